Background: an optimization exercise with open tools, aiming at a short achievable clock period and few clock cycles. Do not read the settings as production practice. Function was checked by simulation only, so behaviour that the tests miss may differ from the original. The runs stand in the order in which they began. Some may have run side by side, so a run need not build on the results above it, and the first need not be the original design. Some runs may be left out. An edit can pass the tests and still lose a function that they never use. Power figures rest on the tool's default switching activity, not on a simulated workload.

### design/flow/design.v
module mips_core (
    input             clock,
    input             reset,
    output     [31:2] mem_addr,
    output            mem_we,
    output      [3:0] mem_be,      
    output     [31:0] mem_wdata,
    input      [31:0] mem_rdata
);
    localparam M_NONE = 4'd0, M_LB = 4'd1, M_LH = 4'd2, M_LWL = 4'd3, M_LW = 4'd4,
               M_LBU = 4'd5, M_LHU = 4'd6, M_LWR = 4'd7, M_SB = 4'd8, M_SH = 4'd9,
               M_SWL = 4'd10, M_SW = 4'd11, M_SWR = 4'd12, M_SC = 4'd13;
    reg [31:0] pc;
    reg [31:0] ifid_instr;
    reg [31:0] ifid_pc4;
    reg        idex_wr;
    reg  [4:0] idex_dst;
    reg  [3:0] idex_aluop;
    reg [31:0] idex_a;
    reg [31:0] idex_b;
    reg [31:0] idex_rtval;
    reg  [4:0] idex_shamt;
    reg        idex_ovchk;
    reg  [3:0] idex_mem;
    reg        exmem_wr;
    reg  [4:0] exmem_dst;
    reg [31:0] exmem_val;
    reg [31:0] exmem_rtval;
    reg  [3:0] exmem_mem;
    reg        memwb_wr;
    reg  [4:0] memwb_dst;
    reg [31:0] memwb_val;
    wire exmem_is_load  = (exmem_mem != M_NONE) && (exmem_mem <= M_LWR);
    wire exmem_is_store = (exmem_mem >= M_SB);
    wire exmem_memop    = exmem_is_load | exmem_is_store;
    wire [31:0] ins    = ifid_instr;
    wire  [5:0] op     = ins[31:26];
    wire  [5:0] fn     = ins[5:0];
    wire  [4:0] rs     = ins[25:21];
    wire  [4:0] rt     = ins[20:16];
    wire  [4:0] rd     = ins[15:11];
    wire [31:0] simm   = {{16{ins[15]}}, ins[15:0]};
    wire [31:0] zimm   = {16'd0, ins[15:0]};
    wire [31:0] rf_a, rf_b;
    wire        wb_we = memwb_wr && (memwb_dst != 5'd0);
    mips_regfile REGS (
        .clock(clock), .reset(reset),
        .addra(rs), .dataa(rf_a),
        .addrb(rt), .datab(rf_b),
        .we(wb_we), .addrw(memwb_dst), .dataw(memwb_val)
    );
    wire [31:0] ex_result;
    wire        ex_wr;
    wire [31:0] va = (rs == 5'd0)                         ? 32'd0 :
                     (ex_wr    && idex_dst  == rs)        ? ex_result :
                     (exmem_wr && exmem_dst == rs)        ? exmem_val :
                     (memwb_wr && memwb_dst == rs)        ? memwb_val : rf_a;
    wire [31:0] vb = (rt == 5'd0)                         ? 32'd0 :
                     (ex_wr    && idex_dst  == rt)        ? ex_result :
                     (exmem_wr && exmem_dst == rt)        ? exmem_val :
                     (memwb_wr && memwb_dst == rt)        ? memwb_val : rf_b;
    localparam A_ADD = 4'd0, A_SUB = 4'd1, A_AND = 4'd2, A_OR = 4'd3, A_XOR = 4'd4,
               A_NOR = 4'd5, A_SLT = 4'd6, A_SLTU = 4'd7, A_SLL = 4'd8, A_SRL = 4'd9,
               A_SRA = 4'd10, A_PASSB = 4'd11;
    reg        d_wr;
    reg  [4:0] d_dst;
    reg  [3:0] d_aluop;
    reg        d_useimm;
    reg [31:0] d_imm;
    reg        d_link;
    reg        d_varshift;
    reg        d_ovchk;
    reg  [3:0] d_mem;
    reg        d_branch;    
    reg [31:0] d_target;
    wire [31:0] br_target = ifid_pc4 + {simm[29:0], 2'b00};
    wire [31:0] j_target  = {ifid_pc4[31:28], ins[25:0], 2'b00};
    wire        a_eq_b    = (va == vb);
    wire        a_neg     = va[31];
    wire        a_zero    = (va == 32'd0);
    always @* begin
        d_wr = 1'b0; d_dst = rd; d_aluop = A_ADD; d_useimm = 1'b0; d_imm = simm;
        d_link = 1'b0; d_varshift = 1'b0; d_ovchk = 1'b0; d_mem = M_NONE;
        d_branch = 1'b0; d_target = br_target;
        case (op)
        6'b000000: begin
            case (fn)
            6'b000000: begin d_wr = 1'b1; d_aluop = A_SLL; end
            6'b000010: begin d_wr = 1'b1; d_aluop = A_SRL; end
            6'b000011: begin d_wr = 1'b1; d_aluop = A_SRA; end
            6'b000100: begin d_wr = 1'b1; d_aluop = A_SLL; d_varshift = 1'b1; end
            6'b000110: begin d_wr = 1'b1; d_aluop = A_SRL; d_varshift = 1'b1; end
            6'b000111: begin d_wr = 1'b1; d_aluop = A_SRA; d_varshift = 1'b1; end
            6'b001000: begin d_branch = 1'b1; d_target = va; end                         
            6'b001001: begin d_branch = 1'b1; d_target = va; d_wr = 1'b1; d_link = 1'b1; end  
            6'b100000: begin d_wr = 1'b1; d_aluop = A_ADD; d_ovchk = 1'b1; end
            6'b100001: begin d_wr = 1'b1; d_aluop = A_ADD; end
            6'b100010: begin d_wr = 1'b1; d_aluop = A_SUB; d_ovchk = 1'b1; end
            6'b100011: begin d_wr = 1'b1; d_aluop = A_SUB; end
            6'b100100: begin d_wr = 1'b1; d_aluop = A_AND; end
            6'b100101: begin d_wr = 1'b1; d_aluop = A_OR;  end
            6'b100110: begin d_wr = 1'b1; d_aluop = A_XOR; end
            6'b100111: begin d_wr = 1'b1; d_aluop = A_NOR; end
            6'b101010: begin d_wr = 1'b1; d_aluop = A_SLT; end
            6'b101011: begin d_wr = 1'b1; d_aluop = A_SLTU; end
            default: ;
            endcase
        end
        6'b000001: begin  
            d_dst = 5'd31;
            case (rt)
            5'b00000: d_branch = a_neg;                                    
            5'b00001: d_branch = ~a_neg;                                   
            5'b10000: begin d_branch = a_neg;  d_wr = 1'b1; d_link = 1'b1; end  
            5'b10001: begin d_branch = ~a_neg; d_wr = 1'b1; d_link = 1'b1; end  
            default: ;
            endcase
        end
        6'b000010: begin d_branch = 1'b1; d_target = j_target; end             
        6'b000011: begin d_branch = 1'b1; d_target = j_target; d_wr = 1'b1;    
                         d_link = 1'b1; d_dst = 5'd31; end
        6'b000100: d_branch = a_eq_b;                                          
        6'b000101: d_branch = ~a_eq_b;                                         
        6'b000110: d_branch = a_neg | a_zero;                                  
        6'b000111: d_branch = ~a_neg & ~a_zero;                                
        6'b001000: begin d_wr = 1'b1; d_dst = rt; d_useimm = 1'b1; d_ovchk = 1'b1; end  
        6'b001001: begin d_wr = 1'b1; d_dst = rt; d_useimm = 1'b1; end                
        6'b001010: begin d_wr = 1'b1; d_dst = rt; d_useimm = 1'b1; d_aluop = A_SLT; end
        6'b001011: begin d_wr = 1'b1; d_dst = rt; d_useimm = 1'b1; d_aluop = A_SLTU; end
        6'b001100: begin d_wr = 1'b1; d_dst = rt; d_useimm = 1'b1; d_imm = zimm; d_aluop = A_AND; end
        6'b001101: begin d_wr = 1'b1; d_dst = rt; d_useimm = 1'b1; d_imm = zimm; d_aluop = A_OR;  end
        6'b001110: begin d_wr = 1'b1; d_dst = rt; d_useimm = 1'b1; d_imm = zimm; d_aluop = A_XOR; end
        6'b001111: begin d_wr = 1'b1; d_dst = rt; d_useimm = 1'b1; d_imm = {ins[15:0], 16'd0};
                         d_aluop = A_PASSB; end                                          
        6'b100000: begin d_wr = 1'b1; d_dst = rt; d_useimm = 1'b1; d_mem = M_LB;  end
        6'b100001: begin d_wr = 1'b1; d_dst = rt; d_useimm = 1'b1; d_mem = M_LH;  end
        6'b100010: begin d_wr = 1'b1; d_dst = rt; d_useimm = 1'b1; d_mem = M_LWL; end
        6'b100011: begin d_wr = 1'b1; d_dst = rt; d_useimm = 1'b1; d_mem = M_LW;  end
        6'b100100: begin d_wr = 1'b1; d_dst = rt; d_useimm = 1'b1; d_mem = M_LBU; end
        6'b100101: begin d_wr = 1'b1; d_dst = rt; d_useimm = 1'b1; d_mem = M_LHU; end
        6'b100110: begin d_wr = 1'b1; d_dst = rt; d_useimm = 1'b1; d_mem = M_LWR; end
        6'b101000: begin d_useimm = 1'b1; d_mem = M_SB;  end
        6'b101001: begin d_useimm = 1'b1; d_mem = M_SH;  end
        6'b101010: begin d_useimm = 1'b1; d_mem = M_SWL; end
        6'b101011: begin d_useimm = 1'b1; d_mem = M_SW;  end
        6'b101110: begin d_useimm = 1'b1; d_mem = M_SWR; end
        6'b110000: begin d_wr = 1'b1; d_dst = rt; d_useimm = 1'b1; d_mem = M_LW;  end  
        6'b111000: begin d_wr = 1'b1; d_dst = rt; d_useimm = 1'b1; d_mem = M_SC;  end  
        default: ;
        endcase
    end
    wire idex_is_load = ((idex_mem != M_NONE) && (idex_mem <= M_LWR)) || (idex_mem == M_SC);
    wire load_use = idex_is_load && idex_wr && (idex_dst != 5'd0) &&
                    ((idex_dst == rs) || (idex_dst == rt));
    wire stall = exmem_memop | load_use;
    wire [31:0] pc4 = pc + 32'd4;
    always @(posedge clock) begin
        if (reset) begin
            pc         <= 32'd0;
            ifid_instr <= 32'd0;
            ifid_pc4   <= 32'd0;
        end else if (!stall) begin
            pc         <= d_branch ? d_target : pc4;
            ifid_instr <= mem_rdata;
            ifid_pc4   <= pc4;
        end
    end
    always @(posedge clock) begin
        if (reset || stall) begin
            idex_wr    <= 1'b0;
            idex_dst   <= 5'd0;
            idex_aluop <= A_ADD;
            idex_a     <= 32'd0;
            idex_b     <= 32'd0;
            idex_rtval <= 32'd0;
            idex_shamt <= 5'd0;
            idex_ovchk <= 1'b0;
            idex_mem   <= M_NONE;
        end else begin
            idex_wr    <= d_wr;
            idex_dst   <= d_dst;
            idex_aluop <= d_link ? A_PASSB : d_aluop;
            idex_a     <= va;
            idex_b     <= d_link ? (ifid_pc4 + 32'd4) : (d_useimm ? d_imm : vb);
            idex_rtval <= vb;
            idex_shamt <= d_varshift ? va[4:0] : ins[10:6];
            idex_ovchk <= d_ovchk;
            idex_mem   <= d_mem;
        end
    end
    wire        ovf;
    mips_alu ALU (
        .op(idex_aluop), .a(idex_a), .b(idex_b), .rtval(idex_rtval),
        .shamt(idex_shamt), .result(ex_result), .overflow(ovf)
    );
    assign ex_wr = idex_wr && !(idex_ovchk && ovf);
    always @(posedge clock) begin
        if (reset) begin
            exmem_wr    <= 1'b0;
            exmem_dst   <= 5'd0;
            exmem_val   <= 32'd0;
            exmem_rtval <= 32'd0;
            exmem_mem   <= M_NONE;
        end else begin
            exmem_wr    <= ex_wr;
            exmem_dst   <= idex_dst;
            exmem_val   <= ex_result;
            exmem_rtval <= idex_rtval;
            exmem_mem   <= idex_mem;
        end
    end
    wire  [1:0] ba = exmem_val[1:0];
    wire [31:0] ld_val;
    wire  [3:0] st_be;
    wire [31:0] st_data;
    mips_lsu LSU (
        .kind(exmem_mem), .ba(ba), .rdata(mem_rdata), .rtval(exmem_rtval),
        .ld_val(ld_val), .st_be(st_be), .st_data(st_data)
    );
    assign mem_addr  = exmem_memop ? exmem_val[31:2] : pc[31:2];
    assign mem_we    = exmem_is_store;
    assign mem_be    = exmem_is_store ? st_be : 4'b0000;
    assign mem_wdata = st_data;
    always @(posedge clock) begin
        if (reset) begin
            memwb_wr  <= 1'b0;
            memwb_dst <= 5'd0;
            memwb_val <= 32'd0;
        end else begin
            memwb_wr  <= exmem_wr;
            memwb_dst <= exmem_dst;
            memwb_val <= (exmem_is_load) ? ld_val :
                         (exmem_mem == M_SC) ? 32'd1 : exmem_val;
        end
    end
endmodule
module mips_regfile (
    input             clock,
    input             reset,
    input       [4:0] addra,
    output     [31:0] dataa,
    input       [4:0] addrb,
    output     [31:0] datab,
    input             we,
    input       [4:0] addrw,
    input      [31:0] dataw
);
    reg [31:0] regs [1:31];
    integer i;
    always @(posedge clock) begin
        if (reset) begin
            for (i = 1; i < 32; i = i + 1)
                regs[i] <= 32'd0;
        end else if (we && addrw != 5'd0) begin
            regs[addrw] <= dataw;
        end
    end
    assign dataa = (addra == 5'd0) ? 32'd0 : regs[addra];
    assign datab = (addrb == 5'd0) ? 32'd0 : regs[addrb];
endmodule
module mips_alu (
    input       [3:0] op,
    input      [31:0] a,
    input      [31:0] b,
    input      [31:0] rtval,
    input       [4:0] shamt,
    output reg [31:0] result,
    output            overflow
);
    wire [31:0] sum  = a + b;
    wire [31:0] diff = a - b;
    wire        is_sub = (op == 4'd1);
    assign overflow = is_sub ? ((a[31] != b[31]) && (diff[31] != a[31]))
                             : ((a[31] == b[31]) && (sum[31]  != a[31]));
    wire        slt  = (a[31] != b[31]) ? a[31] : diff[31];
    wire        sltu = (a < b);
    always @* begin
        case (op)
        4'd0:  result = sum;
        4'd1:  result = diff;
        4'd2:  result = a & b;
        4'd3:  result = a | b;
        4'd4:  result = a ^ b;
        4'd5:  result = ~(a | b);
        4'd6:  result = {31'd0, slt};
        4'd7:  result = {31'd0, sltu};
        4'd8:  result = rtval << shamt;
        4'd9:  result = rtval >> shamt;
        4'd10: result = $signed(rtval) >>> shamt;
        default: result = b;
        endcase
    end
endmodule
module mips_lsu (
    input       [3:0] kind,
    input       [1:0] ba,
    input      [31:0] rdata,
    input      [31:0] rtval,
    output reg [31:0] ld_val,
    output reg  [3:0] st_be,
    output reg [31:0] st_data
);
    reg  [7:0] byte_sel;
    reg [15:0] half_sel;
    always @* begin
        case (ba)
        2'd0: byte_sel = rdata[31:24];
        2'd1: byte_sel = rdata[23:16];
        2'd2: byte_sel = rdata[15:8];
        default: byte_sel = rdata[7:0];
        endcase
        half_sel = ba[1] ? rdata[15:0] : rdata[31:16];
        case (kind)
        4'd1: ld_val = {{24{byte_sel[7]}}, byte_sel};
        4'd2: ld_val = {{16{half_sel[15]}}, half_sel};
        4'd3: case (ba)                                     
              2'd0: ld_val = rdata;
              2'd1: ld_val = {rdata[23:0], rtval[7:0]};
              2'd2: ld_val = {rdata[15:0], rtval[15:0]};
              default: ld_val = {rdata[7:0], rtval[23:0]};
              endcase
        4'd5: ld_val = {24'd0, byte_sel};
        4'd6: ld_val = {16'd0, half_sel};
        4'd7: case (ba)                                     
              2'd0: ld_val = {rtval[31:8], rdata[31:24]};
              2'd1: ld_val = {rtval[31:16], rdata[31:16]};
              2'd2: ld_val = {rtval[31:24], rdata[31:8]};
              default: ld_val = rdata;
              endcase
        default: ld_val = rdata;                            
        endcase
        case (kind)
        4'd8: begin                                         
            st_be   = 4'b1000 >> ba;
            st_data = {4{rtval[7:0]}};
        end
        4'd9: begin                                         
            st_be   = ba[1] ? 4'b0011 : 4'b1100;
            st_data = {2{rtval[15:0]}};
        end
        4'd10: begin                                        
            st_be   = 4'b1111 >> ba;
            st_data = rtval >> {ba, 3'b000};
        end
        4'd12: begin                                        
            st_be   = 4'b1111 << (2'd3 - ba);
            st_data = rtval << {(2'd3 - ba), 3'b000};
        end
        default: begin                                      
            st_be   = 4'b1111;
            st_data = rtval;
        end
        endcase
    end
endmodule
### design/flow/config.mk
export PLATFORM = sky130hd
export DESIGN_NAME = mips_core
export DESIGN_NICKNAME = mips_core
export VERILOG_FILES = /design/flow/design.v
export SDC_FILE = /design/flow/constraint.sdc
export NUM_CORES = 4
export LEC_CHECK = 0
export CAP_MARGIN = 20
export CORE_MARGIN = 2
export CORE_UTILIZATION = 40
export SLEW_MARGIN = 20
### design/flow/run.sh
#!/bin/bash
# synth_recipe.tcl (not shown) runs the flow's synth.tcl, then flattens the netlist and writes it again
# the make line also repeats each setting of config.mk as NAME=value (left out here)
make -C /OpenROAD-flow-scripts/flow DESIGN_CONFIG=/design/flow/config.mk WORK_HOME=/design/flow/orfs CLKGATE_MAP_FILE= SYNTH_SCRIPT=/design/flow/synth_recipe.tcl finish
### design/flow/constraint.sdc
create_clock -name core_clock -period 10.0 [get_ports {clock}]
set_input_delay 2.0000 -clock core_clock [delete_from_list [all_inputs] [get_ports {clock}]]
set_output_delay 2.0000 -clock core_clock [all_outputs]
set_load 0.01 [all_outputs]
==> results of run 1 <==
-- layout make-up --
| class | instances | area [µm²] |
|---|---|---|
| diodes | 12 | 30.0 |
| clock inverters | 81 | 937 |
| repair buffers | 343 | 2980 |
| well taps | 2838 | 3550 |
| fillers | 19600 | 118000 |
| clock buffers | 204 | 4250 |
| inverters | 136 | 512 |
| multi-input cells | 5348 | 46100 |
| flip-flops and latches | 1358 | 37500 |
-- per-layer routing --
metal	global-route usage	part of all wire	vias to the layer above	wire, µm
li1	-	-	28200	-
met1	0.409	0.37	34200	133000
met2	0.509	0.46	4186	166000
met3	0.0674	0.097	918	35000
met4	0.209	0.076	10	27600
met5	0	0.00015	-	55
-- final timing paths --
check,from,end,slack (ns),cells after the start
worst min register to register,pc[0],ifid_pc4[0],0.46,2
worst min-delay path,pc[0],ifid_pc4[0],0.46,2
worst max register to register,idex_b[4],pc[26],0.97,31
worst max-delay path,idex_b[4],pc[26],0.97,31
-- power breakdown --
part / switching [mW] / internal (mW)
clock network: 2.54 / 3.31
registers: 0.596 / 6.38
logic: 2.82 / 1.61
-- kinds of logic after synthesis --
family | synth area share
AND/OR/NAND/NOR | 0.163
AO/OA/AOI/OAI | 0.111
flip-flops | 0.434
multiplexers | 0.215
buffers and inverters | 0.0412
XOR/XNOR | 0.0154
adder cells (fa/ha/maj) | 0.0205
other | 0.0000435
-- sequential cells by signal (all words and copies together) (netlist names), 5 cells and up, named ones only --
name         flops
REGS.regs     1024
exmem_rtval     32
exmem_val       32
idex_a          32
idex_b          32
idex_rtval      32
ifid_instr      32
ifid_pc4        32
memwb_val       32
pc              32
exmem_dst        5
idex_dst         5
idex_shamt       5
memwb_dst        5
-- cell usage after synthesis, drive strengths merged, types with 63 or more instances --
cell    instances
inv           132
a21oi         268
clkbuf        568
mux2           79
o211ai         63
nor3          120
a22oi          79
edfxtp       1024
nor2          512
buf           177
nor2b          95
a211oi        129
dfxtp         334
xnor2          77
mux4          706
o21ai         317
nand3         181
mux2i         173
nand2         476
xor2           75
ha            135
and2         1023
-- per-stage QoR --
stage	instances	setup WS (ns)	cell area (µm²)	utilization	hold WS, ns
6_report	10300	0.968	95900	0.447	0.457
5_1_grt	10300	0.575	95900	0.447	0.475
4_1_cts	10300	1.12	95800	0.447	0.457
3_5_place_dp	10000	1.19	90700	0.423	0.457
3_3_place_gp	10000	1.26	90600	0.422	0.445
2_1_floorplan	7587	3.69	86400	-	0.425
-- worst register-to-register path, delay by kind of cell (launching register included) --
family,cells,cell delay [ns]
AO/OA/AOI/OAI,10,3.09
multiplexers,1,0.24
AND/OR/NAND/NOR,12,2.97
adder cells (fa/ha/maj),2,0.90
buffers and inverters,4,0.93
XOR/XNOR,2,0.37
flip-flops,1,0.37
==> run notes, run 1 <==
- The floorplan step set the die width to 468 µm.
- In the layout the commonest cells are sky130_fd_sc_hd__edfxtp_1, sky130_fd_sc_hd__and2_1, sky130_fd_sc_hd__mux4_2, sky130_fd_sc_hd__nor2_1, sky130_fd_sc_hd__nand2_1.
- The power per cell area is 180 nW/µm².
- The static leakage power is 33.4 nW.
- The H-tree was split into 4 levels.
- The site row count is 170.
- The number of nets in the layout is 7516.
- The cell count after synthesis came out at 7556.
- The floorplan die area is 219000 µm².
- The number of buffers inserted by hold repair at cts is 0.
- Clock tree synthesis inserted a total of 156 buffers.
- Across all layers, the routed design uses 67.5k vias.
- For the worst setup path, the data required time is 10.64 ns.
- Averaged over all synthesized cells, the footprint is 11.4 µm².
- The slew at the pin closest to its max-slew limit is 1.26 ns.
- The share of the Yosys chip area taken by registers is 0.434.
- The die is 468 µm tall.
- Setup violations remaining at the end of the flow were counted as 0.
- The area fraction of the dominant cell type after synthesis is 0.356.
- The congestion estimate from routability-driven global placement came to 1.01.
- The cell family contributing the most delay on the critical path is compound AO/OA/AOI/OAI gates.
- The number of enable flip-flop cells after synthesis is 1024.
- The minimum clock period is 9.03 ns.
- The total count of hold-check failures in the final report is 0.
- The final global-route overflow total is 0.
- Setup repair after global routing left no endpoint under its margin.
- The worst setup path is captured at a flop.
- Sorting the synthesized cells by area gives the leading types as sky130_fd_sc_hd__edfxtp_1, sky130_fd_sc_hd__mux4_2, sky130_fd_sc_hd__dfxtp_1.
- The count of final max-slew check failures is 0.
- The worst-case headroom to the max-slew limit is 0.152.
- Of the available clock period, the critical path in the final layout requires 0.903.
- The clock tree from TritonCTS is built.
- The mean routed wirelength per cell is 35.1 µm.
- The class of the most critical setup path is reg2reg.
- Port buffering added 100 buffers.
- The flow ran to the end and the layout has no timing, DRC or antenna violations.
- Synthesis inferred 1358 register bits.
- The first global-routing pass estimated 508000 µm of wire.
- The min-delay analysis places its worst path in the category reg2reg.
- The number of different library cells used by synthesis comes to 101.
- Of all nets on the critical path, the largest fanout is 21.
- The clock insertion delay at the later pin of the skew report is 0.84 ns.
- The detailed-route DRC error count is 0.
- The initial utilization of the core area, before any placement, comes to 0.402.
- For this run, the total global-route usage over all layers was measured as 0.325.
- 101 I/O pins were placed.
- The worst-case clock buffer depth is 3.
- The routed wire length is 362000 µm.
- The worst-case IR drop observed on VDD is 0.198 mV.
- The count of nets left with antenna violations after detail routing is 0.
- On the worst path, the slowest cell contributes a delay of 0.61 ns.
- On the critical path, the stage with the largest delay is an instance of sky130_fd_sc_hd__o211ai_1.
- The DRC marker count from the first detailed-route iteration is 9862.
- Of all cell types, the one taking the most synthesized area is sky130_fd_sc_hd__edfxtp_1.
- The CTS root buffer is sky130_fd_sc_hd__clkbuf_16.
- Yosys printed 4 warnings.
- The commonest register cell after synthesis is sky130_fd_sc_hd__edfxtp_1.
- The pin count of the biggest net entering global routing is 85.
- The clock-pin slew on the worst setup and hold paths is 0.06 ns.
- After routing, the total negative slack on setup checks comes to 0 ns.
- Static timing analysis puts the maximum clock frequency at 111 MHz.
- The number of global-route vias before repair is 65.7k.
- STA puts the critical path data arrival time at 9.67 ns.
- The floorplan core area is 214000 µm².
- The number of setup buffers added after CTS is 0.
- The critical path buffer and inverter count is 4.
- The first-pass iteration count of the detailed router is 8.
- The number of clock sinks is 1358.
- The tool flagged a number of max-cap violations equal to 0.
- Summed over all nets, the half-perimeter wirelength after detailed placement is 245000 µm.
- The most frequent standard cell in the layout excluding fill and tap cells is sky130_fd_sc_hd__edfxtp_1.
- The mapped netlist covers 86300 µm².
- After detailed routing, the number of vias per cell comes to 6.54.
- The initial antenna violation count was 14.
- The total power is 17.3 mW.
- In the synthesized netlist the async set-or-reset flop fraction comes to 0.
- The category of the worst setup path launch point is a flop.
- Relative to the synthesized area, the layout overhead comes to 11.2%.
- In the final layout, the share of cells above drive strength 1 is 0.195.
- Between clock sinks in the finished design, the worst skew comes to 0.0589 ns.
- The count of cells resized by post-cts repair is 0.
Testbench counts, summed over its fixed seeds: cycles 29,227.
==> run 2, diff against run 1 <==
==> design/flow/design.v (replaced) <==
module mips_core (
    input             clock,
    input             reset,
    output     [31:2] mem_addr,
    output            mem_we,
    output      [3:0] mem_be,      
    output     [31:0] mem_wdata,
    input      [31:0] mem_rdata
);
    localparam L_B = 3'd0, L_H = 3'd1, L_WL = 3'd2, L_W = 3'd3, L_BU = 3'd4,
               L_HU = 3'd5, L_WR = 3'd6;
    localparam S_B = 3'd0, S_H = 3'd1, S_WL = 3'd2, S_W = 3'd3, S_WR = 3'd4;
    localparam B_EQ = 3'd0, B_NE = 3'd1, B_LEZ = 3'd2, B_GTZ = 3'd3,
               B_LTZ = 3'd4, B_GEZ = 3'd5;
    reg [31:2] maddr;
    reg        o_we;
    reg  [3:0] o_be;
    reg [31:0] o_wdata;
    reg [31:2] fpc;
    reg        d_valid;
    reg [31:0] d_ir;
    reg [31:2] d_pc;
    reg        e_wr;         
    reg  [4:0] e_dst;
    reg [31:0] e_a;
    reg [31:0] e_b;
    reg [31:0] e_rt;
    reg  [4:0] e_shamt;
    reg        e_s_add, e_s_sub, e_s_and, e_s_or, e_s_xor, e_s_nor,
               e_s_slt, e_s_sltu, e_s_sll, e_s_srl, e_s_sra, e_s_b, e_s_one;
    reg        e_ovadd, e_ovsub;
    reg        e_load;       
    reg        e_memop;      
    reg        e_store;
    reg  [2:0] e_lkind;
    reg  [2:0] e_skind;
    reg        e_br;         
    reg  [2:0] e_bkind;
    reg        e_pred;       
    reg        e_jr;         
    reg [31:2] e_alt;        
    reg        m_memop;
    reg        m_load;
    reg        m_wr;
    reg  [4:0] m_dst;
    reg [31:0] m_val;
    reg [31:0] m_rt;
    reg  [1:0] m_ba;
    reg  [2:0] m_lkind;
    assign mem_addr  = maddr;
    assign mem_we    = o_we;
    assign mem_be    = o_be;
    assign mem_wdata = o_wdata;
    wire [31:0] ins = d_ir;
    wire  [5:0] op  = ins[31:26];
    wire  [5:0] fn  = ins[5:0];
    wire  [4:0] rs  = ins[25:21];
    wire  [4:0] rt  = ins[20:16];
    wire  [4:0] rd  = ins[15:11];
    wire [31:0] simm = {{16{ins[15]}}, ins[15:0]};
    wire [31:0] zimm = {16'd0, ins[15:0]};
    reg        d_wr;
    reg  [4:0] d_dst;
    reg        d_use_rs, d_use_rt;
    reg        d_useimm;
    reg [31:0] d_imm;
    reg        d_link;
    reg        d_varshift;
    reg        s_add, s_sub, s_and, s_or, s_xor, s_nor, s_slt, s_sltu,
               s_sll, s_srl, s_sra, s_b, s_one;
    reg        d_ovadd, d_ovsub;
    reg        d_load, d_store;
    reg  [2:0] d_lkind, d_skind;
    reg        d_br;
    reg  [2:0] d_bkind;
    reg        d_j;          
    reg        d_jr;
    always @* begin
        d_wr = 1'b0; d_dst = rd; d_use_rs = 1'b0; d_use_rt = 1'b0;
        d_useimm = 1'b0; d_imm = simm; d_link = 1'b0; d_varshift = 1'b0;
        s_add = 1'b0; s_sub = 1'b0; s_and = 1'b0; s_or = 1'b0; s_xor = 1'b0;
        s_nor = 1'b0; s_slt = 1'b0; s_sltu = 1'b0; s_sll = 1'b0; s_srl = 1'b0;
        s_sra = 1'b0; s_b = 1'b0; s_one = 1'b0;
        d_ovadd = 1'b0; d_ovsub = 1'b0;
        d_load = 1'b0; d_store = 1'b0; d_lkind = L_W; d_skind = S_W;
        d_br = 1'b0; d_bkind = B_EQ; d_j = 1'b0; d_jr = 1'b0;
        case (op)
        6'b000000: begin
            d_use_rs = 1'b1; d_use_rt = 1'b1;
            case (fn)
            6'b000000: begin d_wr = 1'b1; s_sll = 1'b1; d_use_rs = 1'b0; end
            6'b000010: begin d_wr = 1'b1; s_srl = 1'b1; d_use_rs = 1'b0; end
            6'b000011: begin d_wr = 1'b1; s_sra = 1'b1; d_use_rs = 1'b0; end
            6'b000100: begin d_wr = 1'b1; s_sll = 1'b1; d_varshift = 1'b1; end
            6'b000110: begin d_wr = 1'b1; s_srl = 1'b1; d_varshift = 1'b1; end
            6'b000111: begin d_wr = 1'b1; s_sra = 1'b1; d_varshift = 1'b1; end
            6'b001000: begin d_jr = 1'b1; d_use_rt = 1'b0; end                      
            6'b001001: begin d_jr = 1'b1; d_use_rt = 1'b0; d_wr = 1'b1; d_link = 1'b1; s_b = 1'b1; end  
            6'b100000: begin d_wr = 1'b1; s_add = 1'b1; d_ovadd = 1'b1; end
            6'b100001: begin d_wr = 1'b1; s_add = 1'b1; end
            6'b100010: begin d_wr = 1'b1; s_sub = 1'b1; d_ovsub = 1'b1; end
            6'b100011: begin d_wr = 1'b1; s_sub = 1'b1; end
            6'b100100: begin d_wr = 1'b1; s_and = 1'b1; end
            6'b100101: begin d_wr = 1'b1; s_or  = 1'b1; end
            6'b100110: begin d_wr = 1'b1; s_xor = 1'b1; end
            6'b100111: begin d_wr = 1'b1; s_nor = 1'b1; end
            6'b101010: begin d_wr = 1'b1; s_slt = 1'b1; end
            6'b101011: begin d_wr = 1'b1; s_sltu = 1'b1; end
            default: begin d_use_rs = 1'b0; d_use_rt = 1'b0; end
            endcase
        end
        6'b000001: begin  
            d_dst = 5'd31; d_use_rs = 1'b1;
            case (rt)
            5'b00000: begin d_br = 1'b1; d_bkind = B_LTZ; end
            5'b00001: begin d_br = 1'b1; d_bkind = B_GEZ; end
            5'b10000: begin d_br = 1'b1; d_bkind = B_LTZ; d_wr = 1'b1; d_link = 1'b1; s_b = 1'b1; end
            5'b10001: begin d_br = 1'b1; d_bkind = B_GEZ; d_wr = 1'b1; d_link = 1'b1; s_b = 1'b1; end
            default: d_use_rs = 1'b0;
            endcase
        end
        6'b000010: d_j = 1'b1;                                                    
        6'b000011: begin d_j = 1'b1; d_wr = 1'b1; d_link = 1'b1; s_b = 1'b1; d_dst = 5'd31; end  
        6'b000100: begin d_br = 1'b1; d_bkind = B_EQ;  d_use_rs = 1'b1; d_use_rt = 1'b1; end
        6'b000101: begin d_br = 1'b1; d_bkind = B_NE;  d_use_rs = 1'b1; d_use_rt = 1'b1; end
        6'b000110: begin d_br = 1'b1; d_bkind = B_LEZ; d_use_rs = 1'b1; end
        6'b000111: begin d_br = 1'b1; d_bkind = B_GTZ; d_use_rs = 1'b1; end
        6'b001000: begin d_wr = 1'b1; d_dst = rt; d_use_rs = 1'b1; d_useimm = 1'b1; s_add = 1'b1; d_ovadd = 1'b1; end
        6'b001001: begin d_wr = 1'b1; d_dst = rt; d_use_rs = 1'b1; d_useimm = 1'b1; s_add = 1'b1; end
        6'b001010: begin d_wr = 1'b1; d_dst = rt; d_use_rs = 1'b1; d_useimm = 1'b1; s_slt = 1'b1; end
        6'b001011: begin d_wr = 1'b1; d_dst = rt; d_use_rs = 1'b1; d_useimm = 1'b1; s_sltu = 1'b1; end
        6'b001100: begin d_wr = 1'b1; d_dst = rt; d_use_rs = 1'b1; d_useimm = 1'b1; d_imm = zimm; s_and = 1'b1; end
        6'b001101: begin d_wr = 1'b1; d_dst = rt; d_use_rs = 1'b1; d_useimm = 1'b1; d_imm = zimm; s_or  = 1'b1; end
        6'b001110: begin d_wr = 1'b1; d_dst = rt; d_use_rs = 1'b1; d_useimm = 1'b1; d_imm = zimm; s_xor = 1'b1; end
        6'b001111: begin d_wr = 1'b1; d_dst = rt; d_useimm = 1'b1; d_imm = {ins[15:0], 16'd0}; s_b = 1'b1; end  
        6'b100000: begin d_wr = 1'b1; d_dst = rt; d_use_rs = 1'b1; d_useimm = 1'b1; d_load = 1'b1; d_lkind = L_B;  end
        6'b100001: begin d_wr = 1'b1; d_dst = rt; d_use_rs = 1'b1; d_useimm = 1'b1; d_load = 1'b1; d_lkind = L_H;  end
        6'b100010: begin d_wr = 1'b1; d_dst = rt; d_use_rs = 1'b1; d_use_rt = 1'b1; d_useimm = 1'b1; d_load = 1'b1; d_lkind = L_WL; end
        6'b100011: begin d_wr = 1'b1; d_dst = rt; d_use_rs = 1'b1; d_useimm = 1'b1; d_load = 1'b1; d_lkind = L_W;  end
        6'b100100: begin d_wr = 1'b1; d_dst = rt; d_use_rs = 1'b1; d_useimm = 1'b1; d_load = 1'b1; d_lkind = L_BU; end
        6'b100101: begin d_wr = 1'b1; d_dst = rt; d_use_rs = 1'b1; d_useimm = 1'b1; d_load = 1'b1; d_lkind = L_HU; end
        6'b100110: begin d_wr = 1'b1; d_dst = rt; d_use_rs = 1'b1; d_use_rt = 1'b1; d_useimm = 1'b1; d_load = 1'b1; d_lkind = L_WR; end
        6'b101000: begin d_use_rs = 1'b1; d_use_rt = 1'b1; d_useimm = 1'b1; d_store = 1'b1; d_skind = S_B;  end
        6'b101001: begin d_use_rs = 1'b1; d_use_rt = 1'b1; d_useimm = 1'b1; d_store = 1'b1; d_skind = S_H;  end
        6'b101010: begin d_use_rs = 1'b1; d_use_rt = 1'b1; d_useimm = 1'b1; d_store = 1'b1; d_skind = S_WL; end
        6'b101011: begin d_use_rs = 1'b1; d_use_rt = 1'b1; d_useimm = 1'b1; d_store = 1'b1; d_skind = S_W;  end
        6'b101110: begin d_use_rs = 1'b1; d_use_rt = 1'b1; d_useimm = 1'b1; d_store = 1'b1; d_skind = S_WR; end
        6'b110000: begin d_wr = 1'b1; d_dst = rt; d_use_rs = 1'b1; d_useimm = 1'b1; d_load = 1'b1; d_lkind = L_W; end  
        6'b111000: begin d_wr = 1'b1; d_dst = rt; d_use_rs = 1'b1; d_use_rt = 1'b1; d_useimm = 1'b1;              
                         d_store = 1'b1; d_skind = S_W; s_one = 1'b1; end
        default: ;
        endcase
    end
    reg [31:0] regs [1:31];
    wire [31:0] rf_a = (rs == 5'd0) ? 32'd0 : regs[rs];
    wire [31:0] rf_b = (rt == 5'd0) ? 32'd0 : regs[rt];
    wire [31:0] sum    = e_a + e_b;
    wire [32:0] diff   = {1'b0, e_a} - {1'b0, e_b};
    wire        ovf    = (e_ovadd & (e_a[31] == e_b[31]) & (sum[31] != e_a[31])) |
                         (e_ovsub & (e_a[31] != e_b[31]) & (diff[31] != e_a[31]));
    wire        slt    = (e_a[31] != e_b[31]) ? e_a[31] : diff[31];
    wire        sltu   = diff[32];
    wire [31:0] shl    = e_b << e_shamt;
    wire [31:0] shr    = e_b >> e_shamt;
    wire [31:0] sha    = $signed(e_b) >>> e_shamt;
    wire [31:0] ex_result =
        ({32{e_s_add}}  & sum)          |
        ({32{e_s_sub}}  & diff[31:0])   |
        ({32{e_s_and}}  & (e_a & e_b))  |
        ({32{e_s_or}}   & (e_a | e_b))  |
        ({32{e_s_xor}}  & (e_a ^ e_b))  |
        ({32{e_s_nor}}  & ~(e_a | e_b)) |
        ({32{e_s_sll}}  & shl)          |
        ({32{e_s_srl}}  & shr)          |
        ({32{e_s_sra}}  & sha)          |
        ({32{e_s_b}}    & e_b)          |
        {31'd0, (e_s_slt & slt) | (e_s_sltu & sltu)};
    wire ex_wr = e_wr & ~ovf;
    wire a_eq  = (e_a == e_rt);
    wire a_neg = e_a[31];
    wire a_zero = (e_a == 32'd0);
    reg  taken;
    always @* begin
        case (e_bkind)
        B_EQ:    taken = a_eq;
        B_NE:    taken = ~a_eq;
        B_LEZ:   taken = a_neg | a_zero;
        B_GTZ:   taken = ~a_neg & ~a_zero;
        B_LTZ:   taken = a_neg;
        default: taken = ~a_neg;
        endcase
    end
    wire        redirect   = e_jr | (e_br & (taken != e_pred));
    wire [31:2] redir_addr = e_jr ? e_a[31:2] : e_alt;
    wire  [1:0] ba = e_a[1:0] + e_b[1:0];
    reg   [3:0] st_be;
    reg  [31:0] st_data;
    always @* begin
        case (e_skind)
        S_B: begin
            st_be   = 4'b1000 >> ba;
            st_data = {4{e_rt[7:0]}};
        end
        S_H: begin
            st_be   = ba[1] ? 4'b0011 : 4'b1100;
            st_data = {2{e_rt[15:0]}};
        end
        S_WL: begin
            st_be   = 4'b1111 >> ba;
            st_data = e_rt >> {ba, 3'b000};
        end
        S_WR: begin
            st_be   = 4'b1111 << (2'd3 - ba);
            st_data = e_rt << {(2'd3 - ba), 3'b000};
        end
        default: begin
            st_be   = 4'b1111;
            st_data = e_rt;
        end
        endcase
    end
    wire fe_a = e_wr & (e_dst == rs);
    wire fe_b = e_wr & (e_dst == rt);
    wire fm_a = m_wr & (m_dst == rs);
    wire fm_b = m_wr & (m_dst == rt);
    wire [31:0] va_old = fm_a ? m_val : rf_a;
    wire [31:0] vb_old = fm_b ? m_val : rf_b;
    wire [31:0] va = (fe_a & ~ovf) ? ex_result : va_old;
    wire [31:0] vb = (fe_b & ~ovf) ? ex_result : vb_old;
    wire load_use = d_valid & e_load & e_wr &
                    ((d_use_rs & (e_dst == rs)) | (d_use_rt & (e_dst == rt)));
    wire fetch_ok = ~m_memop;
    wire adv      = fetch_ok & ~load_use;
    wire [31:2] d_pc1     = d_pc + 30'd1;
    wire [31:2] d_pc2     = d_pc + 30'd2;
    wire [31:2] br_target = d_pc1 + simm[29:0];
    wire [31:2] j_target  = {d_pc1[31:28], ins[25:0]};
    wire        d_back    = ins[15];
    wire        d_ptaken  = d_valid & (d_j | (d_br & d_back));
    wire [31:2] d_ptarget = d_j ? j_target : br_target;
    wire [31:2] fpc_n = redirect ? redir_addr :
                        (adv & d_ptaken) ? d_ptarget :
                        adv ? fpc + 30'd1 : fpc;
    reg  [7:0] byte_sel;
    reg [31:0] ld_val;
    wire [15:0] half_sel = m_ba[1] ? mem_rdata[15:0] : mem_rdata[31:16];
    always @* begin
        case (m_ba)
        2'd0: byte_sel = mem_rdata[31:24];
        2'd1: byte_sel = mem_rdata[23:16];
        2'd2: byte_sel = mem_rdata[15:8];
        default: byte_sel = mem_rdata[7:0];
        endcase
        case (m_lkind)
        L_B:  ld_val = {{24{byte_sel[7]}}, byte_sel};
        L_H:  ld_val = {{16{half_sel[15]}}, half_sel};
        L_WL: case (m_ba)
              2'd0: ld_val = mem_rdata;
              2'd1: ld_val = {mem_rdata[23:0], m_rt[7:0]};
              2'd2: ld_val = {mem_rdata[15:0], m_rt[15:0]};
              default: ld_val = {mem_rdata[7:0], m_rt[23:0]};
              endcase
        L_BU: ld_val = {24'd0, byte_sel};
        L_HU: ld_val = {16'd0, half_sel};
        L_WR: case (m_ba)
              2'd0: ld_val = {m_rt[31:8], mem_rdata[31:24]};
              2'd1: ld_val = {m_rt[31:16], mem_rdata[31:16]};
              2'd2: ld_val = {m_rt[31:24], mem_rdata[31:8]};
              default: ld_val = mem_rdata;
              endcase
        default: ld_val = mem_rdata;
        endcase
    end
    wire [31:0] wb_val = m_load ? ld_val : m_val;
    integer i;
    always @(posedge clock) begin
        if (reset) begin
            for (i = 1; i < 32; i = i + 1)
                regs[i] <= 32'd0;
        end else if (m_wr) begin
            regs[m_dst] <= wb_val;
        end
    end
    always @(posedge clock) begin
        if (reset) begin
            fpc     <= 30'd0;
            maddr   <= 30'd0;
            o_we    <= 1'b0;
            o_be    <= 4'd0;
        end else begin
            fpc     <= fpc_n;
            maddr   <= e_memop ? sum[31:2] : fpc_n;
            o_we    <= e_store;
            o_be    <= e_store ? st_be : 4'd0;
        end
        o_wdata <= st_data;
    end
    always @(posedge clock) begin
        if (reset) begin
            d_valid <= 1'b0;
        end else if (redirect) begin
            if (adv) d_valid <= 1'b0;
        end else if (adv) begin
            d_valid <= 1'b1;
        end
        if (adv) begin
            d_ir <= mem_rdata;
            d_pc <= fpc;
        end
    end
    wire go = adv & d_valid;
    always @(posedge clock) begin
        if (reset || !go) begin
            e_wr    <= 1'b0;
            e_load  <= 1'b0;
            e_memop <= 1'b0;
            e_store <= 1'b0;
            e_br    <= 1'b0;
            e_jr    <= 1'b0;
        end else begin
            e_wr    <= d_wr & (d_dst != 5'd0);
            e_load  <= d_load | (d_store & s_one);
            e_memop <= d_load | d_store;
            e_store <= d_store;
            e_br    <= d_br;
            e_jr    <= d_jr;
        end
        if (go) begin
            e_dst    <= d_dst;
            e_a      <= va;
            e_b      <= d_link ? {d_pc2, 2'b00} : (d_useimm ? d_imm : vb);
            e_rt     <= vb;
            e_shamt  <= d_varshift ? va[4:0] : ins[10:6];
            e_s_add  <= s_add | d_load | d_store;
            e_s_sub  <= s_sub;
            e_s_and  <= s_and;
            e_s_or   <= s_or;
            e_s_xor  <= s_xor;
            e_s_nor  <= s_nor;
            e_s_slt  <= s_slt;
            e_s_sltu <= s_sltu;
            e_s_sll  <= s_sll;
            e_s_srl  <= s_srl;
            e_s_sra  <= s_sra;
            e_s_b    <= s_b;
            e_s_one  <= s_one;
            e_ovadd  <= d_ovadd;
            e_ovsub  <= d_ovsub;
            e_lkind  <= d_lkind;
            e_skind  <= d_skind;
            e_bkind  <= d_bkind;
            e_pred   <= d_back;
            e_alt    <= d_back ? d_pc2 : br_target;
        end
    end
    always @(posedge clock) begin
        if (reset) begin
            m_memop <= 1'b0;
            m_load  <= 1'b0;
            m_wr    <= 1'b0;
        end else begin
            m_memop <= e_memop;
            m_load  <= e_memop & ~e_store;
            m_wr    <= ex_wr;
        end
        m_dst   <= e_dst;
        m_val   <= e_s_one ? 32'd1 : ex_result;
        m_rt    <= e_rt;
        m_ba    <= ba;
        m_lkind <= e_lkind;
    end
endmodule
--- a/design/flow/config.mk
+++ b/design/flow/config.mk
@@ -6,6 +6,8 @@
 export NUM_CORES = 4
 export LEC_CHECK = 0
+export ABC_CLOCK_PERIOD_IN_PS = 2500
 export CAP_MARGIN = 20
 export CORE_MARGIN = 2
 export CORE_UTILIZATION = 40
+export SETUP_SLACK_MARGIN = 5
 export SLEW_MARGIN = 20
==> run notes, run 2 <==
- Across the run, the number of max-cap violations was 0.
- The worst hold path terminates at m_lkind[0].
- The synthesized-area fraction occupied by and/or/nand/nor cells is 0.110.
- The vias per cell is 6.61.
- The flip-flop count of the largest register, all copies and words added is 1024.
- The class of the tightest hold or removal check is reg2reg.
- The worst-case clock buffer depth is 3.
- The share of synthesized area occupied by flip-flops and latches is 0.492.
- The category of the worst setup path launch point is a flop.
- The number of I/O port buffers is 100.
- After synthesis, the mean cell area works out to 12.1 µm².
- The main combinational cell family by area after synthesis is multiplexers.
- Along the worst path, the maximum fanout reaches 8.
- The worst register-to-register path begins at e_a[7].
- The total negative setup slack is 0 ns.
- For this block, the routed nets add up to 351000 µm of wire.
- The hold path startpoint is e_lkind[0].
- The worst-case headroom to the max-slew limit is 0.0610.
- The core region is 210000 µm².
- The number of clock sinks is 1457.
- The most numerous cell in the Yosys netlist is sky130_fd_sc_hd__nor2_1.
- The flow ran to the end and the layout has no timing, DRC or antenna violations.
- The pin count of the biggest net entering global routing is 116.
- In the final design database the tool counted 7094 nets.
- The largest single stage delay on the critical path is 0.54 ns.
- The number of hold buffers added after CTS was 0.
- The initial core utilization is 0.403.
- The static leakage power is 34.8 nW.
- The post-synthesis mux area share is 0.228.
- Detailed placement ended at an HPWL of 233000 µm.
- The relative area change from synthesis to final layout is 13.7%.
- The highest-delay cell along the critical path is sky130_fd_sc_hd__or4_4.
- The gate count of the mapped netlist is 6993.
- The clock tree from TritonCTS is built.
- Data arrives at the worst endpoint at 6.08 ns.
- The terminus of the critical flop-to-flop path is e_shamt[3].
- For this run, the top clock speed supported by timing is 181 MHz.
- For this run, the number of standard cells in the final layout without fillers is 9871.
- The number of CTS-inserted buffers is 161.
- Sorting the synthesized cells by how often they occur yields sky130_fd_sc_hd__nor2_1, sky130_fd_sc_hd__edfxtp_1, sky130_fd_sc_hd__mux4_2.
- The floorplan has 168 rows.
- Data on the critical path is required at its endpoint by 10.57 ns.
- The cell repeated most along the worst path is sky130_fd_sc_hd__buf_4.
- The aggregate global-route resource usage is 0.319.
- Dividing the detail-routed wire length by the instance count gives 35.5 µm.
- The final instance area is 96300 µm².
- The critical path in this run is classified as reg2reg.
- In the layout the commonest cells are sky130_fd_sc_hd__nor2_1, sky130_fd_sc_hd__edfxtp_1, sky130_fd_sc_hd__mux4_2, sky130_fd_sc_hd__nand2_1, sky130_fd_sc_hd__buf_4.
- The fraction of registers with async set or reset after synthesis is 0.
- In the routed design, unresolved DRC markers number 0.
- The largest register by flop count is regs.
- The worst setup margin is 4.49 ns.
- The synthesized flop and latch total is 1457.
- Measured along the y axis, the die boundary spans 464 µm.
- The critical path goes through inv_2 -> ha_4 -> or4_4 -> buf_6 -> nor4_4 -> buf_4 -> o21ai_4 -> a211oi_2 -> buf_4 -> o211ai_1 -> and2_4 -> o21bai_1 -> a21oi_2 -> o31ai_4 -> fa_1 -> xnor2_2 -> o21ai_4 -> buf_6 -> a211oi_4 -> buf_4 -> buf_12 -> a221oi_4 -> a21oi_2 -> mux2_4.
- After clock tree synthesis, the clock-pin slew on the worst setup and hold paths is 0.07 ns.
- The xor/xnor cell area share of the yosys netlist is 0.0197.
- The fraction of the cycle the final worst path needs is 0.551.
- The clock insertion delay at the later pin of the skew report is 0.83 ns.
- The overall die width is 464 µm.
- The count of final max-slew check failures is 0.
- The maximum resistive drop on vdd is 0.193 mV.
- The total number of vias is 65.2k.
- STA classifies the critical path endpoint as a flop.
- Once layout is complete, the utilization of the core stands at 0.458.
- In the post-synthesis netlist, the biggest area contributors are sky130_fd_sc_hd__edfxtp_1, sky130_fd_sc_hd__mux4_2, sky130_fd_sc_hd__nor2_1.
- The power per cell area is 183 nW/µm².
- The most frequent standard cell in the layout excluding fill and tap cells is sky130_fd_sc_hd__nor2_1.
- The arithmetic-cell share of the synthesized area counting full adders, half adders and majority gates is 0.0199.
- In the synthesized netlist the dominant register cell turns out to be sky130_fd_sc_hd__edfxtp_1.
- The final worst clock skew is 0.0637 ns.
- In this run the number of H-tree levels came out at 4.
- Timing analysis after detailed placement gives a worst setup slack of 2.63 ns.
- The number of global-route vias before repair came to 63.0k.
- For this run, the number of Yosys warnings is 1.
- The initial antenna violation count is 14.
- The final global-route overflow total is 0.
- The DRC marker count from the first detailed-route iteration is 10.4k.
- Counting I/O delays and the setup requirement, the final critical path takes 5.51 ns.
- Setup violations remaining at the end of the flow were counted as 0.
- Setup repair after global routing could not meet its margin everywhere.
- Counting the fill cells in the layout gives 18.9k.
- The design draws 17.6 mW.
- In this run the register-to-register setup slack is 4.49 ns.
- The count of nets left with antenna violations once routing finished came out at 0.
- The floorplan die area is 215000 µm².
- The first global-routing pass estimated 489000 µm of wire.
- The share of layout cells above drive strength 1 is 0.241.
- The first detailed-routing pass ran for 8 iterations.
- The cell sitting at the root of the clock tree is a sky130_fd_sc_hd__clkbuf_16.
- The number of cells traversed by the worst register-to-register path is 24.
- The area fraction of the dominant cell type after synthesis is 0.442.
- Counting instances, the worst hold path has a depth of 0.
- The placer's final routability congestion estimate is 1.04.
- The slew at the pin closest to its max-slew limit is 1.41 ns.
- The synthesized netlist occupies a cell area of 84600 µm².
- Hold timing on the final database bottoms out at a slack of 0.340 ns.
- The cell count after placement is 9466.
- Summing all placed instances gives a cell area of 88700 µm².
- Summed over all instances, the cell type with the most area after synthesis is sky130_fd_sc_hd__edfxtp_1.
- The number of different library cells in the post-synthesis netlist is 94.
- The post-synthesis compound-gate area fraction came to 0.0924.
- The number of enable flip-flop cells after synthesis is 1247.
- The total count of hold-check failures in the final report came to 0.
- Pin placement for this block handled 101 I/O pins.
-- run 2: cell types whose count changed after synthesis, sizes merged, moves of 49 or more --
cell	delta
nand3	-95
edfxtp	+223
nor2	+842
a21oi	+55
xnor2	+57
nor3	-49
and2	-1011
clkbuf	-53
dfxtp	-124
nor2b	-63
a211oi	-74
o21ai	-101
-- run 2: worst max-delay path: cells and delay by family (launching register included) --
kind | cells | cell delay, ns
xor+xnor | 1 | 0.19
flops | 1 | 0.46
simple gates | 3 | 0.91
fa+ha+maj | 2 | 0.73
compound gates | 10 | 1.59
buf+inv | 7 | 1.08
mux | 1 | 0.31
-- run 2: final cells by class --
class	count	area (µm²)	area share
Sequential cell	1457	41700	0.433
Multi-Input combinational cell	4714	41400	0.430
Clock buffer	217	4380	0.0455
Timing Repair Buffer	414	3810	0.0396
Tap cell	2805	3510	0.0365
Clock inverter	79	764	0.00794
Inverter	179	676	0.00702
Antenna cell	5	12.5	0.000130
Timing Repair inverter	1	5.00	0.0000520
-- run 2: how the worst max path moves through the flow --
stage / from / endpoint / slack, ns / cells after the start
final: e_a[7] / e_shamt[3] / 4.49 / 24
after global routing: e_a[7] / e_shamt[3] / 4.34 / 24
after CTS: e_a[7] / e_b[14] / 4.61 / 21
after detailed placement: e_a[5] / e_b[14] / 2.63 / 18
after global placement: e_a[5] / e_b[14] / 2.67 / 18
after floorplan: e_b[5] / e_rt[21] / 4.97 / 20
-- run 2: what timing repair did --
| action | in CTS | in global routing |
|---|---|---|
| resized for setup | 132 | 120 |
| setup endpoints to repair | 238 | 336 |
| gates cloned | 10 | 1 |
| buffers inserted | 55 | 36 |
| pin swaps | 26 | 31 |
-- run 2: logic make-up after synthesis --
logic type / count (synthesis)
adders and majority gates: 132
DFF: 1457
AOI/OAI and AO/OA: 1152
muxes: 1003
buffers and inverters: 823
and+or+nand+nor: 2236
xor gates and xnor gates: 190
-- run 2: layer usage --
| metal | vias up | global-route usage | routed length, µm |
|---|---|---|---|
| met5 | - | 0 | 80 |
| met2 | 4569 | 0.498 | 160000 |
| met4 | 12 | 0.205 | 27800 |
| li1 | 26500 | - | - |
| met1 | 33100 | 0.396 | 124000 |
| met3 | 993 | 0.0790 | 39100 |
-- run 2: power by group --
group / leakage, nW / switching [mW] / internal, mW
clock network: 2.50 / 2.63 / 3.31
registers: 14.6 / 0.425 / 6.94
logic: 17.7 / 2.74 / 1.55
Testbench counts for the RTL of run 2, summed over its fixed seeds: cycles 30,061.
==> run 3, diff against run 2 <==
--- a/design/flow/design.v
+++ b/design/flow/design.v
@@ -30,5 +30,5 @@
                e_s_slt, e_s_sltu, e_s_sll, e_s_srl, e_s_sra, e_s_b, e_s_one;
     reg        e_ovadd, e_ovsub;
-    reg        e_load;       
+    reg        e_late;       
     reg        e_memop;      
     reg        e_store;
@@ -155,10 +155,13 @@
     wire [31:0] rf_a = (rs == 5'd0) ? 32'd0 : regs[rs];
     wire [31:0] rf_b = (rt == 5'd0) ? 32'd0 : regs[rt];
-    wire [31:0] sum    = e_a + e_b;
-    wire [32:0] diff   = {1'b0, e_a} - {1'b0, e_b};
+    wire [31:0] sum;
+    wire [31:0] diff;
+    wire        sum_co, diff_co;
+    mips_add32 ADD (.a(e_a), .b(e_b),  .cin(1'b0), .s(sum),  .cout(sum_co));
+    mips_add32 SUB (.a(e_a), .b(~e_b), .cin(1'b1), .s(diff), .cout(diff_co));
     wire        ovf    = (e_ovadd & (e_a[31] == e_b[31]) & (sum[31] != e_a[31])) |
                          (e_ovsub & (e_a[31] != e_b[31]) & (diff[31] != e_a[31]));
     wire        slt    = (e_a[31] != e_b[31]) ? e_a[31] : diff[31];
-    wire        sltu   = diff[32];
+    wire        sltu   = ~diff_co;
     wire [31:0] shl    = e_b << e_shamt;
     wire [31:0] shr    = e_b >> e_shamt;
@@ -166,5 +169,5 @@
     wire [31:0] ex_result =
         ({32{e_s_add}}  & sum)          |
-        ({32{e_s_sub}}  & diff[31:0])   |
+        ({32{e_s_sub}}  & diff)   |
         ({32{e_s_and}}  & (e_a & e_b))  |
         ({32{e_s_or}}   & (e_a | e_b))  |
@@ -226,7 +229,7 @@
     wire [31:0] va_old = fm_a ? m_val : rf_a;
     wire [31:0] vb_old = fm_b ? m_val : rf_b;
-    wire [31:0] va = (fe_a & ~ovf) ? ex_result : va_old;
-    wire [31:0] vb = (fe_b & ~ovf) ? ex_result : vb_old;
-    wire load_use = d_valid & e_load & e_wr &
+    wire [31:0] va = fe_a ? ex_result : va_old;
+    wire [31:0] vb = fe_b ? ex_result : vb_old;
+    wire load_use = d_valid & e_late & e_wr &
                     ((d_use_rs & (e_dst == rs)) | (d_use_rt & (e_dst == rt)));
     wire fetch_ok = ~m_memop;
@@ -237,5 +240,21 @@
     wire [31:2] j_target  = {d_pc1[31:28], ins[25:0]};
     wire        d_back    = ins[15];
-    wire        d_ptaken  = d_valid & (d_j | (d_br & d_back));
+    wire        d_edep    = e_wr & ((d_use_rs & (e_dst == rs)) | (d_use_rt & (e_dst == rt)));
+    wire        d_eq      = (va_old == vb_old);
+    wire        d_neg     = va_old[31];
+    wire        d_zero    = (va_old == 32'd0);
+    reg         d_taken;
+    always @* begin
+        case (d_bkind)
+        B_EQ:    d_taken = d_eq;
+        B_NE:    d_taken = ~d_eq;
+        B_LEZ:   d_taken = d_neg | d_zero;
+        B_GTZ:   d_taken = ~d_neg & ~d_zero;
+        B_LTZ:   d_taken = d_neg;
+        default: d_taken = ~d_neg;
+        endcase
+    end
+    wire        d_bpred   = d_back;
+    wire        d_ptaken  = d_valid & (d_j | (d_br & d_bpred));
     wire [31:2] d_ptarget = d_j ? j_target : br_target;
     wire [31:2] fpc_n = redirect ? redir_addr :
@@ -313,5 +332,5 @@
         if (reset || !go) begin
             e_wr    <= 1'b0;
-            e_load  <= 1'b0;
+            e_late  <= 1'b0;
             e_memop <= 1'b0;
             e_store <= 1'b0;
@@ -320,5 +339,5 @@
         end else begin
             e_wr    <= d_wr & (d_dst != 5'd0);
-            e_load  <= d_load | (d_store & s_one);
+            e_late  <= d_load | (d_store & s_one) | d_ovadd | d_ovsub;
             e_memop <= d_load | d_store;
             e_store <= d_store;
@@ -326,8 +345,9 @@
             e_jr    <= d_jr;
         end
-        if (go) begin
+        begin
             e_dst    <= d_dst;
             e_a      <= va;
-            e_b      <= d_link ? {d_pc2, 2'b00} : (d_useimm ? d_imm : vb);
+            e_b      <= (fe_b & ~d_link & ~d_useimm) ? ex_result :
+                        d_link ? {d_pc2, 2'b00} : (d_useimm ? d_imm : vb_old);
             e_rt     <= vb;
             e_shamt  <= d_varshift ? va[4:0] : ins[10:6];
@@ -351,5 +371,5 @@
             e_bkind  <= d_bkind;
             e_pred   <= d_back;
-            e_alt    <= d_back ? d_pc2 : br_target;
+            e_alt    <= d_back ? d_pc2 : br_target;    
         end
     end
@@ -371,2 +391,55 @@
     end
 endmodule
+module mips_add32 (
+    input  [31:0] a,
+    input  [31:0] b,
+    input         cin,
+    output [31:0] s,
+    output        cout
+);
+    wire [31:0] p0 = a ^ b;
+    wire [31:0] g0 = (a & b) | {31'd0, p0[0] & cin};
+    wire [31:0] g1, p1, g2, p2, g3, p3, g4, p4, g5, p5;
+    genvar i;
+    generate
+        for (i = 0; i < 32; i = i + 1) begin : pfx
+            if (i >= 1) begin : l1
+                assign g1[i] = g0[i] | (p0[i] & g0[i-1]);
+                assign p1[i] = p0[i] & p0[i-1];
+            end else begin : l1n
+                assign g1[i] = g0[i];
+                assign p1[i] = p0[i];
+            end
+            if (i >= 2) begin : l2
+                assign g2[i] = g1[i] | (p1[i] & g1[i-2]);
+                assign p2[i] = p1[i] & p1[i-2];
+            end else begin : l2n
+                assign g2[i] = g1[i];
+                assign p2[i] = p1[i];
+            end
+            if (i >= 4) begin : l3
+                assign g3[i] = g2[i] | (p2[i] & g2[i-4]);
+                assign p3[i] = p2[i] & p2[i-4];
+            end else begin : l3n
+                assign g3[i] = g2[i];
+                assign p3[i] = p2[i];
+            end
+            if (i >= 8) begin : l4
+                assign g4[i] = g3[i] | (p3[i] & g3[i-8]);
+                assign p4[i] = p3[i] & p3[i-8];
+            end else begin : l4n
+                assign g4[i] = g3[i];
+                assign p4[i] = p3[i];
+            end
+            if (i >= 16) begin : l5
+                assign g5[i] = g4[i] | (p4[i] & g4[i-16]);
+                assign p5[i] = p4[i] & p4[i-16];
+            end else begin : l5n
+                assign g5[i] = g4[i];
+                assign p5[i] = p4[i];
+            end
+        end
+    endgenerate
+    assign s    = p0 ^ {g5[30:0], cin};
+    assign cout = g5[31];
+endmodule
==> design/flow/flow/run.sh (new file) <==
#!/bin/bash
# The standard ORFS layout (standard.sh: standard synthesis, floorplan,
# placement, CTS, routing), with timing repair asked to aim for a 3.2 ns
# period: ORFS only repairs paths whose slack is below SETUP_SLACK_MARGIN, so
# at the design's 10 ns clock its default effort stops well short of what
# the design can reach. The clock, constraints and everything else are the
# standard flow's. make's full output goes to standard.log here; ORFS keeps
# each step's own log under orfs/logs.
set -euo pipefail
bash standard.sh SETUP_SLACK_MARGIN=6.8 finish > standard.log 2>&1
==> design/flow/standard.sh (new file) <==
#!/bin/bash
# synth_recipe.tcl (not shown) runs the flow's synth.tcl, then flattens the netlist and writes it again
# the make line also repeats each setting of config.mk as NAME=value (left out here)
make -C /OpenROAD-flow-scripts/flow DESIGN_CONFIG=/design/flow/config.mk WORK_HOME=/design/flow/orfs CLKGATE_MAP_FILE= SYNTH_SCRIPT=/design/flow/synth_recipe.tcl "${@:-finish}"
--- a/design/flow/config.mk
+++ b/design/flow/config.mk
@@ -6,8 +6,6 @@
 export NUM_CORES = 4
 export LEC_CHECK = 0
-export ABC_CLOCK_PERIOD_IN_PS = 2500
 export CAP_MARGIN = 20
 export CORE_MARGIN = 2
 export CORE_UTILIZATION = 40
-export SETUP_SLACK_MARGIN = 5
 export SLEW_MARGIN = 20
removed: design/flow/run.sh
==> run notes, run 3 <==
- The run finished, with violations left.
- The violated checks flagged are capacitance limit, slew limit.
- The sequential share of power is 0.352.
- Counting I/O delays and the setup requirement, the final critical path takes 4.46 ns.
- The area fraction of the dominant cell type after synthesis is 0.394.
- The number of enable flip-flop cells after synthesis is 1086.
- The total negative setup slack is 0 ns.
- The maximum resistive drop on vdd is 0.205 mV.
- The placer's final routability congestion estimate is 1.02.
- The aggregate global-route resource usage is 0.372.
- Summed over all layers, the global routing overflow is 0.
- The initial utilization of the core area, before any placement, comes to 0.401.
- By area the synthesized netlist is led by sky130_fd_sc_hd__edfxtp_1, sky130_fd_sc_hd__mux4_2, sky130_fd_sc_hd__dfxtp_1.
- Dividing the detail-routed via count by the number of cells gives 7.11.
- The number of I/O port buffers is 100.
- In the layout the commonest cells are sky130_fd_sc_hd__edfxtp_1, sky130_fd_sc_hd__nor2_1, sky130_fd_sc_hd__mux4_2, sky130_fd_sc_hd__nor2_4, sky130_fd_sc_hd__buf_4.
- The relative area change from synthesis to final layout is 37.1%.
- The slew at the pin closest to its max-slew limit is 1.51 ns.
- Of all flip-flops after synthesis, the portion carrying an async set or reset was 0.
- Setup violations remaining at the end of the flow were counted as 0.
- The hold-critical path depth is 0.
- The power per cell area is 189 nW/µm².
- The capturing element type of the critical path is a flop.
- Setup repair after global routing could not meet its margin everywhere.
- The share of synthesized area occupied by flip-flops and latches is 0.483.
- In the final design database the tool counted 7780 nets.
- The commonest register cell after synthesis is sky130_fd_sc_hd__edfxtp_1.
- For this run, the number of Yosys warnings is 1.
- The count of final max-slew check failures was 12.
- The routed wire length is 429000 µm.
- The detailed-route DRC error count is 0.
- The maximum operating frequency is 224 MHz.
- The clock tree from TritonCTS is built.
- The die covers 211000 µm².
- The critical path is of the reg2reg type.
- Across the routed clock network, the largest skew measured is 0.0824 ns.
- The fraction of power spent switching nets is 0.372.
- The clock passes through at most 3 buffers.
- The initial antenna violation count is 36.
- Entering global routing, the biggest net connects 74 pins.
- The region available for standard cell placement spans 206000 µm².
- The global-route wire length before repair is 548000 µm.
- For this run, the detailed router's first-pass iteration total came to 12.
- The category of the worst setup path launch point is a flop.
- The analysis attributes to net switching a power of 7.98 mW.
- The number of cells traversed by the worst register-to-register path is 20.
- The DRC marker count from the first detailed-route iteration is 12.8k.
- The cell sitting at the root of the clock tree is a sky130_fd_sc_hd__clkbuf_16.
- After clock tree synthesis, the clock-pin slew on the worst setup and hold paths is 0.06 ns.
- STA puts the critical path data required time at 10.69 ns.
- The number of different library cells in the post-synthesis netlist is 91.
- After detailed routing, the average wire length per cell comes to 41.0 µm.
- The biggest area contributor in the post-synthesis netlist is sky130_fd_sc_hd__edfxtp_1.
- The HPWL after detailed placement is 220000 µm.
- Of the total power, combinational logic draws 0.365.
- The flip-flop count of the largest register, all copies and words added is 1024.
- The largest register by flop count is regs.
- The fraction of the cycle the final worst path needs is 0.446.
- 101 I/O pins were placed.
- After synthesis the netlist holds a flip-flop and latch count of 1457.
- Across all layers, the routed design uses 74.4k vias.
- The synthesized area divided by synthesized cell count is 11.8 µm².
- The die span in y is 459 µm.
- The slowest stage of the critical path belongs to the cell sky130_fd_sc_hd__fa_2.
- Leaving out fill and tap cells, the most frequent cell in the layout is sky130_fd_sc_hd__edfxtp_1.
- The overall die width is 459 µm.
- Of the total power, the clock network draws 0.283.
- Of the cells placed in the final design, the portion with a size suffix greater than 1 is 0.455.
- The biggest fanout along the worst timing path is 4.
- After floorplanning, the core was divided into 167 placement rows.
- The post-synth design cell area is 82900 µm².
- The highest cell delay on the worst timing path is 0.55 ns.
- Measured against its own limit, the worst slew margin works out to -0.0100.
- CTS built an H-tree with a depth of 4.
- The count of nets left with antenna violations after detail routing is 0.
- The clock insertion delay at the later pin of the skew report is 0.88 ns.
- The most numerous cell in the Yosys netlist is sky130_fd_sc_hd__nor2_1.
- In this run, CTS created clock tree buffers numbering 162.
- Internal power comes to 13.4 mW.
- The static leakage power is 40.1 nW.
- The critical path goes through inv_4 -> ha_4 -> o21ba_4 -> or4_4 -> a311oi_4 -> o22ai_4 -> nor4_4 -> o31ai_4 -> a221oi_2 -> a21oi_1 -> nor2_1 -> nor2_1 -> fa_2 -> o21ai_2 -> a21oi_2 -> nand3_1 -> a31oi_1 -> nand2_1 -> a21oi_4 -> a221oi_2.
- The cell count after placement is 9324.
- The gate count of the mapped netlist is 7002.
- The commonest cells after synthesis are sky130_fd_sc_hd__nor2_1, sky130_fd_sc_hd__edfxtp_1, sky130_fd_sc_hd__mux4_2.
- The total power is 21.4 mW.
- For this design, the sink count on the clock tree is 1457.
- The data arrival time of the critical path is 5.14 ns.
- The total count of hold-check failures in the final report is 0.
- The tightest min-delay check is of the reg2reg type.
- The number of buffers inserted by hold repair at cts is 0.
- The max-capacitance violation count is 2.
- The number of global-route vias before repair came to 68.6k.
- The finished layout holds 10.5k standard cells, fillers aside.
run 3: critical path: cells and delay by family (launching register included):
kind                     cells  cell delay (ns)
adder cells (fa/ha/maj)      2             0.77
flip-flops                   1             0.41
buffers and inverters        1             0.05
AND/OR/NAND/NOR              6             1.13
AO/OA/AOI/OAI               11             1.92
run 3: path summary, 6_finish.rpt:
kind,start,to,slack (ns)
worst max-delay path,e_a[1],e_b[31],5.54
worst min-delay path,e_lkind[1],m_lkind[1],0.33
worst max register to register,e_a[1],e_b[31],5.54
worst min register to register,e_lkind[1],m_lkind[1],0.33
run 3: power by group through the flow:
stage                     clock [mW]  combinational (mW)  sequential, mW
after global routing            6.26                7.88            7.53
after CTS                       6.00                6.45            7.46
after detailed placement           0                4.59            7.53
after floorplan                    0                3.14            7.23
after global placement             0                4.56            7.51
final                           6.06                7.81            7.54
run 3: metrics by stage:
| step | hold slack [ns] | util | setup WS, ns | instance area, µm² |
|---|---|---|---|---|
| finish | 0.326 | 0.550 | 5.54 | 114000 |
| global route | 0.330 | 0.550 | 5.40 | 114000 |
| CTS | 0.328 | 0.509 | 5.60 | 105000 |
| detailed placement | 0.314 | 0.422 | 4.48 | 87200 |
| global placement | 0.312 | 0.422 | 4.47 | 87100 |
| floorplan | 0.310 | - | 6.01 | 84500 |
run 3: layout make-up:
cell class,instances,area (µm²)
Fill cell,16200,92900
Timing Repair inverter,1,11.3
Tap cell,2704,3380
Multi-Input combinational cell,4801,49700
Clock buffer,207,4330
Sequential cell,1457,40300
Timing Repair Buffer,1012,14200
Antenna cell,16,40.0
Clock inverter,85,876
Inverter,170,704
run 3: timing repair:
| item | 4_1_cts | 5_1_grt |
|---|---|---|
| gates cloned | 126 | 45 |
| resized for setup | 1626 | 1387 |
| setup endpoints to repair | 2426 | 2192 |
| pin swaps | 177 | 216 |
| setup buffers | 448 | 201 |
run 3: per-layer routing:
layer | GRT usage | part of all wire | vias to the layer above
met5 | 0.00804 | 0.0025 | -
li1 | - | - | 28000
met3 | 0.153 | 0.16 | 2287
met4 | 0.294 | 0.11 | 52
met2 | 0.546 | 0.42 | 7141
met1 | 0.430 | 0.31 | 36900
run 3: logic make-up after synthesis:
family / count (synthesis) / synth area share
adders and majority gates: 141 / 0.0217
xor gates and xnor gates: 180 / 0.0190
buffers and inverters: 803 / 0.0377
AOI/OAI and AO/OA: 1206 / 0.0960
and+or+nand+nor: 2207 / 0.113
muxes: 1008 / 0.230
DFF: 1457 / 0.483
Testbench counts for the RTL of run 3, summed over its fixed seeds: cycles 30,161.
==> run 4, diff against run 3 <==
--- a/design/flow/design.v
+++ b/design/flow/design.v
@@ -20,5 +20,6 @@
     reg        d_valid;
     reg [31:0] d_ir;
-    reg [31:2] d_pc;
+    reg [31:2] d_pc1;       
+    reg [31:2] d_pc2;       
     reg        e_wr;         
     reg  [4:0] e_dst;
@@ -167,7 +168,5 @@
     wire [31:0] shr    = e_b >> e_shamt;
     wire [31:0] sha    = $signed(e_b) >>> e_shamt;
-    wire [31:0] ex_result =
-        ({32{e_s_add}}  & sum)          |
-        ({32{e_s_sub}}  & diff)   |
+    wire [31:0] ex_other =
         ({32{e_s_and}}  & (e_a & e_b))  |
         ({32{e_s_or}}   & (e_a | e_b))  |
@@ -177,6 +176,7 @@
         ({32{e_s_srl}}  & shr)          |
         ({32{e_s_sra}}  & sha)          |
-        ({32{e_s_b}}    & e_b)          |
-        {31'd0, (e_s_slt & slt) | (e_s_sltu & sltu)};
+        ({32{e_s_b}}    & e_b);
+    wire        ex_cmp    = (e_s_slt & slt) | (e_s_sltu & sltu);
+    wire [31:0] ex_result = ({32{e_s_add}} & sum) | ({32{e_s_sub}} & diff) | ex_other | {31'd0, ex_cmp};
     wire ex_wr = e_wr & ~ovf;
     wire a_eq  = (e_a == e_rt);
@@ -231,10 +231,20 @@
     wire [31:0] va = fe_a ? ex_result : va_old;
     wire [31:0] vb = fe_b ? ex_result : vb_old;
+    wire        fb_sel  = fe_b & ~d_link & ~d_useimm;
+    wire        fs_sel  = fe_a & d_varshift;
+    wire [31:0] b_old   = d_link ? {d_pc2, 2'b00} : (d_useimm ? d_imm : vb_old);
+    wire  [4:0] sh_old  = d_varshift ? va_old[4:0] : ins[10:6];
+    wire [31:0] nx_a  = ({32{fe_a & e_s_add}} & sum) | ({32{fe_a & e_s_sub}} & diff) |
+                        ({32{fe_a}} & ex_other) | {31'd0, fe_a & ex_cmp} | ({32{~fe_a}} & va_old);
+    wire [31:0] nx_b  = ({32{fb_sel & e_s_add}} & sum) | ({32{fb_sel & e_s_sub}} & diff) |
+                        ({32{fb_sel}} & ex_other) | {31'd0, fb_sel & ex_cmp} | ({32{~fb_sel}} & b_old);
+    wire [31:0] nx_rt = ({32{fe_b & e_s_add}} & sum) | ({32{fe_b & e_s_sub}} & diff) |
+                        ({32{fe_b}} & ex_other) | {31'd0, fe_b & ex_cmp} | ({32{~fe_b}} & vb_old);
+    wire  [4:0] nx_sh = ({5{fs_sel & e_s_add}} & sum[4:0]) | ({5{fs_sel & e_s_sub}} & diff[4:0]) |
+                        ({5{fs_sel}} & ex_other[4:0]) | {4'd0, fs_sel & ex_cmp} | ({5{~fs_sel}} & sh_old);
     wire load_use = d_valid & e_late & e_wr &
                     ((d_use_rs & (e_dst == rs)) | (d_use_rt & (e_dst == rt)));
     wire fetch_ok = ~m_memop;
     wire adv      = fetch_ok & ~load_use;
-    wire [31:2] d_pc1     = d_pc + 30'd1;
-    wire [31:2] d_pc2     = d_pc + 30'd2;
     wire [31:2] br_target = d_pc1 + simm[29:0];
     wire [31:2] j_target  = {d_pc1[31:28], ins[25:0]};
@@ -258,7 +268,8 @@
     wire        d_ptaken  = d_valid & (d_j | (d_br & d_bpred));
     wire [31:2] d_ptarget = d_j ? j_target : br_target;
+    wire [31:2] fpc1  = fpc + 30'd1;
     wire [31:2] fpc_n = redirect ? redir_addr :
                         (adv & d_ptaken) ? d_ptarget :
-                        adv ? fpc + 30'd1 : fpc;
+                        adv ? fpc1 : fpc;
     reg  [7:0] byte_sel;
     reg [31:0] ld_val;
@@ -325,5 +336,6 @@
         if (adv) begin
             d_ir <= mem_rdata;
-            d_pc <= fpc;
+            d_pc1 <= fpc1;
+            d_pc2 <= fpc + 30'd2;
         end
     end
@@ -347,9 +359,8 @@
         begin
             e_dst    <= d_dst;
-            e_a      <= va;
-            e_b      <= (fe_b & ~d_link & ~d_useimm) ? ex_result :
-                        d_link ? {d_pc2, 2'b00} : (d_useimm ? d_imm : vb_old);
-            e_rt     <= vb;
-            e_shamt  <= d_varshift ? va[4:0] : ins[10:6];
+            e_a      <= nx_a;
+            e_b      <= nx_b;
+            e_rt     <= nx_rt;
+            e_shamt  <= nx_sh;
             e_s_add  <= s_add | d_load | d_store;
             e_s_sub  <= s_sub;
@@ -398,48 +409,16 @@
     output        cout
 );
-    wire [31:0] p0 = a ^ b;
-    wire [31:0] g0 = (a & b) | {31'd0, p0[0] & cin};
-    wire [31:0] g1, p1, g2, p2, g3, p3, g4, p4, g5, p5;
-    genvar i;
-    generate
-        for (i = 0; i < 32; i = i + 1) begin : pfx
-            if (i >= 1) begin : l1
-                assign g1[i] = g0[i] | (p0[i] & g0[i-1]);
-                assign p1[i] = p0[i] & p0[i-1];
-            end else begin : l1n
-                assign g1[i] = g0[i];
-                assign p1[i] = p0[i];
-            end
-            if (i >= 2) begin : l2
-                assign g2[i] = g1[i] | (p1[i] & g1[i-2]);
-                assign p2[i] = p1[i] & p1[i-2];
-            end else begin : l2n
-                assign g2[i] = g1[i];
-                assign p2[i] = p1[i];
-            end
-            if (i >= 4) begin : l3
-                assign g3[i] = g2[i] | (p2[i] & g2[i-4]);
-                assign p3[i] = p2[i] & p2[i-4];
-            end else begin : l3n
-                assign g3[i] = g2[i];
-                assign p3[i] = p2[i];
-            end
-            if (i >= 8) begin : l4
-                assign g4[i] = g3[i] | (p3[i] & g3[i-8]);
-                assign p4[i] = p3[i] & p3[i-8];
-            end else begin : l4n
-                assign g4[i] = g3[i];
-                assign p4[i] = p3[i];
-            end
-            if (i >= 16) begin : l5
-                assign g5[i] = g4[i] | (p4[i] & g4[i-16]);
-                assign p5[i] = p4[i] & p4[i-16];
-            end else begin : l5n
-                assign g5[i] = g4[i];
-                assign p5[i] = p4[i];
-            end
-        end
-    endgenerate
-    assign s    = p0 ^ {g5[30:0], cin};
-    assign cout = g5[31];
+    wire [8:0] b0  = {1'b0, a[7:0]}   + {1'b0, b[7:0]}   + {8'd0, cin};
+    wire [8:0] b10 = {1'b0, a[15:8]}  + {1'b0, b[15:8]};
+    wire [8:0] b11 = {1'b0, a[15:8]}  + {1'b0, b[15:8]}  + 9'd1;
+    wire [8:0] b20 = {1'b0, a[23:16]} + {1'b0, b[23:16]};
+    wire [8:0] b21 = {1'b0, a[23:16]} + {1'b0, b[23:16]} + 9'd1;
+    wire [8:0] b30 = {1'b0, a[31:24]} + {1'b0, b[31:24]};
+    wire [8:0] b31 = {1'b0, a[31:24]} + {1'b0, b[31:24]} + 9'd1;
+    wire c8  = b0[8];
+    wire c16 = b10[8] | (b11[8] & c8);
+    wire c24 = b20[8] | (b21[8] & c16);
+    assign cout = b30[8] | (b31[8] & c24);
+    assign s = {c24 ? b31[7:0] : b30[7:0], c16 ? b21[7:0] : b20[7:0],
+                c8 ? b11[7:0] : b10[7:0], b0[7:0]};
 endmodule
==> run notes, run 4 <==
- The number of different library cells in the post-synthesis netlist is 98.
- The static leakage power is 41.0 nW.
- The first global-routing pass estimated 560000 µm of wire.
- Clock tree synthesis found a total of 1487 sinks.
- The number of I/O port buffers is 100.
- The worst slack after detailed placement is 4.56 ns.
- The share of synthesized area occupied by flip-flops and latches is 0.485.
- The initial antenna violation count is 40.
- The worst setup margin is 6.15 ns.
- Once detail routing completed, the nets flagged for antenna violations numbered 0.
- Leaving out fill and tap cells, the most frequent cell in the layout is sky130_fd_sc_hd__edfxtp_1.
- Synthesis produced 7137 cells.
- The class of the most critical setup path is reg2reg.
- For hold timing, the worst endpoint is m_lkind[2].
- Setup repair after global routing could not meet its margin everywhere.
- TritonCTS built the clock tree.
- The detailed router placed 77.2k vias in this run.
- The detailed-route DRC error count is 0.
- The worst setup slack for register-to-register paths is 6.15 ns.
- The synthesized flop and latch total is 1487.
- The design draws 21.7 mW.
- The top cell types in the final layout, fill and taps aside, are sky130_fd_sc_hd__edfxtp_1, sky130_fd_sc_hd__mux4_2, sky130_fd_sc_hd__nor2_1, sky130_fd_sc_hd__nor2_4, sky130_fd_sc_hd__buf_4.
- The total negative setup slack is 0 ns.
- The class of the tightest hold or removal check is reg2reg.
- The most numerous cell in the Yosys netlist is sky130_fd_sc_hd__nor2_1.
- The flow ran to the end and the layout has no timing, DRC or antenna violations.
- The floorplan step defined a die boundary enclosing 215000 µm².
- The minimum clock period is 3.85 ns.
- At the end of the flow the core is filled with cells to 0.554.
- The floorplan core area is 210000 µm².
- For the pin with the worst max-slew slack, the measured transition is 1.35 ns.
- After detailed routing, the number of vias per cell comes to 7.19.
- STA classifies the critical path endpoint as a flop.
- The routed wire length is 439000 µm.
- For this run the aggregate overflow at the end of global routing stands at 0.
- The initial core utilization is 0.402.
- The site row count is 168.
- The area growth from synthesis to layout is 37.6%.
- The worst hold path passes through 0 cells.
- A synthesized cell averages 11.8 µm².
- Entering global routing, the biggest net connects 73 pins.
- The root buffer cell chosen for the clock tree is sky130_fd_sc_hd__clkbuf_16.
- Summing every instance area after synthesis gives 84400 µm².
- The clock-pin slew on the worst setup and hold paths is 0.06 ns.
- The number of nets in the layout is 7925.
- IR analysis of the VDD net gives a maximum drop of 0.199 mV.
- On the final layout, the worst clock skew is 0.0884 ns.
- Along the worst path, the maximum fanout reaches 12.
- The commonest register cell after synthesis is sky130_fd_sc_hd__edfxtp_1.
- The die span in y is 463 µm.
- Summed over all nets, the half-perimeter wirelength after detailed placement is 220000 µm.
- In this run the critical register-to-register path is captured at e_shamt[0].
- Counting along the longest clock path gives a buffer depth of 3.
- The first detailed-routing pass took 15 iterations.
- The fraction of registers with async set or reset after synthesis is 0.
- The number of cells traversed by the worst register-to-register path is 14.
- The fraction of the cycle the final worst path needs is 0.385.
- The biggest area contributor in the post-synthesis netlist is sky130_fd_sc_hd__edfxtp_1.
- The count of final max-slew check failures is 0.
- The detailed router finished its first iteration with 14.3k violations.
- The number of global-route vias before repair came to 69.8k.
- The later pin in the worst-skew pair is clocked with a latency of 0.87 ns.
- The congestion estimate from routability-driven global placement came to 1.01.
- Counting the buffers created by CTS gives 163.
- In the post-synthesis netlist, the biggest area contributors are sky130_fd_sc_hd__edfxtp_1, sky130_fd_sc_hd__mux4_2, sky130_fd_sc_hd__dfxtp_1.
- The largest register by flop count is regs.
- In this run the count of I/O pins placed on the die edge is 101.
- Dividing the detail-routed wire length by the instance count gives 40.9 µm.
- Dividing total power by cell area gives a power density of 187 nW/µm².
- The clock tree synthesis step divided the H-tree into 4 levels.
- In this run the critical register-to-register path is launched from e_a[13].
- Of the post-synthesis cell area, the dominant cell type holds 0.397.
- The overall die width is 463 µm.
- The flip-flop count of the largest register, all copies and words added is 1024.
- Setup violations remaining at the end of the flow were counted as 0.
- The data arrival time of the critical path is 4.56 ns.
- For this run, the number of Yosys warnings is 1.
- The critical path required time is 10.71 ns.
- The category of the worst setup path launch point is a flop.
- The max-capacitance violation count is 0.
- The share of layout cells above drive strength 1 is 0.475.
- The hold path startpoint is e_lkind[2].
- Across every metal layer, demand over resource in global routing totals 0.371.
- By count the netlist is led by sky130_fd_sc_hd__nor2_1, sky130_fd_sc_hd__edfxtp_1, sky130_fd_sc_hd__mux4_2.
- The total count of hold-check failures in the final report is 0.
- The maximum operating frequency is 260 MHz.
- Measured against its own limit, the worst slew margin works out to 0.0969.
- The number of enable flip-flop cells after synthesis is 1116.
## run 4: final cells by class
type / count / area, µm²
fill: 16500 / 93600
clock inverter: 76 / 786
antenna: 40 / 100
timing repair inverter: 2 / 20.0
sequential: 1487 / 41300
timing repair buffer: 1053 / 14200
clock buffer: 224 / 4540
tap: 2805 / 3510
inverter: 174 / 733
multi-input combinational: 4868 / 51000
## run 4: logic make-up (layout without fill, tap and decap cells)
logic type | after synthesis | in the layout | share of synthesized area
buffers and inverters | 835 | 1529 | 0.0383
AOI/OAI and AO/OA | 1184 | 1196 | 0.0942
and+or+nand+nor | 2320 | 2360 | 0.118
adders and majority gates | 142 | 142 | 0.0218
xor gates and xnor gates | 211 | 211 | 0.0219
muxes | 958 | 959 | 0.221
DFF | 1487 | 1487 | 0.485
other | 0 | 40 | 0
## run 4: where the power goes
| group | switching [mW] | internal (mW) |
|---|---|---|
| combinational | 4.59 | 3.28 |
| sequential | 0.625 | 7.04 |
| clock | 2.81 | 3.38 |
## run 4: worst max-delay path by stage
stage,start,end,depth (start not counted)
final,e_a[13],e_shamt[0],14
after CTS,d_ir[0],maddr[28],13
after global placement,d_ir[28],fpc[9],11
after floorplan,mem_rdata[31],regs[14][15],10
after global routing,e_a[8],e_rt[25],13
after detailed placement,mem_rdata[15],regs[22][18],9
## run 4: timing repair
action,in CTS,in global routing
endpoints found under the setup margin,2402,1976
cloned,124,39
hold buffers,0,0
pin swaps,563,496
gates resized for setup,1791,1549
setup buffers,485,201
## run 4: worst max-delay path: stages, from the launching register on
cell                       delay, ns
sky130_fd_sc_hd__dfxtp_4        0.44
sky130_fd_sc_hd__inv_1          0.11
sky130_fd_sc_hd__ha_4           0.28
sky130_fd_sc_hd__or2_2          0.30
sky130_fd_sc_hd__a2111o_1       0.38
sky130_fd_sc_hd__o211ai_2       0.09
sky130_fd_sc_hd__nor4_1         0.08
sky130_fd_sc_hd__a211o_2        0.39
sky130_fd_sc_hd__a311o_2        0.54
sky130_fd_sc_hd__buf_6          0.17
sky130_fd_sc_hd__buf_6          0.10
sky130_fd_sc_hd__nand3b_1       0.07
sky130_fd_sc_hd__and4bb_4       0.36
sky130_fd_sc_hd__a21oi_4        0.10
sky130_fd_sc_hd__mux2_4         0.30
## run 4: through the flow
step,area [µm²],hold slack (ns),instances
floorplan,86100,0.310,7137
global placement,88700,0.317,9538
detailed placement,88700,0.312,9539
CTS,107000,0.337,10400
global route,116000,0.349,10700
finish,116000,0.339,10700
## run 4: layer usage
metal | global-route usage | part of all wire
met5 | 0.00713 | 0.0027
met4 | 0.288 | 0.11
met3 | 0.151 | 0.17
met2 | 0.531 | 0.41
met1 | 0.445 | 0.31
Testbench counts for the RTL of run 4, summed over its fixed seeds: cycles 30,161.
==> run 5, diff against run 4 <==
--- a/design/flow/design.v
+++ b/design/flow/design.v
@@ -22,4 +22,6 @@
     reg [31:2] d_pc1;       
     reg [31:2] d_pc2;       
+    reg [31:18] d_hi_p1;    
+    reg [31:18] d_hi_m1;    
     reg        e_wr;         
     reg  [4:0] e_dst;
@@ -49,4 +51,12 @@
     reg  [1:0] m_ba;
     reg  [2:0] m_lkind;
+    reg        w_wr;
+    reg        w_load;
+    reg  [4:0] w_dst;
+    reg [31:0] w_val;
+    reg [31:0] w_raw;
+    reg [31:0] w_rt;
+    reg  [1:0] w_ba;
+    reg  [2:0] w_lkind;
     assign mem_addr  = maddr;
     assign mem_we    = o_we;
@@ -223,10 +233,43 @@
         endcase
     end
+    reg  [7:0] byte_sel;
+    reg [31:0] ld_val;
+    wire [15:0] half_sel = w_ba[1] ? w_raw[15:0] : w_raw[31:16];
+    always @* begin
+        case (w_ba)
+        2'd0: byte_sel = w_raw[31:24];
+        2'd1: byte_sel = w_raw[23:16];
+        2'd2: byte_sel = w_raw[15:8];
+        default: byte_sel = w_raw[7:0];
+        endcase
+        case (w_lkind)
+        L_B:  ld_val = {{24{byte_sel[7]}}, byte_sel};
+        L_H:  ld_val = {{16{half_sel[15]}}, half_sel};
+        L_WL: case (w_ba)
+              2'd0: ld_val = w_raw;
+              2'd1: ld_val = {w_raw[23:0], w_rt[7:0]};
+              2'd2: ld_val = {w_raw[15:0], w_rt[15:0]};
+              default: ld_val = {w_raw[7:0], w_rt[23:0]};
+              endcase
+        L_BU: ld_val = {24'd0, byte_sel};
+        L_HU: ld_val = {16'd0, half_sel};
+        L_WR: case (w_ba)
+              2'd0: ld_val = {w_rt[31:8], w_raw[31:24]};
+              2'd1: ld_val = {w_rt[31:16], w_raw[31:16]};
+              2'd2: ld_val = {w_rt[31:24], w_raw[31:8]};
+              default: ld_val = w_raw;
+              endcase
+        default: ld_val = w_raw;
+        endcase
+    end
+    wire [31:0] wb_val = w_load ? ld_val : w_val;
     wire fe_a = e_wr & (e_dst == rs);
     wire fe_b = e_wr & (e_dst == rt);
     wire fm_a = m_wr & (m_dst == rs);
     wire fm_b = m_wr & (m_dst == rt);
-    wire [31:0] va_old = fm_a ? m_val : rf_a;
-    wire [31:0] vb_old = fm_b ? m_val : rf_b;
+    wire fw_a = w_wr & (w_dst == rs);
+    wire fw_b = w_wr & (w_dst == rt);
+    wire [31:0] va_old = fm_a ? m_val : fw_a ? wb_val : rf_a;
+    wire [31:0] vb_old = fm_b ? m_val : fw_b ? wb_val : rf_b;
     wire [31:0] va = fe_a ? ex_result : va_old;
     wire [31:0] vb = fe_b ? ex_result : vb_old;
@@ -247,5 +290,8 @@
     wire fetch_ok = ~m_memop;
     wire adv      = fetch_ok & ~load_use;
-    wire [31:2] br_target = d_pc1 + simm[29:0];
+    wire [16:0] br_lo     = {1'b0, d_pc1[17:2]} + {1'b0, ins[15:0]};
+    wire [31:18] br_hi    = (br_lo[16] == ins[15]) ? d_pc1[31:18] :
+                            br_lo[16] ? d_hi_p1 : d_hi_m1;
+    wire [31:2] br_target = {br_hi, br_lo[15:0]};
     wire [31:2] j_target  = {d_pc1[31:28], ins[25:0]};
     wire        d_back    = ins[15];
@@ -272,35 +318,4 @@
                         (adv & d_ptaken) ? d_ptarget :
                         adv ? fpc1 : fpc;
-    reg  [7:0] byte_sel;
-    reg [31:0] ld_val;
-    wire [15:0] half_sel = m_ba[1] ? mem_rdata[15:0] : mem_rdata[31:16];
-    always @* begin
-        case (m_ba)
-        2'd0: byte_sel = mem_rdata[31:24];
-        2'd1: byte_sel = mem_rdata[23:16];
-        2'd2: byte_sel = mem_rdata[15:8];
-        default: byte_sel = mem_rdata[7:0];
-        endcase
-        case (m_lkind)
-        L_B:  ld_val = {{24{byte_sel[7]}}, byte_sel};
-        L_H:  ld_val = {{16{half_sel[15]}}, half_sel};
-        L_WL: case (m_ba)
-              2'd0: ld_val = mem_rdata;
-              2'd1: ld_val = {mem_rdata[23:0], m_rt[7:0]};
-              2'd2: ld_val = {mem_rdata[15:0], m_rt[15:0]};
-              default: ld_val = {mem_rdata[7:0], m_rt[23:0]};
-              endcase
-        L_BU: ld_val = {24'd0, byte_sel};
-        L_HU: ld_val = {16'd0, half_sel};
-        L_WR: case (m_ba)
-              2'd0: ld_val = {m_rt[31:8], mem_rdata[31:24]};
-              2'd1: ld_val = {m_rt[31:16], mem_rdata[31:16]};
-              2'd2: ld_val = {m_rt[31:24], mem_rdata[31:8]};
-              default: ld_val = mem_rdata;
-              endcase
-        default: ld_val = mem_rdata;
-        endcase
-    end
-    wire [31:0] wb_val = m_load ? ld_val : m_val;
     integer i;
     always @(posedge clock) begin
@@ -308,6 +323,6 @@
             for (i = 1; i < 32; i = i + 1)
                 regs[i] <= 32'd0;
-        end else if (m_wr) begin
-            regs[m_dst] <= wb_val;
+        end else if (w_wr) begin
+            regs[w_dst] <= wb_val;
         end
     end
@@ -338,4 +353,6 @@
             d_pc1 <= fpc1;
             d_pc2 <= fpc + 30'd2;
+            d_hi_p1 <= fpc1[31:18] + 14'd1;
+            d_hi_m1 <= fpc1[31:18] - 14'd1;
         end
     end
@@ -401,4 +418,18 @@
         m_lkind <= e_lkind;
     end
+    always @(posedge clock) begin
+        if (reset) begin
+            w_wr    <= 1'b0;
+        end else begin
+            w_wr    <= m_wr;
+        end
+        w_load  <= m_load;
+        w_dst   <= m_dst;
+        w_val   <= m_val;
+        w_raw   <= mem_rdata;
+        w_rt    <= m_rt;
+        w_ba    <= m_ba;
+        w_lkind <= m_lkind;
+    end
 endmodule
 module mips_add32 (
@@ -409,16 +440,27 @@
     output        cout
 );
-    wire [8:0] b0  = {1'b0, a[7:0]}   + {1'b0, b[7:0]}   + {8'd0, cin};
-    wire [8:0] b10 = {1'b0, a[15:8]}  + {1'b0, b[15:8]};
-    wire [8:0] b11 = {1'b0, a[15:8]}  + {1'b0, b[15:8]}  + 9'd1;
-    wire [8:0] b20 = {1'b0, a[23:16]} + {1'b0, b[23:16]};
-    wire [8:0] b21 = {1'b0, a[23:16]} + {1'b0, b[23:16]} + 9'd1;
-    wire [8:0] b30 = {1'b0, a[31:24]} + {1'b0, b[31:24]};
-    wire [8:0] b31 = {1'b0, a[31:24]} + {1'b0, b[31:24]} + 9'd1;
-    wire c8  = b0[8];
-    wire c16 = b10[8] | (b11[8] & c8);
-    wire c24 = b20[8] | (b21[8] & c16);
-    assign cout = b30[8] | (b31[8] & c24);
-    assign s = {c24 ? b31[7:0] : b30[7:0], c16 ? b21[7:0] : b20[7:0],
-                c8 ? b11[7:0] : b10[7:0], b0[7:0]};
+    wire [7:0] bg, bp;               
+    wire [3:0] s0 [0:7];
+    wire [3:0] s1 [0:7];
+    genvar k;
+    generate
+        for (k = 0; k < 8; k = k + 1) begin : blk
+            assign {bg[k], s0[k]} = {1'b0, a[4*k+3:4*k]} + {1'b0, b[4*k+3:4*k]};
+            assign {bp[k], s1[k]} = {1'b0, a[4*k+3:4*k]} + {1'b0, b[4*k+3:4*k]} + 5'd1;
+        end
+    endgenerate
+    wire [7:0] g0 = {bg[7:1], bg[0] | (bp[0] & cin)};
+    wire [7:0] p0 = {bp[7:1], 1'b0};
+    wire [7:0] g1 = {g0[7:1] | (p0[7:1] & g0[6:0]), g0[0]};
+    wire [7:0] p1 = {p0[7:1] & p0[6:0], p0[0]};
+    wire [7:0] g2 = {g1[7:2] | (p1[7:2] & g1[5:0]), g1[1:0]};
+    wire [7:0] p2 = {p1[7:2] & p1[5:0], p1[1:0]};
+    wire [7:0] g3 = {g2[7:4] | (p2[7:4] & g2[3:0]), g2[3:0]};
+    wire [8:0] c  = {g3, cin};       
+    generate
+        for (k = 0; k < 8; k = k + 1) begin : sel
+            assign s[4*k+3:4*k] = c[k] ? s1[k] : s0[k];
+        end
+    endgenerate
+    assign cout = c[8];
 endmodule
==> design/flow/flow/run.sh (replaced) <==
#!/bin/bash
# The standard ORFS layout (standard.sh: standard synthesis, floorplan,
# placement, CTS, routing), with timing repair asked to aim for a 3.2 ns
# period: ORFS only repairs paths whose slack is below SETUP_SLACK_MARGIN, so
# at the design's 10 ns clock its default effort stops well short of what
# the design can reach. Slew and capacitance repair aim further below the
# library limits, so that the heavier timing repair leaves no violation.
# The clock, constraints and everything else are the standard flow's.
# make's full output goes to standard.log here; ORFS keeps each step's own
# log under orfs/logs.
set -euo pipefail
bash standard.sh SETUP_SLACK_MARGIN=6.8 SLEW_MARGIN=40 CAP_MARGIN=40 finish > standard.log 2>&1
==> run notes, run 5 <==
- The floorplan step set the die height to 472 µm.
- Synthesis inferred 1622 register bits.
- The worst-case headroom to the max-slew limit is 0.341.
- At the pin with the least slew margin, the transition time is 0.979 ns.
- The worst setup path is of the reg2reg kind.
- In this design, the stage delay of the slowest critical-path cell is 0.52 ns.
- In the layout the commonest cells are sky130_fd_sc_hd__nor2_1, sky130_fd_sc_hd__edfxtp_1, sky130_fd_sc_hd__mux4_2, sky130_fd_sc_hd__nand2_1, sky130_fd_sc_hd__buf_4.
- For this run, the number of Yosys warnings is 1.
- The arithmetic-cell share of the synthesized area counting full adders, half adders and majority gates is 0.0227.
- The post-synthesis compound-gate area fraction is 0.0893.
- The CTS root buffer is sky130_fd_sc_hd__clkbuf_16.
- The highest-delay cell along the critical path is sky130_fd_sc_hd__fa_1.
- The worst-case clock buffer depth is 3.
- Summing all non-filler instances in the final layout gives an area of 108000 µm².
- The clock tree synthesis step divided the H-tree into 4 levels.
- The floorplan die area is 223000 µm².
- Setup violations remaining at the end of the flow were counted as 0.
- The overall die width is 472 µm.
- The share of the Yosys chip area taken by registers is 0.501.
- In the routed layout, each cell is associated on average with a via count of 6.63.
- The library cell used most frequently in the layout, excluding fill and tap cells, is sky130_fd_sc_hd__nor2_1.
- By area, the combinational part of the netlist is dominated by multiplexers.
- The post-synth design cell area is 87600 µm².
- The DRC marker count from the first detailed-route iteration is 10.7k.
- Wires add up to 372000 µm.
- The synthesized area divided by synthesized cell count is 12.1 µm².
- The maximum resistive drop on vdd is 0.215 mV.
- Between clock sinks in the finished design, the worst skew comes to 0.0617 ns.
- After synthesis, the most frequently instantiated cells are sky130_fd_sc_hd__nor2_1, sky130_fd_sc_hd__edfxtp_1, sky130_fd_sc_hd__mux4_2.
- The netlist uses 104 different library cells.
- Summing all placed instances gives a cell area of 92300 µm².
- The worst hold path passes through 0 cells.
- The fraction of registers with async set or reset after synthesis is 0.
- The number of buffers inserted by hold repair at cts is 0.
- The most numerous cell in the Yosys netlist is sky130_fd_sc_hd__nor2_1.
- The total power is 21.5 mW.
- Counting flops per register, the top entry is regs.
- The detailed-route DRC error count is 0.
- The number of clock sinks is 1622.
- The share of synthesized area in the top cell type comes to 0.392.
- The clock tree from TritonCTS is built.
- At the worst endpoint, the arrival time is 4.53 ns.
- The terminus of the critical flop-to-flop path is e_b[28].
- The path class of the tightest hold or removal check is reg2reg.
- The max-capacitance violation count is 0.
- The total number of vias is 69.2k.
- The worst setup path is launched from a flop.
- The commonest register cell after synthesis is sky130_fd_sc_hd__edfxtp_1.
- The count of final max-slew check failures was 0.
- The worst setup path is captured at a flop.
- The biggest area contributor in the post-synthesis netlist is sky130_fd_sc_hd__edfxtp_1.
- The number of cells traversed by the worst register-to-register path is 14.
- In the synthesized netlist, the number of instances is 7238.
- The final worst hold slack is 0.307 ns.
- The register with the most flip-flops in the layout has 1024 of them.
- The startpoint identified for the worst register-to-register timing path is e_b[0].
- At the worst endpoint, the required time is 10.76 ns.
- In this run the tool buffered the top-level ports with 100 buffer cells.
- The flow ran to the end and the layout has no timing, DRC or antenna violations.
- The path with the worst hold slack has its endpoint at w_rt[31].
- The synthesized-area fraction occupied by and/or/nand/nor cells is 0.108.
- The number of nets in the layout is 7619.
- Global routing finished with a remaining overflow of 0.
- The floorplan core area is 217000 µm².
- The number of global-route vias before repair came to 67.2k.
- Entering global routing, the biggest net connects 65 pins.
- Yosys attributes the largest share of cell area to sky130_fd_sc_hd__edfxtp_1, sky130_fd_sc_hd__mux4_2, sky130_fd_sc_hd__dfxtp_1.
- The first-pass iteration count of the detailed router is 10.
- The portion of synthesized area spent on multiplexers is 0.218.
- The number of enable flip-flop cells after synthesis is 1143.
- Static timing analysis puts the maximum clock frequency at 265 MHz.
- The relative area change from synthesis to final layout is 22.9%.
- The count of nets left with antenna violations after detail routing is 0.
- The clock insertion delay at the later pin of the skew report is 0.87 ns.
- The HPWL after detailed placement is 228000 µm.
- Counting the buffers created by CTS gives 174.
- Along the worst path, the maximum fanout reaches 4.
- The placer's final routability congestion estimate is 0.984.
- The worst setup slack for register-to-register paths is 6.22 ns.
- After clock tree synthesis, the clock-pin slew on the worst setup and hold paths is 0.06 ns.
- The aggregate global-route resource usage is 0.326.
- In this run the most critical hold path is launched from m_rt[31].
- The total count of hold-check failures in the final report was 0.
- For this design the ratio of total power to cell area is 199 nW/µm².
- The initial antenna violation count is 12.
- In the finished design, the share of the clock period the worst path needs comes to 0.378.
- 101 I/O pins were placed.
- The first global-routing pass estimated 517000 µm of wire.
- The total negative setup slack is 0 ns.
- The minimum clock period is 3.78 ns.
- The xor/xnor cell area share of the yosys netlist is 0.0229.
- Setup repair after global routing could not meet its margin everywhere.
- Of the cells placed in the final design, the portion with a size suffix greater than 1 is 0.332.
- The site row count is 171.
- Traced cell by cell, the critical path runs through inv_4 -> ha_4 -> fa_1 -> ha_2 -> o211ai_1 -> buf_4 -> a211oi_4 -> buf_12 -> o2111ai_4 -> and3_4 -> o211a_1 -> a2111o_1 -> mux2_4 -> a31o_4.
- After detailed routing, the average wire length per cell comes to 35.7 µm.
- The initial utilization of the core area, before any placement, comes to 0.403.
- The static leakage power is 38.9 nW.
## run 5: cell count changes after synthesis, sizes merged, moves of 27 or more
cell	delta
edfxtp	+27
dfxtp	+108
nand2b	-43
mux2	-39
a211oi	-36
a21oi	-128
o21ai	+42
o211ai	+27
xnor2	+36
mux2i	+96
o221ai	+61
## run 5: per-layer routing
metal	track usage	part of all wire	up-vias
met5	0	0.00013	-
met4	0.208	0.080	8
met3	0.0870	0.12	1168
met2	0.506	0.45	5005
met1	0.403	0.35	35200
li1	-	-	27800
## run 5: critical path: cells and delay by family, from the launching register on
family / cells / cell delay (ns)
compound gates: 6 / 1.40
buf+inv: 3 / 0.39
simple gates: 1 / 0.25
flops: 1 / 0.40
fa+ha+maj: 3 / 0.88
mux: 1 / 0.36
## run 5: logic make-up (layout without fill, tap and decap cells)
kind of cell / after synthesis / in the layout
flops: 1622 / 1622
simple gates: 2229 / 2253
buf+inv: 862 / 1177
compound gates: 1138 / 1139
fa+ha+maj: 149 / 149
xor+xnor: 228 / 228
other cells: 0 / 3
mux: 1010 / 1010
## run 5: what timing repair did
action	4_1_cts	5_1_grt
pin swaps	138	123
setup endpoints to repair	1987	741
resized for setup	1105	386
setup buffers	254	80
cloned	62	12
## run 5: area by class of cell
type / instances / area (µm²)
fillers: 18700 / 110000
multi-input cells: 4779 / 45600
flip-flops and latches: 1622 / 44300
repair buffers: 655 / 7640
clock buffers: 222 / 4800
well taps: 2854 / 3570
clock inverters: 96 / 981
inverters: 200 / 816
repair inverters: 4 / 35.0
diodes: 3 / 7.51
## run 5: through the flow
step	worst slack, ns	util	instances
after floorplan	6.71	-	7238
after global placement	4.64	0.423	9692
after detailed placement	4.67	0.425	9705
after CTS	6.36	0.484	10300
after global routing	6.15	0.496	10400
final	6.22	0.496	10400
## run 5: report_power, final
part           internal (mW)  leakage [nW]  switching (mW)
Clock                   3.73          2.84            2.92
Combinational           2.62          20.2            3.88
Sequential              7.70          15.9           0.601
Total                   14.1          38.9            7.41
## run 5: how the worst max path moves through the flow
| stage | startpoint | to | slack, ns | depth (start not counted) |
|---|---|---|---|---|
| 6_report | e_b[0] | e_b[28] | 6.22 | 14 |
| 5_1_grt | e_b[20] | e_b[28] | 6.15 | 14 |
| 4_1_cts | e_b[0] | e_b[28] | 6.36 | 14 |
| 3_5_place_dp | reset | regs[19][6] | 4.67 | 7 |
| 3_3_place_gp | reset | regs[23][15] | 4.64 | 6 |
| 2_1_floorplan | e_b[16] | e_b[28] | 6.71 | 16 |
Testbench counts for the RTL of run 5, summed over its fixed seeds: cycles 30,161.
==> run 6, diff against run 5 <==
--- a/design/flow/design.v
+++ b/design/flow/design.v
@@ -286,7 +286,16 @@
     wire  [4:0] nx_sh = ({5{fs_sel & e_s_add}} & sum[4:0]) | ({5{fs_sel & e_s_sub}} & diff[4:0]) |
                         ({5{fs_sel}} & ex_other[4:0]) | {4'd0, fs_sel & ex_cmp} | ({5{~fs_sel}} & sh_old);
-    wire load_use = d_valid & e_late & e_wr &
-                    ((d_use_rs & (e_dst == rs)) | (d_use_rt & (e_dst == rt)));
-    wire fetch_ok = ~m_memop;
+    wire load_use = d_valid & ((e_late & e_wr &
+                    ((d_use_rs & (e_dst == rs)) | (d_use_rt & (e_dst == rt)))) |
+                    (m_load & m_wr &
+                    ((d_use_rs & (m_dst == rs)) | (d_use_rt & (m_dst == rt)))));
+    localparam IC_N = 3;
+    reg  [31:IC_N+2] ic_tag [0:(1<<IC_N)-1];
+    reg       [31:0] ic_word [0:(1<<IC_N)-1];
+    reg  [(1<<IC_N)-1:0] ic_valid;
+    wire [IC_N-1:0] ic_idx  = fpc[IC_N+1:2];
+    reg             f_hit;
+    wire     [31:0] f_word  = m_memop ? ic_word[ic_idx] : mem_rdata;
+    wire fetch_ok = ~m_memop | f_hit;
     wire adv      = fetch_ok & ~load_use;
     wire [16:0] br_lo     = {1'b0, d_pc1[17:2]} + {1'b0, ins[15:0]};
@@ -315,4 +324,10 @@
     wire [31:2] d_ptarget = d_j ? j_target : br_target;
     wire [31:2] fpc1  = fpc + 30'd1;
+    wire [IC_N-1:0] ic_idx1 = fpc1[IC_N+1:2];
+    wire            ic_hit1 = ic_valid[ic_idx1] & (ic_tag[ic_idx1] == fpc1[31:IC_N+2]) &
+                              ~(o_we & (maddr[IC_N+1:2] == ic_idx1));
+    wire            f_hit_n = redirect ? 1'b0 :
+                              adv ? (~d_ptaken & ic_hit1) :
+                              (~m_memop | (f_hit & ~(o_we & (maddr[IC_N+1:2] == ic_idx))));
     wire [31:2] fpc_n = redirect ? redir_addr :
                         (adv & d_ptaken) ? d_ptarget :
@@ -330,4 +345,5 @@
         if (reset) begin
             fpc     <= 30'd0;
+            f_hit   <= 1'b0;
             maddr   <= 30'd0;
             o_we    <= 1'b0;
@@ -335,4 +351,5 @@
         end else begin
             fpc     <= fpc_n;
+            f_hit   <= f_hit_n;
             maddr   <= e_memop ? sum[31:2] : fpc_n;
             o_we    <= e_store;
@@ -343,4 +360,17 @@
     always @(posedge clock) begin
         if (reset) begin
+            ic_valid <= {(1<<IC_N){1'b0}};
+        end else if (m_memop) begin
+            if (o_we) ic_valid[maddr[IC_N+1:2]] <= 1'b0;
+        end else begin
+            ic_valid[ic_idx] <= 1'b1;
+        end
+        if (!m_memop) begin
+            ic_tag[ic_idx]  <= fpc[31:IC_N+2];
+            ic_word[ic_idx] <= mem_rdata;
+        end
+    end
+    always @(posedge clock) begin
+        if (reset) begin
             d_valid <= 1'b0;
         end else if (redirect) begin
@@ -350,5 +380,5 @@
         end
         if (adv) begin
-            d_ir <= mem_rdata;
+            d_ir <= f_word;
             d_pc1 <= fpc1;
             d_pc2 <= fpc + 30'd2;
==> run notes, run 6 <==
- The biggest area consumer among synthesized cells is sky130_fd_sc_hd__edfxtp_1.
- Max-cap violations in this run came to 1.
- The number of enable flip-flop cells after synthesis is 1615.
- The flow ran to the end, but the layout failed its checks.
- The most numerous cell in the Yosys netlist is sky130_fd_sc_hd__edfxtp_1.
- At the end of the flow the core is filled with cells to 0.507.
- Summed over all nets, the switching power comes to 9.66 mW.
- Of the total power, the share spent switching nets is 0.343.
- Data arrives at the worst endpoint at 4.59 ns.
- The overall die width is 518 µm.
- Setup repair after global routing could not meet its margin everywhere.
- The share of total power dissipated in combinational logic is 0.310.
- Setup slack on the worst reg-to-reg path comes out at 6.18 ns.
- For this run, asynchronously set or reset flops after synthesis account for 0.
- The static leakage power is 48.2 nW.
- After clock tree synthesis, the flow added hold-fix buffers numbering 0.
- The slew at the pin closest to its max-slew limit is 1.51 ns.
- The initial core utilization is 0.403.
- Data on the critical path is required at its endpoint by 10.76 ns.
- For this design the ratio of total power to cell area is 211 nW/µm².
- Global routing finished with a remaining overflow of 0.
- In the routed layout, each cell is associated on average with a via count of 6.67.
- The class of the most critical setup path is reg2reg.
- The synthesized-area fraction occupied by and/or/nand/nor cells is 0.0990.
- The maximum operating frequency is 262 MHz.
- The number of different library cells used by synthesis comes to 110.
- The hold-critical path depth is 0.
- Across the routed clock network, the largest skew measured is 0.0766 ns.
- Of the synthesized area, sequential elements account for 0.546.
- The number of clock buffers added by TritonCTS is 217.
- The synthesized area divided by synthesized cell count is 13.1 µm².
- The capturing element type of the critical path is a flop.
- The count of nets left with antenna violations once routing finished came out at 0.
- In the synthesized netlist, the cells that appear most often are sky130_fd_sc_hd__edfxtp_1, sky130_fd_sc_hd__nor2_1, sky130_fd_sc_hd__mux4_2.
- The count of buffers added on input and output ports is 100.
- The minimum clock period is 3.82 ns.
- After the first detailed-routing iteration, the DRC count stood at 15.1k.
- Setup violations remaining at the end of the flow were counted as 0.
- The site row count is 188.
- The register with the most flip-flops in the layout has 1024 of them.
- The pre-antenna-repair detailed-routing pass consisted of 10 iterations.
- The die is 518 µm tall.
- The initial antenna violation count is 40.
- The library cells used most frequently in the layout, excluding fill and tap cells, are sky130_fd_sc_hd__edfxtp_1, sky130_fd_sc_hd__nor2_1, sky130_fd_sc_hd__mux4_2, sky130_fd_sc_hd__nand2_1, sky130_fd_sc_hd__buf_4.
- Dividing the detail-routed wire length by the instance count gives 36.5 µm.
- Along the worst path, the maximum fanout reaches 5.
- The largest register by flop count is regs.
- The post-synthesis compound-gate area fraction is 0.0728.
- In this run the worst hold path is classified as reg2reg.
- In the routed design, unresolved DRC markers number 0.
- The floorplan core area is 263000 µm².
- The share of synthesized area in the top cell type comes to 0.459.
- The H-tree generated during clock tree synthesis spans 4 levels.
- The share of layout cells above drive strength 1 is 0.348.
- Counting along the longest clock path gives a buffer depth of 3.
- Cell internal power was estimated by the tool at 18.5 mW.
- Across every metal layer, demand over resource in global routing totals 0.319.
- The total number of vias is 82.3k.
- The clock-pin slew on the worst setup and hold paths is 0.06 ns.
- The number of global-route vias before repair was 76.2k.
- Of the total power, the clock network draws 0.308.
- The number of cells traversed by the worst register-to-register path is 18.
- The synthesized flop and latch total is 2074.
- The sequential share of power is 0.382.
- Of the total synthesized cell area, the portion taken by XOR and XNOR cells is 0.0215.
- The number of clock sinks is 2074.
- TritonCTS built the clock tree.
- The post-synth design cell area is 106000 µm².
- In the final layout, the registers with the most flip-flops are regs x1024, ic_word x256, ic_tag x216.
- The yosys synthesis warning count is 1.
- Routability-driven placement finished with a final weighted congestion of 1.01.
- The category of the worst setup path launch point is a flop.
- Of the available clock period, the critical path in the final layout requires 0.382.
- The first global-routing pass estimated 604000 µm of wire.
- The violated checks flagged are capacitance limit, slew limit.
- The total negative setup slack is 0 ns.
- In the post-synthesis netlist, the biggest area contributors are sky130_fd_sc_hd__edfxtp_1, sky130_fd_sc_hd__mux4_2, sky130_fd_sc_hd__dfxtp_1.
- VDD sags by at most 0.205 mV.
- The commonest register cell after synthesis is sky130_fd_sc_hd__edfxtp_1.
- The routed wire length is 450000 µm.
- The arithmetic-cell share of the synthesized area counting full adders, half adders and majority gates is 0.0198.
- The HPWL after detailed placement is 260000 µm.
- Counting every instance in the synthesized netlist gives 8072.
- After the last flow step, the layout net total stands at 8797.
- The most frequent standard cell in the layout excluding fill and tap cells is sky130_fd_sc_hd__edfxtp_1.
- The die covers 268000 µm².
- The count of final max-slew check failures is 7.
- The pin count of the biggest net entering global routing is 78.
- The relative area change from synthesis to final layout is 26.1%.
- Measured against the total synthesized area, the mux share comes to 0.208.
- The count of pins on the block boundary is 101.
- The tree is rooted in a sky130_fd_sc_hd__clkbuf_16.
- The total count of hold-check failures in the final report is 0.
- The worst-case headroom to the max-slew limit is -0.0138.
- The main combinational cell family by area after synthesis is multiplexers.
- The clock reaches the later pin of the worst-skew pair after 0.92 ns.
==> run 6: changes by cell type after synthesis, sizes merged, moves of 20 or more <==
cell	previous run	this run
mux4	709	822
a22oi	15	35
edfxtp	1143	1615
buf	140	166
nand2	436	483
a31oi	22	51
xor2	75	114
mux2i	236	265
o21ai	267	301
nand2b	33	88
nand3	88	116
a211oi	69	46
dfxtp	479	459
a221oi	60	40
==> run 6: stage by stage <==
step / power [mW] / setup WS (ns) / area [µm²] / cells / hold WS, ns
final: 28.2 / 6.18 / 133000 / 12300 / 0.316
after global routing: 28.7 / 6.13 / 133000 / 12300 / 0.331
after CTS: 27.1 / 6.26 / 128000 / 12100 / 0.324
after detailed placement: 17.0 / 4.73 / 111000 / 11200 / 0.312
after global placement: 17.0 / 4.69 / 111000 / 11200 / 0.311
after floorplan: 14.4 / 6.68 / 106000 / 8072 / 0.310
==> run 6: worst paths after layout <==
check                   from          to
setup / recovery      e_a[8]     e_a[23]
hold / removal    m_lkind[2]  w_lkind[2]
hold reg to reg   m_lkind[2]  w_lkind[2]
setup reg to reg      e_a[8]     e_a[23]
==> run 6: cell type report <==
type | count | area [µm²]
Timing Repair inverter | 4 | 56.3
Inverter | 193 | 792
Multi-Input combinational cell | 5158 | 49800
Sequential cell | 2074 | 58000
Timing Repair Buffer | 958 | 12500
Clock inverter | 139 | 1720
Antenna cell | 14 | 35.0
Fill cell | 21800 | 129000
Clock buffer | 270 | 5860
Tap cell | 3515 | 4400
==> run 6: timing repair <==
item | CTS | global route
resized for setup | 1324 | 494
setup buffers | 353 | 207
pin swaps | 200 | 175
gates cloned | 94 | 19
setup endpoints to repair | 2300 | 1208
==> run 6: power by group through the flow <==
stage                     Combinational (mW)  Clock [mW]  Sequential [mW]
final                                   8.73        8.66             10.8
after global routing                    8.89        9.02             10.8
after CTS                               7.70        8.69             10.7
after detailed placement                6.16           0             10.9
after global placement                  6.09           0             10.9
after floorplan                         3.97           0             10.4
==> run 6: logic make-up (layout without fill, tap and decap cells) <==
logic type	count (synthesis)	in the layout
and+or+nand+nor	2417	2449
DFF	2074	2074
muxes	1154	1154
AOI/OAI and AO/OA	1144	1145
buffers and inverters	873	1564
xor gates and xnor gates	253	253
adders and majority gates	157	157
other	0	14
==> run 6: routing by layer <==
layer | routed length, µm | GRT usage
met5 | 453 | 0.00818
met4 | 29500 | 0.165
met3 | 72900 | 0.127
met2 | 188000 | 0.451
met1 | 159000 | 0.420
==> run 6: worst max-delay path, cell delays in order (launching register included) <==
cell and delay [ns]:
sky130_fd_sc_hd__dfxtp_2 0.33, sky130_fd_sc_hd__buf_8 0.14, sky130_fd_sc_hd__ha_4 0.17, sky130_fd_sc_hd__fa_2 0.42, sky130_fd_sc_hd__xor2_4 0.21, sky130_fd_sc_hd__nand4_1 0.24
sky130_fd_sc_hd__a211oi_2 0.32, sky130_fd_sc_hd__a211oi_4 0.09, sky130_fd_sc_hd__buf_4 0.16, sky130_fd_sc_hd__buf_6 0.12, sky130_fd_sc_hd__buf_6 0.11, sky130_fd_sc_hd__o31ai_4 0.21
sky130_fd_sc_hd__buf_6 0.16, sky130_fd_sc_hd__nand4_1 0.16, sky130_fd_sc_hd__xnor2_2 0.20, sky130_fd_sc_hd__a221oi_2 0.26, sky130_fd_sc_hd__buf_4 0.21, sky130_fd_sc_hd__buf_6 0.11
sky130_fd_sc_hd__mux2i_1 0.06
Testbench counts for the RTL of run 6, summed over its fixed seeds: cycles 29,450.
==> run 7, diff against run 6 <==
--- a/design/flow/flow/run.sh
+++ b/design/flow/flow/run.sh
@@ -1,5 +1,5 @@
 #!/bin/bash
 # The standard ORFS layout (standard.sh: standard synthesis, floorplan,
-# placement, CTS, routing), with timing repair asked to aim for a 3.2 ns
+# placement, CTS, routing), with timing repair asked to aim for a 2.8 ns
 # period: ORFS only repairs paths whose slack is below SETUP_SLACK_MARGIN, so
 # at the design's 10 ns clock its default effort stops well short of what
@@ -10,3 +10,3 @@
 # log under orfs/logs.
 set -euo pipefail
-bash standard.sh SETUP_SLACK_MARGIN=6.8 SLEW_MARGIN=40 CAP_MARGIN=40 finish > standard.log 2>&1
+bash standard.sh SETUP_SLACK_MARGIN=7.2 SLEW_MARGIN=40 CAP_MARGIN=40 finish > standard.log 2>&1
==> run notes, run 7 <==
- The flow ran to the end, but the layout failed its checks.
- The checks that failed were capacitance limit, slew limit.
- By count the netlist is led by sky130_fd_sc_hd__edfxtp_1, sky130_fd_sc_hd__nor2_1, sky130_fd_sc_hd__mux4_2.
- The clock tree from TritonCTS is built.
- On the critical path the largest part of the delay comes from multiplexers.
- The post-synth design cell area is 106000 µm².
- The number of clock sinks is 2074.
- The initial antenna violation count came to 60.
- The floorplan core area is 263000 µm².
- The net count of the finished layout is 9284.
- The die span in y is 518 µm.
- The number of enable flip-flop cells after synthesis is 1615.
- The largest register by flop count is regs.
- Hold timing on the final database bottoms out at a slack of 0.289 ns.
- The biggest area consumer among synthesized cells is sky130_fd_sc_hd__edfxtp_1.
- The die covers 268000 µm².
- The maximum operating frequency is 215 MHz.
- The final global-route overflow total is 0.
- The worst-case clock buffer depth is 4.
- The synthesized area divided by synthesized cell count is 13.1 µm².
- Data on the critical path is required at its endpoint by 10.80 ns.
- The CTS root buffer is sky130_fd_sc_hd__clkbuf_16.
- The minimum clock period is 4.64 ns.
- The count of final max-slew check failures is 7.
- The initial core utilization is 0.403.
- The clock-pin slew on the worst setup and hold paths is 0.06 ns.
- The highest-delay cell along the critical path is sky130_fd_sc_hd__mux2i_1.
- The data arrival time of the critical path is 5.44 ns.
- The relative area change from synthesis to final layout is 35.5%.
- The yosys synthesis warning count is 1.
- In the final routed layout, each cell accounts on average for 41.5 µm.
- The setup path with the least slack is of type reg2reg.
- The pin count of the biggest net entering global routing is 78.
- The number of global-route vias before repair is 80.2k.
- In the routed design, unresolved DRC markers number 0.
- For the final routed database, the setup TNS stands at 0 ns.
- The DRC marker count from the first detailed-route iteration is 17.1k.
- The power per cell area is 202 nW/µm².
- The max-capacitance violation count is 3.
- The worst-case headroom to the max-slew limit is -0.393.
- After synthesis, the cell types taking the most area are sky130_fd_sc_hd__edfxtp_1, sky130_fd_sc_hd__mux4_2, sky130_fd_sc_hd__dfxtp_1.
- Detailed placement finished with a half-perimeter wire length of 276000 µm.
- The gate count of the mapped netlist is 8072.
- The layout filler cell count is 20.6k.
- The maximum resistive drop on vdd is 0.164 mV.
- Hold repair after CTS inserted 0 buffers.
- The count of nets left with antenna violations after detail routing is 0.
- At the pin with the least slew margin, the transition time is 2.03 ns.
- The fraction of the cycle the final worst path needs is 0.464.
- The first-pass iteration count of the detailed router is 9.
- During I/O placement, the number of pins put on the boundary was 101.
- The number of placed instances, taps included, is 11.2k.
- The largest registers in the layout are regs x1024, ic_word x256, ic_tag x216.
- The flip-flop count of the largest register, all copies and words added is 1024.
- The commonest register cell after synthesis is sky130_fd_sc_hd__edfxtp_1.
- The most frequent standard cell in the layout excluding fill and tap cells is sky130_fd_sc_hd__edfxtp_1.
- The number of H-tree levels is 4.
- In this run, CTS created clock tree buffers numbering 226.
- The total count of hold-check failures in the final report was 0.
- The signal on the critical path passes through buf_12 -> buf_6 -> buf_12 -> mux4_2 -> mux4_2 -> mux2i_1 -> o221ai_1 -> o21ai_0 -> nor2_1 -> a21o_1.
- The worst setup path is captured at a flop.
- sky130_fd_sc_hd__edfxtp_1 is the most common cell in the netlist.
- Setup repair after global routing could not meet its margin everywhere.
- After synthesis, the netlist uses 110 different library cells.
- The clock reaches the later pin of the worst-skew pair after 0.94 ns.
- Synthesis inferred 2074 register bits.
- The aggregate global-route resource usage is 0.352.
- The class of the tightest hold or removal check is reg2reg.
- The top cell types in the final layout, fill and taps aside, are sky130_fd_sc_hd__edfxtp_1, sky130_fd_sc_hd__nor2_1, sky130_fd_sc_hd__mux4_2, sky130_fd_sc_hd__buf_4, sky130_fd_sc_hd__nand2_1.
- The worst setup path is launched from a flop.
- The overall die width is 518 µm.
- In this design, the stage delay of the slowest critical-path cell is 1.55 ns.
- Of the post-synthesis cell area, the dominant cell type holds 0.459.
- The number of buffers and inverters on the critical path is 3.
- In the synthesized netlist the async set-or-reset flop fraction comes to 0.
- Leaving out filler cells and counting taps, the final layout contains 12.8k.
- The routed design has 533000 µm of wire.
- The global-route wire length before repair is 660000 µm.
- The number of setup violations in the final report is 0.
- The analysis attributes to cell leakage a power of 52.6 nW.
- The vias per cell is 6.97.
- Along the worst path, the maximum fanout reaches 22.
- Of the cells placed in the final design, the portion with a size suffix greater than 1 is 0.418.
- The share of the Yosys chip area taken by registers is 0.546.
- Port buffering added 100 buffers.
- Detailed routing inserted a total of 89.5k vias.
- The placer's final routability congestion estimate is 1.02.
- For the final database, setup skew stands at 0.0886 ns.
- After floorplanning, the core was divided into 188 placement rows.
-- run 7: cell types whose count changed in the layout (fill, tap and decap cells not counted), sizes merged, moves of 2 or more --
cell	delta
clkbuf	+91
inv	+11
diode	+34
buf	+393
nand2	+3
and2	+5
bufinv	-12
bufbuf	+2
clkinvlp	-5
clkinv	-11
-- run 7: per-layer routing --
| metal | vias to the layer above | track usage | wire, µm | part of all wire |
|---|---|---|---|---|
| met5 | - | 0 | 910 | 0.0017 |
| met4 | 50 | 0.220 | 51400 | 0.097 |
| met3 | 2724 | 0.131 | 92600 | 0.17 |
| met2 | 9187 | 0.498 | 212000 | 0.40 |
| met1 | 44500 | 0.455 | 176000 | 0.33 |
| li1 | 33000 | - | - | - |
-- run 7: worst paths after layout --
kind	startpoint	end	slack (ns)	cells after the start
max	d_ir[21]	e_a[28]	5.36	10
min	m_rt[24]	w_rt[24]	0.29	0
max reg2reg	d_ir[21]	e_a[28]	5.36	10
min reg2reg	m_rt[24]	w_rt[24]	0.29	0
-- run 7: where the power goes --
| part | internal (mW) | switching [mW] |
|---|---|---|
| sequential | 9.98 | 0.806 |
| clock | 4.89 | 3.75 |
| combinational | 3.95 | 5.52 |
| total | 18.8 | 10.1 |
-- run 7: metrics by stage --
step                cell area, µm²  power, mW  setup slack (ns)  utilization
floorplan                   107000       14.5              6.68            -
detailed placement          112000       17.1              4.97        0.425
finish                      143000       28.9              5.36        0.546
global route                143000       29.3              5.40        0.545
CTS                         133000       27.3              6.15        0.508
global placement            111000       17.0              4.74        0.424
-- run 7: layout make-up --
class                      instances  area (µm²)  area share
sequential                      2074       58100       0.406
timing repair inverter            14         240     0.00168
clock inverter                   112        1050     0.00730
clock buffer                     298        6370      0.0445
tap                             3515        4400      0.0307
inverter                         193         823     0.00575
timing repair buffer            1416       19900       0.139
antenna                           48         120    0.000839
multi-input combinational       5168       52200       0.364
-- run 7: what timing repair did --
item	CTS	global route
resized for setup	1661	1032
buffers inserted	555	357
cloned	140	102
pin swaps	214	232
endpoints found under the setup margin	2744	2059
-- run 7: cell families after synthesis --
group,after synthesis,share of synthesized area
and+or+nand+nor,2417,0.0990
DFF,2074,0.546
muxes,1154,0.208
AOI/OAI and AO/OA,1144,0.0728
buffers and inverters,873,0.0334
xor gates and xnor gates,253,0.0215
adders and majority gates,157,0.0198

separate check: timing with driven ports:
Ports are ideal in the flow. The routed layouts listed here were re-timed in OpenROAD.
Step 1 (the two cells are an assumption about what drives the block):
set clk [get_ports {clock}]
set_driving_cell -lib_cell sky130_fd_sc_hd__clkbuf_16 $clk
set_driving_cell -lib_cell sky130_fd_sc_hd__buf_2 [delete_from_list [all_inputs] $clk]
Step 2 adds t to the input delays and takes it off the output delays; t is the mean of the earliest and latest rising clock arrival at the registers after step 1. Input paths then give back, and output paths get back, about the clock's delay inside the block.
Three values: ideal ports, drivers, drivers and shift; two values: the first two.
| run | shift t [ns] | setup WS [ns] | worst setup path at the end | slew at the worst register clock pin (ns) | cell pins on the clock port's net |
|---|---|---|---|---|---|
| run 1 | 0.898 | 0.968 / 0.968 / 0.968 | register to register | 0.07 / 0.07 | 1 |
| run 2 | 0.901 | 4.487 / 4.487 / 4.201 | input to register | 0.07 / 0.07 | 1 |
| run 3 | 0.924 | 5.542 / 5.542 / 5.443 | input to register | 0.07 / 0.07 | 1 |
| run 4 | 0.914 | 6.149 / 6.149 / 5.513 | input to register | 0.08 / 0.08 | 1 |
| run 5 | 0.923 | 6.223 / 6.223 / 5.895 | input to register | 0.07 / 0.07 | 1 |
| run 6 | 0.991 | 6.178 / 6.178 / 5.673 | input to register | 0.08 / 0.08 | 1 |
| run 7 | 0.997 | 5.359 / 5.359 / 5.309 | input to register | 0.08 / 0.08 | 1 |
For run 4, which loses most, drivers alone change the setup slack by 0.000 ns; drivers and shift together by -0.636 ns.
